From an optimization exercise on the open Yosys and OpenROAD flow, aimed at small area and a short achievable clock period; shortcuts taken in it are not production practice. Only simulation tests tie the RTL to the original design; equivalence was not proved. Runs are listed by start time; runs that overlapped did not see each other's results, and the first one shown may already differ from the original design. Not every run is shown, and edits may drop behaviour that the tests do not exercise. Power figures rest on the tool's default switching activity, not on a simulated workload.

==> flow/design.v <==
module trysim(input i_clk, input i_rst, input i_cfg_we, input [4:0] i_cfg_idx, input [3:0] i_cfg_vel,
              output o2,o3,o4,o5,o6,o7,o8,o9,o10,o11,o12,o13,o14,o15,o16,o17,o18,o19,o20,o21);
parameter dim = 20;
parameter step = 2;
parameter t = 200;
reg [2:0] b21,b2,b3,b4,b5,b6,b7,b8,b9,b10,b11,b12,b13,b14,b15,b16,b17,b18,b19,b20;
reg [3:0] vel [0:99];
reg [10:0] tim;
reg [10:0] pos [0:99];
reg [1:0] ans [0:99];
integer ctr;
integer i;
reg [1:0] stopp;
integer l;
always @(posedge i_clk) begin
	if (i_rst) begin
		for (i = 0; i < 30; i = i + 1) begin
			if (i_cfg_we && i_cfg_idx == i) begin
				vel[i] <= i_cfg_vel;
			end
			pos[i] <= 0;
		end
		ctr <= 0;
		stopp <= 2'b00;
		b2 <= 0; b3 <= 0; b4 <= 0; b5 <= 0; b6 <= 0; b7 <= 0; b8 <= 0; b9 <= 0; b10 <= 0; b11 <= 0;
		b12 <= 0; b13 <= 0; b14 <= 0; b15 <= 0; b16 <= 0; b17 <= 0; b18 <= 0; b19 <= 0; b20 <= 0; b21 <= 0;
	end else if (stopp==2'b00) begin
			for (i = 0; i < 30; i = i + 1) begin
					tim = 2*i;  
					if (ctr < tim) begin
						pos[i] = 0;
					end 
					if (ctr == tim) begin
							pos[i] = 11'b00000000001;
					end
					if (ctr > tim) begin
							pos[i] = pos[i] + vel[i];
					end
			end
		  for (i = 1; i < 30; i = i + 1) begin
				if ((pos[i] != 0) && (pos[i-1] != 0) && (pos[i] >= pos[i-1])) begin
					 pos[i] = pos[i-1] - 1;
					 vel[i] = vel[i-1];
				 end
		  end
		  for (l = 0; l < dim +1; l = l + 1) begin
				ans[l]=0;
			end
		  for (l = 1; l < dim+1 ; l = l + 1) begin
				for (i = 0; i < 30; i = i + 1) begin
					 if (l == pos[i] ) begin
						  ans[l] = 3'b001;
					 end
				end
		  end
		  for (i = 3; i < 30; i = i + 1) begin
				if ((pos[i] != 0) && (pos[i-3] < dim) && (pos[i] == pos[i-1] - 1) && (pos[i-1] == pos[i-2] - 1) && (pos[i-2] == pos[i-3] - 1)) begin
					 stopp = 2'b01;
				 end
		  end
			ctr <= ctr + 1;
	b2 <= ans[1];
	b3 <= ans[2];
	b4 <= ans[3];
	b5 <= ans[4];
	b6 <= ans[5];
	b7 <= ans[6];
	b8 <= ans[7];
	b9 <= ans[8];
	b10 <= ans[9];
	b11 <= ans[10];
	b12 <= ans[11];
	b13 <= ans[12];
	b14 <= ans[13];
	b15 <= ans[14];
	b16 <= ans[15];
	b17 <= ans[16];
	b18 <= ans[17];
	b19 <= ans[18];
	b20 <= ans[19];
	b21 <= ans[20];
end
end
	assign o2 = b2;
	assign o3 = b3;
	assign o4 = b4;
	assign o5 = b5;
	assign o6 = b6;
	assign o7 = b7;
	assign o8 = b8;
	assign o9 = b9;
	assign o10 = b10;
	assign o11 = b11;
	assign o12 = b12;
	assign o13 = b13;
	assign o14 = b14;
	assign o15 = b15;
	assign o16 = b16;
	assign o17 = b17;
	assign o18 = b18;
	assign o19 = b19;
	assign o20 = b20;
	assign o21 = b21;
endmodule
==> flow/run.sh <==
#!/bin/bash
# synth_recipe.tcl (not shown) runs the flow's synth.tcl, then flattens the netlist and writes it again
# the make line also repeats each setting of config.mk as NAME=value (left out here)
make -C /OpenROAD-flow-scripts/flow DESIGN_CONFIG=/design/flow/config.mk WORK_HOME=/design/flow/orfs CLKGATE_MAP_FILE= SYNTH_SCRIPT=/design/flow/synth_recipe.tcl finish
==> flow/config.mk <==
export PLATFORM = sky130hd
export DESIGN_NAME = trysim
export DESIGN_NICKNAME = trysim
export VERILOG_FILES = /design/flow/design.v
export SDC_FILE = /design/flow/constraint.sdc
export NUM_CORES = 4
export LEC_CHECK = 0
export CAP_MARGIN = 20
export CORE_MARGIN = 2
export CORE_UTILIZATION = 40
export PLACE_DENSITY = 0.6
export SLEW_MARGIN = 20
==> flow/constraint.sdc <==
create_clock -name core_clock -period 65.0 [get_ports {i_clk}]
set_input_delay 13.0000 -clock core_clock [delete_from_list [all_inputs] [get_ports {i_clk}]]
set_output_delay 13.0000 -clock core_clock [all_outputs]
set_load 0.01 [all_outputs]
==> results.toml, run 1 <==
[sta]
postLayoutSetupSlackWorst_ps = 2570
drv_slew = 0
final_period_minus_worst_setup_slack_ps = 62430
final-hold-violation-count = 0
relSlewSlack = 0.173
setup_viol = 0
max_slew.worst_pin.slew_ps = 1230
fin_skew_ps = 50.9
fmax_ghz = 0.0160
min_period_over_period = 0.960

[power_and_ir_drop]
cellInternalPower_mw = 0.685
totalPowerFinal_mw = 1.08
p_leak_nw = 33.5
power_switching_mw = 0.400
sw_frac_of_total = 0.369
cellPowerDensity_mw_per_mm2 = 13.0
vdd_drop_max_mv = 0.0199
seqPwrFrac = 0.313
clock_power_share = 0.399
pwr-share-comb = 0.288

[clock_network]
numCtsBuffers = 73
clock_path_buffers = 3
cts_hold_buf = 0
clock_root_buffer = "clkbuf_16"
htree_num_levels = 3
clock-sinks = 503
tritoncts = "built"
clkSlewWorstSetupHoldPaths_ps = 60
worstSkewPairLatency_ps = 740

[yosys]
synth_sequential_area_ratio = 0.154
asyncSetResetFlopFracSynth = 0
synth_top_cells_by_area = "dfxtp_1 10%, ha_1 8.6%, nor2_1 7.1%, xnor2_1 6.6%, a21oi_1 5.9%"
syn-cell-area_mm2 = 0.0732
synth.avg_cell_area_um2 = 7.41
post_synth_inst_count = 9872
post-synth-top-area-fraction = 0.105
synth_seq_cells = 503
number_of_enable_type_register_cells_in_the_synthesized_netlist = 120
dominantRegCellSynth = "dfxtp_1"
synthesis.yosys.warnings = 4
synthDominantAreaCellType = "dfxtp_1"
synth_cell_types = 215

[detailed_routing]
postRouteAntennaNets = 0
viasPerCell = 6.30
detail_route.drc_violations = 0
wl_per_cell_um = 25.6
initialDrtViolationCount = 8897
postRouteWirelength_mm = 322
num_vias = 79400
detail_route.first_pass.iterations = 9

[critical_path]
critical_path_arrival_ps = 63040
timing.critical_path.from_type = "flip-flop"
worstSetupStartpoint = "ctr[12]"
worst_setup_path_end_kind = "flip-flop"
setup.worst_path.class = "reg2reg"
timing.critical_path.slowest_cell_delay_ps = 570
ff2ff_path_depth = 349
worst_path_most_repeated_cell = "a21o_1"
crit_path_end = "b4[0]"
worst_ep_required_time_ps = 65610
register_to_register_path_setup_slack_ps = 2570
worst_r2r_start = "ctr[12]"
critical_path.slowest_cell = "or4_4"
max_fanout_on_critical_path = 25
regToRegEndpoint = "b4[0]"

[floorplan]
placeableCoreArea_mm2 = 0.181
placement_rows = 156
die_w_um = 432
effective_utilization_at_floorplan = 0.404
chip_height_um = 432
floorplan.io_pins = 32
die_area_mm2 = 0.186

[placement]
gp_routability_congestion = 1.01
hpwl_dp_mm = 254
io_buffers = 31
pre_cts_ws_ps = -1230

[grt]
number_of_antenna_violations_at_the_first_check_in_global_routing = 11
groute.usage.overall = 0.327
via_count_of_the_first_global_routing_pass = 73500
grt_overflow_total = 0
global_route_wire_length_before_repair_mm = 475
maximum_number_of_pins_on_one_net_before_global_route_repair = 130

[layout]
share_of_cells_above_drive_strength_1 = 0.180
nets = 10700
register_area_mm2 = 0.0113
fillers = 18400
multi_input_comb_area_mm2 = 0.0602
area_growth_syn_to_layout_pct = 14.1

[min_path]
hold_path.class = "reg2reg"

[flow_run]
timing.max_cap.violations = 0

[status]
status = "no timing/DRC/antenna violations"
## layer usage
layer,share of wire,track usage,vias to the layer above
met2,0.43,0.500,3608
met1,0.46,0.473,38600
met5,0.000084,0,-
met4,0.030,0.0905,4
li1,-,-,36600
met3,0.080,0.0481,516
## cell usage in the layout (no fill, tap or decap), types with 93 or more instances in the layout
master    count
nor3_1      220
nand4_1     140
nor2b_1     120
xor2_1      227
o21ai_0     459
nor2_1     1342
nand3_1     235
dfxtp_1     380
a21oi_2     103
a221oi_1     93
inv_1       292
a21oi_1     778
buf_4       580
a31oi_1     110
xnor2_1     552
ha_1        474
nand2b_1     96
a21o_1      192
nand2_1     934
edfxtp_1    120
and2_1      132
mux2i_1     171
## critical path, delay by kind of cell, from the launching register on
kind	cells	cell delay [ps]
multiplexers	7	2110
buffers and inverters	44	5690
adder cells (fa/ha/maj)	33	8710
flip-flops	1	330
AND/OR/NAND/NOR	100	15740
XOR/XNOR	2	350
AO/OA/AOI/OAI	163	29160
## sequential cells by signal, indices dropped and copies added, names as in the netlist
signal  cells
b8          1
b19         1
b2          1
b20         1
b11         1
b17         1
b15         1
b14         1
b3          1
stopp       1
b21         1
vel       120
b13         1
b6          1
b9          1
b7          1
ctr        32
pos       330
b18         1
b5          1
b4          1
b12         1
b10         1
b16         1
## what timing repair did
action	CTS	global route
setup endpoints to repair	36	70
cloned	1	12
pin swaps	13	147
resized for setup	43	256
buffers inserted	23	192
## stage by stage
stage | cells | TNS (ps) | hold WS (ps) | utilization | cell area (µm²)
6_report | 12600 | 0 | 459 | 0.461 | 83500
5_1_grt | 12600 | -5890 | 476 | 0.461 | 83500
4_1_cts | 12400 | 0 | 459 | 0.445 | 80700
3_5_place_dp | 12200 | -32640 | 451 | 0.429 | 77800
3_3_place_gp | 12200 | -1440 | 446 | 0.429 | 77800
2_1_floorplan | 9872 | 0 | 436 | - | 74700
## power by group through the flow
stage               Clock, mW  Sequential, mW  Combinational (mW)
floorplan                   0           0.342               0.192
global placement            0           0.346               0.291
detailed placement          0           0.346               0.291
CTS                     0.443           0.339               0.293
global route            0.451           0.340               0.325
finish                  0.433           0.340               0.312
## layout make-up
cell class / instances / share of cell area
well taps: 2370 / 0.0355
multi-input cells: 8594 / 0.721
clock inverters: 40 / 0.00595
diodes: 5 / 0.000150
repair buffers: 649 / 0.0624
inverters: 348 / 0.0163
flip-flops and latches: 503 / 0.135
clock buffers: 95 / 0.0242
## worst min path at each step
stage / start / endpoint / slack, ps / depth (start not counted)
final: pos[27][3] / pos[27][3] / 460 / 2
after global routing: pos[29][0] / pos[29][0] / 480 / 2
after CTS: pos[27][1] / pos[27][1] / 460 / 2
after detailed placement: pos[27][1] / pos[27][1] / 450 / 2
after global placement: pos[22][2] / pos[22][2] / 450 / 2
after floorplan: pos[12][2] / pos[12][2] / 440 / 2
## cell usage after synthesis (all sizes together), types with 32 or more instances
library cell  instances
xor2                233
edfxtp              120
a21boi               32
a221o                84
nand3               251
or3                  95
buf                 175
o221ai               74
nand2b              102
o21a                 99
nor2b               128
o21ai               583
nand4               143
a21o                219
nor4                100
o31ai                67
o22ai                50
o2111ai              37
o211ai               70
a31oi               127
dfxtp               383
mux2                 69
or2                  94
and3                123
inv                 341
a221oi              105
ha                  501
clkbuf              255
nor3b                43
xnor2               567
nor3                255
o31a                 33
and2                169
nor2               1420
mux2i               218
a21oi               908
nand2               982
a211oi               55
## logic make-up (layout without fill, tap and decap cells)
group	after synthesis	after routing	share of synthesized area
simple gates	4058	4066	0.275
compound gates	2895	2896	0.277
xor+xnor	805	805	0.0987
buf+inv	784	1132	0.0565
fa+ha+maj	539	539	0.0950
flops	503	503	0.154
mux	288	288	0.0435
other cells	0	5	0
==> inputs of run 2 (changes only) <==
==> flow/design.v (replaced) <==
module trysim(input i_clk, input i_rst, input i_cfg_we, input [4:0] i_cfg_idx, input [3:0] i_cfg_vel,
              output o2,o3,o4,o5,o6,o7,o8,o9,o10,o11,o12,o13,o14,o15,o16,o17,o18,o19,o20,o21);
localparam N = 30;
localparam W = 12;
reg [W-1:0] pos [0:N-1];     
reg [3:0]   vel [0:N-1];
reg [5:0]   ctr;             
reg         stopp;
reg [20:1]  occ;
wire [W-1:0] c  [0:N-1];
wire [W-1:0] u  [0:N-1];
wire [3:0]   nv [0:N-1];
wire [N-1:0] zero;
wire [N-1:0] eq;             
genvar i, k;
generate
for (i = 0; i < N; i = i + 1) begin : car
	wire notent = !stopp && (ctr < 2*i);
	wire enter  = !stopp && (ctr == 2*i);
	wire [3:0] vm = stopp ? 4'd0 : vel[i];
	wire [W-1:0] s = pos[i] + {8'd0, vm};
	wire wrap = s[W-1] && (s[W-2:0] >= i);
	wire [W-1:0] mv = {s[W-1] & ~wrap, s[W-2:0]};
	assign c[i] = notent ? i : enter ? i + 1 : mv;
	wire [N:i+1] ge;
	wire [N:i+1] g;
	for (k = i + 1; k <= N; k = k + 1) begin : th
		assign ge[k] = (c[i] >= k);
		if (i == 0) begin : g0
			assign g[k] = ge[k];
		end else begin : gn
			assign g[k] = ge[k] & (zero[i-1] | car[i-1].g[k]);
		end
	end
	assign zero[i] = ~g[i+1];
	if (i == 0) begin : r0
		assign u[i]  = c[i];
		assign nv[i] = vel[i];
		assign eq[i] = 1'b0;
	end else begin : rn
		wire [W:0] sa, sb;   
		assign sa[W] = zero[i-1];
		assign sb[W] = 1'b0;
		for (k = W - 1; k >= 0; k = k - 1) begin : bt
			wire a = c[i][k];
			wire b = u[i-1][k];
			assign u[i][k] = (a | sb[k+1]) & (b | sa[k+1]);
			assign sa[k] = sa[k+1] | (~sb[k+1] & ~a & b);
			assign sb[k] = sb[k+1] | (~sa[k+1] & a & ~b);
		end
		assign nv[i] = sb[0] ? nv[i-1] : vel[i];
		assign eq[i] = ~sa[0];
	end
end
endgenerate
wire [20:1] hit [0:N-1];
wire [N-1:0] jam;
generate
for (i = 0; i < N; i = i + 1) begin : res
	for (k = 1; k <= 20; k = k + 1) begin : dec
		assign hit[i][k] = (u[i] == i + k);
	end
	if (i >= 3) begin : jm
		assign jam[i] = eq[i] & eq[i-1] & eq[i-2] & ~zero[i] & (u[i] <= i + 16);
	end else begin : nj
		assign jam[i] = 1'b0;
	end
	always @(posedge i_clk) begin
		pos[i] <= u[i];
		if (i_rst) begin
			if (i_cfg_we && i_cfg_idx == i) vel[i] <= i_cfg_vel;
		end else begin
			vel[i] <= nv[i];
		end
	end
end
endgenerate
reg [20:1] any;
integer j;
always @* begin
	any = 20'd0;
	for (j = 0; j < N; j = j + 1) any = any | hit[j];
end
always @(posedge i_clk) begin
	if (i_rst) begin
		ctr <= 6'd0;
		stopp <= 1'b0;
		occ <= 20'd0;
	end else begin
		if (ctr != 6'd63) ctr <= ctr + 6'd1;
		stopp <= |jam;
		occ <= any;
	end
end
assign {o21,o20,o19,o18,o17,o16,o15,o14,o13,o12,o11,o10,o9,o8,o7,o6,o5,o4,o3,o2} = occ;
endmodule
--- a/flow/config.mk
+++ b/flow/config.mk
@@ -5,6 +5,7 @@
 export SDC_FILE = /design/flow/constraint.sdc
 export NUM_CORES = 4
 export LEC_CHECK = 0
+export ABC_AREA = 1
 export CAP_MARGIN = 20
 export CORE_MARGIN = 2
 export CORE_UTILIZATION = 40
==> results.toml, run 2 <==
[layout]
layout.cells.most_common_list = "2,946 x nand2_1, 1,655 x inv_1, 1,196 x nor2_1, 709 x nand3_1, 595 x o21ai_0"
share_of_cells_above_drive_strength_1 = 0.0860
max_flop_register = "pos"
fillers = 15600
area_growth_syn_to_layout_pct = 8.24
post-route-cell-area_mm2 = 0.0622
largest_registers = "pos: 359 flops, vel: 120 flops, occ: 20 flops"
final_common_cell = "nand2_1"
nets = 10200
largest_register_ff_count = 359

[clock_network]
cts-resized-gates = 0
htree_num_levels = 3
clock-sinks = 506
clkSlewWorstSetupHoldPaths_ps = 60
clock_root_buffer = "clkbuf_16"
clock_path_buffers = 3
tritoncts = "built"
cts_setup_buffers = 0
worstSkewPairLatency_ps = 710
numCtsBuffers = 72
cts_hold_buf = 0

[yosys]
synth_sequential_area_ratio = 0.197
number_of_enable_type_register_cells_in_the_synthesized_netlist = 120
synth_cell_types = 84
ys_top_cells_by_count = "2,948 x nand2_1, 1,655 x inv_1, 1,196 x nor2_1, 709 x nand3_1, 597 x o21ai_0"
syn-cell-area_mm2 = 0.0574
post_synth_inst_count = 10000
post-synth-top-area-fraction = 0.193
synthMostInstantiatedCell = "nand2_1"
dominantRegCellSynth = "dfxtp_1"
synth.avg_cell_area_um2 = 5.72
synthesis.yosys.warnings = 3
synthDominantAreaCellType = "nand2_1"
asyncSetResetFlopFracSynth = 0
synth_seq_cells = 506
synth_top_cells_by_area = "nand2_1 19%, dfxtp_1 13%, inv_1 11%, nor2_1 7.8%, edfxtp_1 6.3%"

[sta]
fin_skew_ps = 44.3
drv_slew = 0
setup_viol = 0
relSlewSlack = 0.239
final_period_minus_worst_setup_slack_ps = 17340
final-hold-violation-count = 0
rsz0062_at_grt = "false"
timing.setup.tns_ps = 0
max_slew.worst_pin.slew_ps = 1140
min_period_over_period = 0.267
fmax_ghz = 0.0577

[floorplan]
die_area_mm2 = 0.147
die_w_um = 383
effective_utilization_at_floorplan = 0.401
floorplan.io_pins = 32
chip_height_um = 383
placeableCoreArea_mm2 = 0.143
placement_rows = 139

[detailed_routing]
initialDrtViolationCount = 6063
detail_route.first_pass.iterations = 7
wl_per_cell_um = 19.2
num_vias = 65100
postRouteAntennaNets = 0
postRouteWirelength_mm = 231
viasPerCell = 5.41
detail_route.drc_violations = 0

[placement]
hpwl_dp_mm = 194
placed_cell_area_mm2 = 0.0597
io_buffers = 31
gp_routability_congestion = 1.04

[power_and_ir_drop]
p_leak_nw = 31.9
vdd_drop_max_mv = 0.0196
cellPowerDensity_mw_per_mm2 = 17.0

[critical_path]
critical_path_arrival_ps = 17680
worst_setup_path_end_kind = "flip-flop"
worst_ep_required_time_ps = 65340
timing.critical_path.slowest_cell_delay_ps = 780
worst_path_most_repeated_cell = "nand2_1"
critical_path.slowest_cell = "a21oi_2"
max_fanout_on_critical_path = 84
setup.worst_path.class = "reg2reg"
register_to_register_path_setup_slack_ps = 47660
timing.critical_path.from_type = "flip-flop"

[status]
status = "no timing/DRC/antenna violations"

[grt]
groute.usage.overall = 0.305
grt_overflow_total = 0
maximum_number_of_pins_on_one_net_before_global_route_repair = 85
number_of_antenna_violations_at_the_first_check_in_global_routing = 4
global_route_wire_length_before_repair_mm = 349
via_count_of_the_first_global_routing_pass = 60500

[min_path]
hold_path.class = "reg2reg"

[flow_run]
timing.max_cap.violations = 0
## run 2: changes by cell type after synthesis, sizes merged, moves of 131 or more
| cell | previous run | this run |
|---|---|---|
| inv | 341 | 1723 |
| xnor2 | 567 | 36 |
| ha | 501 | 123 |
| clkbuf | 255 | 61 |
| nand2 | 982 | 3434 |
| a21o | 219 | 6 |
| mux2i | 218 | 0 |
| nand3 | 251 | 763 |
| and2 | 169 | 7 |
| buf | 175 | 44 |
| a21oi | 908 | 378 |
| nor2 | 1420 | 1230 |
## run 2: cells by family after synthesis
kind of cell,count (synthesis),share of synthesized area
buffers and inverters,1845,0.125
adders and majority gates,153,0.0373
and+or+nand+nor,5907,0.460
AOI/OAI and AO/OA,1419,0.147
xor gates and xnor gates,214,0.0326
DFF,506,0.197
## run 2: per-layer routing
metal	track usage	share of wire
met1	0.411	0.45
met2	0.493	0.44
met3	0.0404	0.066
met4	0.116	0.042
met5	0	0.000099
## run 2: area by class of cell
class | instances | area, µm² | share of cell area
inverter | 1740 | 6560 | 0.105
clock inverter | 38 | 542 | 0.00872
sequential | 506 | 11300 | 0.182
timing repair buffer | 51 | 470 | 0.00757
multi-input combinational | 7693 | 38900 | 0.626
clock buffer | 92 | 1950 | 0.0313
tap | 1903 | 2380 | 0.0383
antenna | 2 | 5.00 | 0.0000805
## run 2: worst max-delay path, delay by kind of cell, from the launching register on
| family | cells | cell delay, ps |
|---|---|---|
| AO/OA/AOI/OAI | 23 | 8660 |
| adder cells (fa/ha/maj) | 2 | 460 |
| buffers and inverters | 5 | 1070 |
| XOR/XNOR | 1 | 360 |
| flip-flops | 1 | 740 |
| AND/OR/NAND/NOR | 45 | 5390 |
## run 2: final timing paths
check / start / end / cells after the start
max: stopp / vel[29][1] / 76
min: pos[4][11] / pos[4][11] / 2
max reg2reg: stopp / vel[29][1] / 76
min reg2reg: pos[4][11] / pos[4][11] / 2
## run 2: stage by stage
stage | hold WS, ps | util | setup slack [ps] | instances | power, mW
floorplan | 495 | - | 50590 | 10000 | 0.531
global placement | 510 | 0.417 | 48500 | 11900 | 0.632
detailed placement | 518 | 0.417 | 47920 | 11900 | 0.632
CTS | 532 | 0.434 | 47880 | 12000 | 1.06
global route | 546 | 0.434 | 45910 | 12000 | 1.10
finish | 527 | 0.434 | 47660 | 12000 | 1.06
## run 2: power breakdown
group	total, mW	internal, mW	switching [mW]	leakage [nW]
clock	0.424	0.250	0.173	1.20
sequential	0.342	0.335	0.00647	4.30
combinational	0.292	0.0809	0.211	26.4
total	1.06	0.667	0.391	31.9
==> inputs of run 3 (changes only) <==
--- a/flow/design.v
+++ b/flow/design.v
@@ -17,15 +17,27 @@
 for (i = 0; i < N; i = i + 1) begin : car
 	wire notent = !stopp && (ctr < 2*i);
 	wire enter  = !stopp && (ctr == 2*i);
+	wire move   = !notent && !enter;
 	wire [3:0] vm = stopp ? 4'd0 : vel[i];
-	wire [W-1:0] s = pos[i] + {8'd0, vm};
-	wire wrap = s[W-1] && (s[W-2:0] >= i);
+	wire [5:0] lo = {1'b0, pos[i][4:0]} + {2'b00, vm};
+	wire [6:0] hi = pos[i][W-1:5];
+	wire       k5 = lo[5];
+	wire [W-1:0] s = {hi + {6'd0, k5}, lo[4:0]};
+	wire hz = (hi == 7'd0) && !k5;                               
+	wire hw = ((hi == 7'd64) && !k5) || ((hi == 7'd63) && k5);    
+	wire loi = (lo[4:0] >= i);
+	wire wrap = s[W-1] && !(hw && !loi);
 	wire [W-1:0] mv = {s[W-1] & ~wrap, s[W-2:0]};
 	assign c[i] = notent ? i : enter ? i + 1 : mv;
+	wire sml = hz || (hw && loi);
 	wire [N:i+1] ge;
 	wire [N:i+1] g;
 	for (k = i + 1; k <= N; k = k + 1) begin : th
-		assign ge[k] = (c[i] >= k);
+		if (k == i + 1) begin : ent
+			assign ge[k] = enter || (move && (!sml || lo[4:0] >= k));
+		end else begin : mov
+			assign ge[k] = move && (!sml || lo[4:0] >= k);
+		end
 		if (i == 0) begin : g0
 			assign g[k] = ge[k];
 		end else begin : gn
--- a/flow/config.mk
+++ b/flow/config.mk
@@ -8,6 +8,6 @@
 export ABC_AREA = 1
 export CAP_MARGIN = 20
 export CORE_MARGIN = 2
-export CORE_UTILIZATION = 40
-export PLACE_DENSITY = 0.6
+export CORE_UTILIZATION = 60
+export PLACE_DENSITY = 0.72
 export SLEW_MARGIN = 20
==> results.toml, run 3 <==
[power_and_ir_drop]
p_leak_nw = 32.2
cellPowerDensity_mw_per_mm2 = 17.2
vdd_drop_max_mv = 0.0195
totalPowerFinal_mw = 1.07

[grt]
grt_overflow_total = 0
global_route_wire_length_before_repair_mm = 342
maximum_number_of_pins_on_one_net_before_global_route_repair = 99
number_of_antenna_violations_at_the_first_check_in_global_routing = 4
via_count_of_the_first_global_routing_pass = 64100
groute.usage.overall = 0.434

[clock_network]
worstSkewPairLatency_ps = 680
cts_setup_buffers = 0
cts_hold_buf = 0
clock_path_buffers = 3
cts-resized-gates = 0
tritoncts = "built"
htree_num_levels = 3
clock_root_buffer = "clkbuf_16"
numCtsBuffers = 69
clock-sinks = 506
clkSlewWorstSetupHoldPaths_ps = 60

[yosys]
number_of_enable_type_register_cells_in_the_synthesized_netlist = 120
synthDominantAreaCellType = "nand2_1"
synth_top_cells_by_area = "nand2_1 18%, dfxtp_1 13%, inv_1 11%, nor2_1 7.4%, edfxtp_1 6.2%"
ys_top_cells_by_count = "2,784 x nand2_1, 1,661 x inv_1, 1,148 x nor2_1, 615 x nand3_1, 544 x o21ai_0"
syn-cell-area_mm2 = 0.0582
dominantRegCellSynth = "dfxtp_1"
synth.avg_cell_area_um2 = 5.82
synthesis.yosys.warnings = 3
synthMostInstantiatedCell = "nand2_1"
synth_sequential_area_ratio = 0.195
synth_cell_types = 85
post-synth-top-area-fraction = 0.180
post_synth_inst_count = 9999
asyncSetResetFlopFracSynth = 0
synth_seq_cells = 506

[critical_path]
max_fanout_on_critical_path = 75
critical_path.n_buffers_inverters = 4
setup.worst_path.class = "reg2reg"
worst_path_most_repeated_cell = "a21oi_4"
worst_ep_required_time_ps = 65360
ff2ff_path_depth = 74
cpLargestDelayFamily = "compound AO/OA/AOI/OAI gates"
crit_path_end = "vel[28][3]"
critical_path_arrival_ps = 17030
timing.critical_path.from_type = "flip-flop"
worst_setup_path_end_kind = "flip-flop"
worstSetupStartpoint = "stopp"
crit_cells = 74
critical_path.slowest_cell = "dfxtp_4"
worst_r2r_start = "stopp"
regToRegEndpoint = "vel[28][3]"
timing.critical_path.slowest_cell_delay_ps = 920
register_to_register_path_setup_slack_ps = 48320

[flow_run]
timing.max_cap.violations = 0

[layout]
final_cells = 11300
largest_register_ff_count = 359
area_growth_syn_to_layout_pct = 6.54
largest_registers = "pos: 359 flops, vel: 120 flops, occ: 20 flops"
max_flop_register = "pos"
multi_input_comb_area_mm2 = 0.0394
utilization = 0.643
share_of_cells_above_drive_strength_1 = 0.104
register_area_mm2 = 0.0113
nets = 10200
layout.cells.most_common_list = "2,784 x nand2_1, 1,661 x inv_1, 1,148 x nor2_1, 615 x nand3_1, 544 x o21ai_0"
fillers = 8989
final_common_cell = "nand2_1"
post-route-cell-area_mm2 = 0.0620

[sta]
setup_viol = 0
fin_skew_ps = 40.9
drv_slew = 0
rsz0062_at_grt = "false"
final_period_minus_worst_setup_slack_ps = 16680
timing.setup.tns_ps = 0
min_period_over_period = 0.257
final-hold-violation-count = 0
fmax_ghz = 0.0600
max_slew.worst_pin.slew_ps = 1170
holdWs_ps = 639
postLayoutSetupSlackWorst_ps = 48320
relSlewSlack = 0.219

[floorplan]
chip_height_um = 315
effective_utilization_at_floorplan = 0.603
die_w_um = 315
placement_rows = 114
placeableCoreArea_mm2 = 0.0964
floorplan.io_pins = 32
die_area_mm2 = 0.0994

[min_path]
min_delay_path_depth = 2
hold_path.class = "reg2reg"

[detailed_routing]
wl_per_cell_um = 19.8
num_vias = 68400
detail_route.drc_violations = 0
postRouteAntennaNets = 0
viasPerCell = 6.03
initialDrtViolationCount = 8642
postRouteWirelength_mm = 224
detail_route.first_pass.iterations = 9

[placement]
gp_routability_congestion = 1.11
placed_cells_incl_taps = 11200
pre_cts_ws_ps = 49080
hpwl_dp_mm = 183
placed_cell_area_mm2 = 0.0594
io_buffers = 31

[status]
status = "no timing/DRC/antenna violations"
-- run 3: layout make-up --
cell class / count / area share
antenna: 4 / 0.000162
clock buffer: 82 / 0.0307
clock inverter: 43 / 0.00913
inverter: 1769 / 0.108
multi-input combinational: 7622 / 0.637
sequential: 506 / 0.183
tap: 1276 / 0.0258
timing repair buffer: 44 / 0.00699
-- run 3: power by group --
part | total [mW] | switching, mW | internal, mW | leakage [nW]
logic | 0.301 | 0.223 | 0.0783 | 26.7
clock network | 0.427 | 0.175 | 0.252 | 1.20
registers | 0.340 | 0.00546 | 0.335 | 4.30
total | 1.07 | 0.404 | 0.665 | 32.2
-- run 3: worst min-delay path by stage --
stage,to,from
3_5_place_dp,pos[0][10],pos[0][10]
3_3_place_gp,pos[20][11],pos[20][11]
4_1_cts,pos[0][10],pos[0][10]
5_1_grt,pos[20][11],pos[20][11]
2_1_floorplan,pos[0][10],pos[0][10]
6_report,pos[0][10],pos[0][10]
-- run 3: cell families (layout without fill, tap and decap cells) --
group / count (synthesis) / after routing / share of synthesized area
AND/OR/NAND/NOR: 5814 / 5814 / 0.457
flip-flops: 506 / 506 / 0.195
XOR/XNOR: 109 / 109 / 0.0168
other: 0 / 4 / 0
adder cells (fa/ha/maj): 213 / 213 / 0.0497
AO/OA/AOI/OAI: 1486 / 1486 / 0.154
buffers and inverters: 1871 / 1938 / 0.127
-- run 3: worst min-delay path, delay by kind of cell, from the launching register on --
kind	cells	cell delay (ps)
AND/OR/NAND/NOR	1	120
AO/OA/AOI/OAI	1	110
flip-flops	1	330
-- run 3: metal layers --
metal	GRT usage	wire, µm	vias up
met3	0.0783	20300	1024
met2	0.740	104000	3905
met1	0.492	82100	31100
met5	0	38	-
li1	-	-	32300
met4	0.302	18200	6
==> inputs of run 4 (changes only) <==
--- a/flow/design.v
+++ b/flow/design.v
@@ -57,8 +57,8 @@
 			wire a = c[i][k];
 			wire b = u[i-1][k];
 			assign u[i][k] = (a | sb[k+1]) & (b | sa[k+1]);
-			assign sa[k] = sa[k+1] | (~sb[k+1] & ~a & b);
-			assign sb[k] = sb[k+1] | (~sa[k+1] & a & ~b);
+			assign sa[k] = sa[k+1] | (b & ~u[i][k]);
+			assign sb[k] = sb[k+1] | (a & ~u[i][k]);
 		end
 		assign nv[i] = sb[0] ? nv[i-1] : vel[i];
 		assign eq[i] = ~sa[0];
@@ -69,11 +69,17 @@
 wire [N-1:0] jam;
 generate
 for (i = 0; i < N; i = i + 1) begin : res
+	wire hz6 = (u[i][W-1:6] == 0);
+	wire [7:0] ah, bl;
+	for (k = 0; k < 8; k = k + 1) begin : pd
+		assign ah[k] = hz6 && (u[i][5:3] == k);
+		assign bl[k] = (u[i][2:0] == k);
+	end
 	for (k = 1; k <= 20; k = k + 1) begin : dec
-		assign hit[i][k] = (u[i] == i + k);
+		assign hit[i][k] = ah[(i + k) >> 3] & bl[(i + k) & 7];
 	end
 	if (i >= 3) begin : jm
-		assign jam[i] = eq[i] & eq[i-1] & eq[i-2] & ~zero[i] & (u[i] <= i + 16);
+		assign jam[i] = eq[i] & eq[i-1] & eq[i-2] & (|hit[i][16:1]);
 	end else begin : nj
 		assign jam[i] = 1'b0;
 	end
==> results.toml, run 4 <==
[status]
status = "no timing/DRC/antenna violations"

[layout]
area_growth_syn_to_layout_pct = 6.49
utilization = 0.646
fillers = 8462
final_cells = 10900
final_common_cell = "nand2_1"
largest_register_ff_count = 359
layout.cells.most_common_list = "2,790 x nand2_1, 1,580 x inv_1, 970 x nor2_1, 573 x nand3_1, 573 x o21ai_0"
largest_registers = "pos: 359 flops, vel: 120 flops, occ: 20 flops"
share_of_cells_above_drive_strength_1 = 0.0810
nets = 9795
max_flop_register = "pos"

[sta]
fmax_ghz = 0.0632
timing.setup.tns_ps = 0
final_period_minus_worst_setup_slack_ps = 15820
drv_slew = 0
fin_skew_ps = 52.4
rsz0062_at_grt = "false"
relSlewSlack = 0.165
min_period_over_period = 0.243
final-hold-violation-count = 0
setup_viol = 0
max_slew.worst_pin.slew_ps = 1220

[grt]
maximum_number_of_pins_on_one_net_before_global_route_repair = 98
groute.usage.overall = 0.412
number_of_antenna_violations_at_the_first_check_in_global_routing = 7
via_count_of_the_first_global_routing_pass = 60000
grt_overflow_total = 0
global_route_wire_length_before_repair_mm = 315

[critical_path]
worst_ep_required_time_ps = 65370
timing.critical_path.from_type = "flip-flop"
worst_setup_path_end_kind = "flip-flop"
max_fanout_on_critical_path = 68
critical_path_arrival_ps = 16190
setup.worst_path.class = "reg2reg"
critical_path.slowest_cell = "a21oi_2"
timing.critical_path.slowest_cell_delay_ps = 730
worst_path_most_repeated_cell = "nand2_1"

[yosys]
synth_sequential_area_ratio = 0.203
post_synth_inst_count = 9560
synthMuxAreaShare = 0.000763
number_of_enable_type_register_cells_in_the_synthesized_netlist = 120
syn-cell-area_mm2 = 0.0557
synth_compound_area_frac = 0.163
synth_xor_xnor_area_share = 0.0194
synthDominantAreaCellType = "nand2_1"
ys_top_cells_by_count = "2,790 x nand2_1, 1,580 x inv_1, 970 x nor2_1, 573 x nand3_1, 573 x o21ai_0"
synthMostInstantiatedCell = "nand2_1"
synth_simple_gate_area_share = 0.436
synth.avg_cell_area_um2 = 5.83
synthesis.yosys.warnings = 3
synth_cell_types = 88
synth_top_cells_by_area = "nand2_1 19%, dfxtp_1 14%, inv_1 11%, nor2_1 6.5%, edfxtp_1 6.5%"
synth_seq_cells = 506
asyncSetResetFlopFracSynth = 0
largest_family_of_logic_cells_by_synthesized_area = "simple AND/OR/NAND/NOR gates"
synth_adder_area_share = 0.0519
post-synth-top-area-fraction = 0.188
dominantRegCellSynth = "dfxtp_1"

[clock_network]
clock_path_buffers = 3
numCtsBuffers = 68
htree_num_levels = 3
worstSkewPairLatency_ps = 680
clock-sinks = 506
clock_root_buffer = "clkbuf_16"
clkSlewWorstSetupHoldPaths_ps = 60
cts_hold_buf = 0
cts-resized-gates = 0
tritoncts = "built"
cts_setup_buffers = 0

[placement]
hpwl_dp_mm = 166
gp_routability_congestion = 1.07
io_buffers = 31
placed_cells_incl_taps = 10700

[power_and_ir_drop]
cellPowerDensity_mw_per_mm2 = 17.4
vdd_drop_max_mv = 0.0176
totalPowerFinal_mw = 1.03
p_leak_nw = 30.5

[detailed_routing]
viasPerCell = 5.95
detail_route.drc_violations = 0
postRouteAntennaNets = 0
wl_per_cell_um = 18.7
num_vias = 64600
initialDrtViolationCount = 7664
detail_route.first_pass.iterations = 7
postRouteWirelength_mm = 203

[floorplan]
placeableCoreArea_mm2 = 0.0918
chip_height_um = 309
placement_rows = 111
die_area_mm2 = 0.0953
die_w_um = 309
floorplan.io_pins = 32
effective_utilization_at_floorplan = 0.607

[flow_run]
timing.max_cap.violations = 0

[min_path]
hold_path.class = "reg2reg"
[run 4: changes by cell type in the layout (fill, tap and decap cells not counted), sizes merged, moves of 31 or more]
cell / previous run / this run
nor3: 196 / 263
nand4: 154 / 122
nand3: 684 / 601
inv: 1758 / 1645
nor2: 1196 / 1004
o21ai: 608 / 639
nand2: 3395 / 3228
[run 4: path summary, 6_finish.rpt]
kind | start | end | slack (ps) | depth (start not counted)
hold / removal | ctr[0] | ctr[0] | 590 | 1
setup reg to reg | stopp | vel[29][2] | 49180 | 74
hold reg to reg | ctr[0] | ctr[0] | 590 | 1
setup / recovery | stopp | vel[29][2] | 49180 | 74
[run 4: worst max-delay path: cells and delay by family, from the launching register on]
kind                       cells  cell delay, ps
buffers and inverters          3            1110
DFF                            1             690
xor gates and xnor gates       1             390
adders and majority gates      1             430
and+or+nand+nor               46            5130
AOI/OAI and AO/OA             23            7690
[run 4: report_power, final]
group          internal [mW]  leakage [nW]  switching (mW)
Clock                  0.231          1.14           0.170
Combinational         0.0797          25.1           0.211
Sequential             0.335          4.30         0.00643
Total                  0.646          30.5           0.387
[run 4: cell type report]
type | instances | area [µm²] | area share
multi-input combinational | 7284 | 37400 | 0.630
sequential | 506 | 11300 | 0.191
inverter | 1665 | 6270 | 0.106
clock buffer | 88 | 1870 | 0.0315
tap | 1243 | 1560 | 0.0262
clock inverter | 38 | 485 | 0.00818
timing repair buffer | 45 | 413 | 0.00696
antenna | 3 | 7.51 | 0.000127
[run 4: kinds of logic after synthesis]
kind of cell,count (synthesis)
multiplexers,4
adder cells (fa/ha/maj),213
AND/OR/NAND/NOR,5433
flip-flops,506
buffers and inverters,1770
AO/OA/AOI/OAI,1514
XOR/XNOR,120
[run 4: metrics by stage]
| step | worst slack [ps] | hold WS (ps) | area [µm²] |
|---|---|---|---|
| floorplan | 50570 | 483 | 55700 |
| global placement | 49690 | 553 | 57000 |
| detailed placement | 49490 | 559 | 57000 |
| CTS | 49580 | 574 | 59300 |
| global route | 47650 | 599 | 59300 |
| finish | 49180 | 592 | 59300 |
[run 4: metal layers]
metal	global-route usage	up-vias	routed length, µm
met5	0	-	54
met4	0.209	8	11400
met3	0.0783	695	18600
met2	0.676	3364	90500
met1	0.516	29500	82300
li1	-	31100	-
==> inputs of run 5 (changes only) <==
--- a/flow/design.v
+++ b/flow/design.v
@@ -6,6 +6,7 @@
 reg [3:0]   vel [0:N-1];
 reg [5:0]   ctr;             
 reg         stopp;
+reg [5:0]   stp;             
 reg [20:1]  occ;
 wire [W-1:0] c  [0:N-1];
 wire [W-1:0] u  [0:N-1];
@@ -15,10 +16,11 @@
 genvar i, k;
 generate
 for (i = 0; i < N; i = i + 1) begin : car
-	wire notent = !stopp && (ctr < 2*i);
-	wire enter  = !stopp && (ctr == 2*i);
+	wire st = stp[i / 5];
+	wire notent = !st && (ctr < 2*i);
+	wire enter  = !st && (ctr == 2*i);
 	wire move   = !notent && !enter;
-	wire [3:0] vm = stopp ? 4'd0 : vel[i];
+	wire [3:0] vm = st ? 4'd0 : vel[i];
 	wire [5:0] lo = {1'b0, pos[i][4:0]} + {2'b00, vm};
 	wire [6:0] hi = pos[i][W-1:5];
 	wire       k5 = lo[5];
@@ -103,10 +105,12 @@
 	if (i_rst) begin
 		ctr <= 6'd0;
 		stopp <= 1'b0;
+		stp <= 6'd0;
 		occ <= 20'd0;
 	end else begin
 		if (ctr != 6'd63) ctr <= ctr + 6'd1;
 		stopp <= |jam;
+		for (j = 0; j < 6; j = j + 1) stp[j] <= (|(jam >> (5 * j + 3))) | (|(jam << (30 - 5 * j - 3)));
 		occ <= any;
 	end
 end
==> results.toml, run 5 <==
[yosys]
synthDominantAreaCellType = "nand2_1"
synth_sequential_area_ratio = 0.207
syn-cell-area_mm2 = 0.0553
synth_top_cells_by_area = "nand2_1 21%, dfxtp_1 14%, inv_1 11%, nor2_1 6.6%, edfxtp_1 6.5%"
dominantRegCellSynth = "dfxtp_1"
synth_seq_cells = 511
ys_top_cells_by_count = "3,033 x nand2_1, 1,640 x inv_1, 975 x nor2_1, 650 x nand3_1, 529 x o21ai_0"
asyncSetResetFlopFracSynth = 0
post-synth-top-area-fraction = 0.206
number_of_enable_type_register_cells_in_the_synthesized_netlist = 120
post_synth_inst_count = 9719
synth.avg_cell_area_um2 = 5.69
synth_cell_types = 79
synthesis.yosys.warnings = 3
synthMostInstantiatedCell = "nand2_1"

[grt]
groute.layer.met2.usage = 0.654
groute.usage.overall = 0.429
grt_overflow_total = 0
via_count_of_the_first_global_routing_pass = 60100
global_route_wire_length_before_repair_mm = 323
gr-usage-met3 = 0.109
gr-usage-met1 = 0.582
maximum_number_of_pins_on_one_net_before_global_route_repair = 114
number_of_antenna_violations_at_the_first_check_in_global_routing = 5
grt_busiest_layer = "met2"

[critical_path]
worst_path_most_repeated_cell = "nand2_1"
worstSetupStartpoint = "ctr[1]"
critical_path.slowest_cell = "dfxtp_1"
worst_setup_path_end_kind = "flip-flop"
worst_ep_required_time_ps = 65540
timing.critical_path.slowest_cell_delay_ps = 980
setup.worst_path.class = "reg2reg"
max_fanout_on_critical_path = 28
timing.critical_path.from_type = "flip-flop"
worst_r2r_start = "ctr[1]"
critical_path_arrival_ps = 17060

[layout]
layout.cells.most_common_list = "3,033 x nand2_1, 1,640 x inv_1, 975 x nor2_1, 650 x nand3_1, 529 x o21ai_0"
max_flop_register = "pos"
final_cells = 11000
final_common_cell = "nand2_1"
register_area_mm2 = 0.0114
area_growth_syn_to_layout_pct = 6.85
nets = 9961
largest_register_ff_count = 359
fillers = 8671
multi_input_comb_area_mm2 = 0.0370
largest_registers = "pos: 359 flops, vel: 120 flops, occ: 20 flops"
share_of_cells_above_drive_strength_1 = 0.0558

[power_and_ir_drop]
totalPowerFinal_mw = 1.05
cellPowerDensity_mw_per_mm2 = 17.7
vdd_drop_max_mv = 0.0231
p_leak_nw = 31.1

[sta]
drv_slew = 0
min_period_over_period = 0.254
setup_viol = 0
final-hold-violation-count = 0
timing.setup.tns_ps = 0
fmax_ghz = 0.0606
fin_skew_ps = 28.2
final_period_minus_worst_setup_slack_ps = 16510
relSlewSlack = 0.119
rsz0062_at_grt = "false"
postLayoutSetupSlackWorst_ps = 48490
max_slew.worst_pin.slew_ps = 1320

[floorplan]
floorplan.io_pins = 32
placement_rows = 111
effective_utilization_at_floorplan = 0.605
die_w_um = 308
placeableCoreArea_mm2 = 0.0915
chip_height_um = 308
die_area_mm2 = 0.0947

[detailed_routing]
num_vias = 66700
postRouteWirelength_mm = 213
detail_route.drc_violations = 0
wl_per_cell_um = 19.4
postRouteAntennaNets = 0
detail_route.first_pass.iterations = 9
viasPerCell = 6.07
initialDrtViolationCount = 9186

[min_path]
timing.hold.worst.start = "ctr[0]"
hold_path.class = "reg2reg"

[clock_network]
htree_num_levels = 3
clkSlewWorstSetupHoldPaths_ps = 50
cts-resized-gates = 0
worstSkewPairLatency_ps = 670
clock-sinks = 511
clock_path_buffers = 3
cts_hold_buf = 0
numCtsBuffers = 69
cts_setup_buffers = 0
clock_root_buffer = "clkbuf_16"
tritoncts = "built"

[placement]
gp_routability_congestion = 1.12
io_buffers = 31
hpwl_dp_mm = 173
placed_cells_incl_taps = 10900
pre_cts_ws_ps = 49260

[status]
status = "no timing/DRC/antenna violations"

[flow_run]
timing.max_cap.violations = 0
-- run 5: cell count changes in the layout (fill, tap and decap cells not counted), sizes merged, moves of 11 or more --
cell | previous run | this run
inv | 1645 | 1687
nor3 | 263 | 297
o2111ai | 52 | 27
o21ai | 639 | 583
nor2 | 1004 | 993
nand3 | 601 | 661
nand4 | 122 | 168
a31o | 12 | 25
nand2 | 3228 | 3298
a21oi | 448 | 430
a211oi | 13 | 24
xnor2 | 29 | 8
-- run 5: final timing paths --
| path | end | slack [ps] | cells after the start |
|---|---|---|---|
| min reg2reg | ctr[0] | 570 | 1 |
| min | ctr[0] | 570 | 1 |
| max reg2reg | stp[0] | 48490 | 77 |
| max | stp[0] | 48490 | 77 |
-- run 5: final cells by class --
cell class,instances,area share
multi-input combinational,7398,0.626
sequential,511,0.193
inverter,1702,0.108
clock buffer,83,0.0316
tap,1186,0.0251
timing repair buffer,54,0.00813
clock inverter,41,0.00766
antenna,5,0.000212
-- run 5: report_power, final --
part           switching, mW  leakage (nW)  internal [mW]
clock network          0.167          1.14          0.235
logic                  0.221          25.6         0.0790
registers            0.00596          4.34          0.338
-- run 5: critical path: cells and delay by family, from the launching register on --
kind	cells	cell delay, ps
AOI/OAI and AO/OA	18	6590
adders and majority gates	1	330
buffers and inverters	3	490
DFF	1	980
and+or+nand+nor	55	7900
-- run 5: metrics by stage --
stage | util | area [µm²] | hold WS (ps)
after floorplan | - | 55300 | 494
after global placement | 0.620 | 56800 | 536
after detailed placement | 0.620 | 56800 | 544
after CTS | 0.646 | 59100 | 560
after global routing | 0.646 | 59100 | 597
final | 0.646 | 59100 | 573
-- run 5: cells by family after synthesis --
family,count (synthesis),share of synthesized area
AO/OA/AOI/OAI,1460,0.158
adder cells (fa/ha/maj),213,0.0522
flip-flops,511,0.207
XOR/XNOR,99,0.0161
buffers and inverters,1810,0.125
AND/OR/NAND/NOR,5626,0.441
-- run 5: metal layers --
layer  vias to the layer above  wire, µm  part of all wire
li1                      31600         -                 -
met1                     30500     87700              0.41
met2                      4009     89000              0.42
met3                       587     27100              0.13
met4                         6      8690             0.041
met5                         -        32           0.00015
==> inputs of run 6 (changes only) <==
--- a/flow/design.v
+++ b/flow/design.v
@@ -2,6 +2,7 @@
               output o2,o3,o4,o5,o6,o7,o8,o9,o10,o11,o12,o13,o14,o15,o16,o17,o18,o19,o20,o21);
 localparam N = 30;
 localparam W = 12;
+localparam NEAR = 3;         
 reg [W-1:0] pos [0:N-1];     
 reg [3:0]   vel [0:N-1];
 reg [5:0]   ctr;             
@@ -11,8 +12,10 @@
 wire [W-1:0] c  [0:N-1];
 wire [W-1:0] u  [0:N-1];
 wire [3:0]   nv [0:N-1];
-wire [N-1:0] zero;
-wire [N-1:0] eq;             
+wire [N-1:0] zero;          
+wire [N-1:0] zerof;         
+wire [N-1:0] eq;
+wire [N-1:0] cp;             
 genvar i, k;
 generate
 for (i = 0; i < N; i = i + 1) begin : car
@@ -42,18 +45,29 @@
 		end
 		if (i == 0) begin : g0
 			assign g[k] = ge[k];
-		end else begin : gn
+		end else if (k == i + 1) begin : gz
+			assign g[k] = ~zero[i];
+		end else if (k <= i + 1 + NEAR) begin : gc
 			assign g[k] = ge[k] & (zero[i-1] | car[i-1].g[k]);
+		end else begin : gf
+			assign g[k] = ge[k] & (zerof[i-1] | car[i-1].g[k]);
 		end
 	end
-	assign zero[i] = ~g[i+1];
+	if (i == 0) begin : z0
+		zgate zc (.c(ge[1]), .z(1'b0), .g(1'b1), .zo(zero[i]));
+		zgate zf (.c(ge[1]), .z(1'b0), .g(1'b1), .zo(zerof[i]));
+	end else begin : zn
+		zgate zc (.c(ge[i+1]), .z(zero[i-1]), .g(car[i-1].g[i+1]), .zo(zero[i]));
+		zgate zf (.c(ge[i+1]), .z(zero[i-1]), .g(car[i-1].g[i+1]), .zo(zerof[i]));
+	end
 	if (i == 0) begin : r0
 		assign u[i]  = c[i];
 		assign nv[i] = vel[i];
+		assign cp[i] = 1'b0;
 		assign eq[i] = 1'b0;
 	end else begin : rn
 		wire [W:0] sa, sb;   
-		assign sa[W] = zero[i-1];
+		assign sa[W] = zerof[i-1];
 		assign sb[W] = 1'b0;
 		for (k = W - 1; k >= 0; k = k - 1) begin : bt
 			wire a = c[i][k];
@@ -62,6 +76,7 @@
 			assign sa[k] = sa[k+1] | (b & ~u[i][k]);
 			assign sb[k] = sb[k+1] | (a & ~u[i][k]);
 		end
+		assign cp[i] = sb[0];
 		assign nv[i] = sb[0] ? nv[i-1] : vel[i];
 		assign eq[i] = ~sa[0];
 	end
@@ -85,12 +100,13 @@
 	end else begin : nj
 		assign jam[i] = 1'b0;
 	end
+	wire wr = i_rst && i_cfg_we && (i_cfg_idx == i);
 	always @(posedge i_clk) begin
 		pos[i] <= u[i];
-		if (i_rst) begin
-			if (i_cfg_we && i_cfg_idx == i) vel[i] <= i_cfg_vel;
-		end else begin
-			vel[i] <= nv[i];
+		if (wr) begin
+			vel[i] <= i_cfg_vel;
+		end else if (!i_rst && cp[i]) begin
+			vel[i] <= nv[(i == 0) ? 0 : i - 1];
 		end
 	end
 end
@@ -116,3 +132,6 @@
 end
 assign {o21,o20,o19,o18,o17,o16,o15,o14,o13,o12,o11,o10,o9,o8,o7,o6,o5,o4,o3,o2} = occ;
 endmodule
+module zgate(input c, input z, input g, output zo);
+	assign zo = ~(c & (z | g));
+endmodule
--- a/flow/config.mk
+++ b/flow/config.mk
@@ -11,3 +11,4 @@
 export CORE_UTILIZATION = 60
 export PLACE_DENSITY = 0.72
 export SLEW_MARGIN = 20
+export SYNTH_HIERARCHICAL = 1
==> results.toml, run 6 <==
[floorplan]
placement_rows = 113
die_w_um = 313
placeableCoreArea_mm2 = 0.0947
chip_height_um = 313
effective_utilization_at_floorplan = 0.604
floorplan.io_pins = 32
die_area_mm2 = 0.0978

[layout]
largest_register_ff_count = 359
final_cells = 11100
largest_registers = "pos: 359 flops, vel: 120 flops, occ: 20 flops"
final_common_cell = "nand2_1"
layout.cells.most_common_list = "2,442 x nand2_1, 1,733 x inv_1, 1,043 x nor2_1, 629 x nand3_1, 541 x o21ai_0"
antenna-diode-count = 0
utilization = 0.648
area_growth_syn_to_layout_pct = 7.27
nets = 10000
share_of_cells_above_drive_strength_1 = 0.0871
max_flop_register = "pos"

[detailed_routing]
postRouteAntennaNets = 0
num_vias = 66800
initialDrtViolationCount = 8279
postRouteWirelength_mm = 213
viasPerCell = 6.01
detail_route.first_pass.iterations = 9
detail_route.drc_violations = 0
wl_per_cell_um = 19.2

[sta]
final_period_minus_worst_setup_slack_ps = 16550
timing.setup.tns_ps = 0
final-hold-violation-count = 0
setup_viol = 0
relSlewSlack = 0.175
drv_slew = 0
fin_skew_ps = 51.3
min_period_over_period = 0.255
rsz0062_at_grt = "false"
max_slew.worst_pin.slew_ps = 1210
fmax_ghz = 0.0604

[clock_network]
htree_num_levels = 3
cts_hold_buf = 0
clock-sinks = 511
numCtsBuffers = 69
clock_path_buffers = 3
cts_setup_buffers = 0
cts-resized-gates = 0
worstSkewPairLatency_ps = 680
clkSlewWorstSetupHoldPaths_ps = 60
tritoncts = "built"
clock_root_buffer = "clkbuf_16"

[critical_path]
max_fanout_on_critical_path = 20
setup.worst_path.class = "reg2reg"
critical_path.slowest_cell = "dfxtp_1"
worst_ep_required_time_ps = 65310
worstSetupStartpoint = "stp[0]"
worst_setup_path_end_kind = "flip-flop"
worst_r2r_start = "stp[0]"
timing.critical_path.from_type = "flip-flop"
regToRegEndpoint = "vel[26][0]"
register_to_register_path_setup_slack_ps = 48450
timing.critical_path.slowest_cell_delay_ps = 800
ff2ff_path_depth = 76
crit_path_end = "vel[26][0]"
critical_path_arrival_ps = 16860
worst_path_most_repeated_cell = "nand2_1"

[yosys]
synth_simple_gate_area_share = 0.442
synth_seq_cells = 511
synth_top_cells_by_area = "nand2_1 16%, dfxtp_1 14%, inv_1 11%, nor2_1 6.8%, edfxtp_1 6.3%"
synth_sequential_area_ratio = 0.200
synthMuxAreaShare = 0.000350
synth_compound_area_frac = 0.164
synth.avg_cell_area_um2 = 5.88
synth_xor_xnor_area_share = 0.0182
synth_adder_area_share = 0.0505
post_synth_inst_count = 9731
ys_top_cells_by_count = "2,442 x nand2_1, 1,733 x inv_1, 1,043 x nor2_1, 629 x nand3_1, 541 x o21ai_0"
largest_family_of_logic_cells_by_synthesized_area = "simple AND/OR/NAND/NOR gates"
synth_cell_types = 86
synthesis.yosys.warnings = 9
dominantRegCellSynth = "dfxtp_1"
synthDominantAreaCellType = "nand2_1"
asyncSetResetFlopFracSynth = 0
synthMostInstantiatedCell = "nand2_1"
number_of_enable_type_register_cells_in_the_synthesized_netlist = 120
post-synth-top-area-fraction = 0.160
syn-cell-area_mm2 = 0.0572

[grt]
via_count_of_the_first_global_routing_pass = 61800
groute.usage.overall = 0.417
grt_overflow_total = 0
grt_busiest_layer = "met2"
maximum_number_of_pins_on_one_net_before_global_route_repair = 50
groute.layer.met2.usage = 0.677
global_route_wire_length_before_repair_mm = 329
gr-usage-met1 = 0.535
gr-usage-met3 = 0.0797
number_of_antenna_violations_at_the_first_check_in_global_routing = 7

[power_and_ir_drop]
cellPowerDensity_mw_per_mm2 = 16.2
vdd_drop_max_mv = 0.0198
p_leak_nw = 32.5

[placement]
gp_routability_congestion = 1.09
hpwl_dp_mm = 173
io_buffers = 31
placed_cells_incl_taps = 11000

[min_path]
hold_path.class = "reg2reg"

[status]
status = "no timing/DRC/antenna violations"

[flow_run]
timing.max_cap.violations = 0
[run 6: changes by cell type in the layout (fill, tap and decap cells not counted), sizes merged, moves of 14 or more]
| cell | previous run | this run |
|---|---|---|
| a21oi | 430 | 515 |
| a31o | 25 | 6 |
| a31oi | 105 | 90 |
| inv | 1687 | 1768 |
| nand2 | 3298 | 3025 |
| nand3b | 76 | 107 |
| nand4 | 168 | 125 |
| nor2 | 993 | 1062 |
| nor3 | 297 | 313 |
| o2111ai | 27 | 41 |
| o21ai | 583 | 626 |
[run 6: where the power goes]
part	switching (mW)	internal, mW	leakage [nW]	total [mW]
logic	0.166	0.0624	27.0	0.228
clock network	0.176	0.249	1.19	0.426
registers	0.00531	0.333	4.24	0.338
total	0.347	0.644	32.5	0.992
[run 6: worst max-delay path, delay by kind of cell (launching register included)]
family | cells | cell delay (ps)
AOI/OAI and AO/OA | 28 | 8380
and+or+nand+nor | 40 | 5080
buffers and inverters | 7 | 1570
DFF | 1 | 800
adders and majority gates | 1 | 320
[run 6: layout make-up]
type,instances,area [µm²]
Fill cell,8980,33400
Inverter,1784,6700
Sequential cell,511,11400
Clock buffer,84,1930
Timing Repair Buffer,57,500
Multi-Input combinational cell,7362,38700
Tap cell,1265,1580
Clock inverter,44,551
[run 6: layer usage]
metal | vias to the layer above | share of wire
met4 | 12 | 0.050
met3 | 658 | 0.10
met2 | 3594 | 0.44
met1 | 30600 | 0.40
li1 | 31900 | -
met5 | - | 0.00032
[run 6: worst min path at each step]
stage / from / to / slack [ps] / cells after the start
2_1_floorplan: pos[0][7] / pos[0][7] / 510 / 2
4_1_cts: pos[0][7] / pos[0][7] / 560 / 2
3_5_place_dp: pos[0][7] / pos[0][7] / 550 / 2
3_3_place_gp: pos[0][7] / pos[0][7] / 540 / 2
5_1_grt: pos[0][7] / pos[0][7] / 580 / 2
6_report: pos[0][7] / pos[0][7] / 560 / 2
[run 6: metrics by stage]
step           instance area [µm²]  setup WS, ps  hold WS [ps]  total power, mW
4_1_cts                      61400         49370           558            0.979
3_3_place_gp                 58900         49640           535            0.561
3_5_place_dp                 58900         49450           553            0.561
6_report                     61400         48450           565            0.992
5_1_grt                      61400         47180           584             1.02
2_1_floorplan                57200         50580           513            0.486
[run 6: cell families (layout without fill, tap and decap cells)]
family,after synthesis,in the layout
flip-flops,511,511
AND/OR/NAND/NOR,5417,5417
XOR/XNOR,118,118
AO/OA/AOI/OAI,1608,1608
multiplexers,2,2
buffers and inverters,1860,1969
other,2,4
adder cells (fa/ha/maj),213,213
[run 6: Yosys stat by module (local to each module, per instance)]
module	flops+latches	cells	cell area, µm²
trysim	511	9674	56900
zgate	0	1	5.00
==> inputs of run 7 (changes only) <==
==> flow/design.v (replaced) <==
module trysim(input i_clk, input i_rst, input i_cfg_we, input [4:0] i_cfg_idx, input [3:0] i_cfg_vel,
              output o2,o3,o4,o5,o6,o7,o8,o9,o10,o11,o12,o13,o14,o15,o16,o17,o18,o19,o20,o21);
localparam N = 30;
localparam W = 12;
reg [W-1:0] pos [0:N-1];     
reg [3:0]   vel [0:N-1];
reg [5:0]   ctr;             
reg         stopp;
reg [20:1]  occ;
wire [W-1:0] c  [0:N-1];
wire [W-1:0] u  [0:N-1];
wire [3:0]   nv [0:N-1];    
wire [3:0]   lc [0:N-1];    
wire [N-1:0] anc;           
wire [N-1:0] zero;
wire [N-1:0] eq;             
genvar i, k;
generate
for (i = 0; i < N; i = i + 1) begin : car
	wire notent = !stopp && (ctr < 2*i);
	wire enter  = !stopp && (ctr == 2*i);
	wire move   = !notent && !enter;
	wire [3:0] vm = stopp ? 4'd0 : vel[i];
	wire [5:0] lo = {1'b0, pos[i][4:0]} + {2'b00, vm};
	wire [6:0] hi = pos[i][W-1:5];
	wire       k5 = lo[5];
	wire [W-1:0] s = {hi + {6'd0, k5}, lo[4:0]};
	wire hz = (hi == 7'd0) && !k5;                               
	wire hw = ((hi == 7'd64) && !k5) || ((hi == 7'd63) && k5);    
	wire loi = (lo[4:0] >= i);
	wire wrap = s[W-1] && !(hw && !loi);
	wire [W-1:0] mv = {s[W-1] & ~wrap, s[W-2:0]};
	assign c[i] = notent ? i : enter ? i + 1 : mv;
	wire sml = hz || (hw && loi);
	wire [N:i+1] ge;
	wire [N:i+1] g;
	for (k = i + 1; k <= N; k = k + 1) begin : th
		if (k == i + 1) begin : ent
			assign ge[k] = enter || (move && (!sml || lo[4:0] >= k));
		end else begin : mov
			assign ge[k] = move && (!sml || lo[4:0] >= k);
		end
		if (i == 0) begin : g0
			assign g[k] = ge[k];
		end else begin : gn
			assign g[k] = ge[k] & (zero[i-1] | car[i-1].g[k]);
		end
	end
	assign zero[i] = ~g[i+1];
	if (i == 0) begin : r0
		assign u[i]  = c[i];
		assign nv[i] = vel[i];
		assign lc[i] = vel[i];
		assign anc[i] = 1'b1;
		assign eq[i] = 1'b0;
	end else begin : rn
		wire [W:0] sa, sb;   
		assign sa[W] = zero[i-1];
		assign sb[W] = 1'b0;
		for (k = W - 1; k >= 0; k = k - 1) begin : bt
			wire a = c[i][k];
			wire b = u[i-1][k];
			assign u[i][k] = (a | sb[k+1]) & (b | sa[k+1]);
			assign sa[k] = sa[k+1] | (~sb[k+1] & ~a & b);
			assign sb[k] = sb[k+1] | (~sa[k+1] & a & ~b);
		end
		if (i % 5 == 0) begin : vb
			assign lc[i]  = vel[i];
			assign anc[i] = ~sb[0];
		end else begin : vr
			assign lc[i]  = sb[0] ? lc[i-1] : vel[i];
			assign anc[i] = anc[i-1] | ~sb[0];
		end
		if (i < 5) begin : vn0
			assign nv[i] = lc[i];
		end else begin : vnx
			assign nv[i] = anc[i] ? lc[i] : nv[(i / 5) * 5 - 1];
		end
		assign eq[i] = ~sa[0];
	end
end
endgenerate
wire [20:1] hit [0:N-1];
wire [N-1:0] jam;
generate
for (i = 0; i < N; i = i + 1) begin : res
	wire hz6 = (u[i][W-1:6] == 0);
	wire [7:0] ah, bl;
	for (k = 0; k < 8; k = k + 1) begin : pd
		assign ah[k] = hz6 && (u[i][5:3] == k);
		assign bl[k] = (u[i][2:0] == k);
	end
	for (k = 1; k <= 20; k = k + 1) begin : dec
		assign hit[i][k] = ah[(i + k) >> 3] & bl[(i + k) & 7];
	end
	if (i >= 3) begin : jm
		assign jam[i] = eq[i] & eq[i-1] & eq[i-2] & (|hit[i][16:1]);
	end else begin : nj
		assign jam[i] = 1'b0;
	end
	always @(posedge i_clk) begin
		pos[i] <= u[i];
		if (i_rst) begin
			if (i_cfg_we && i_cfg_idx == i) vel[i] <= i_cfg_vel;
		end else begin
			vel[i] <= nv[i];
		end
	end
end
endgenerate
reg [20:1] any;
integer j;
always @* begin
	any = 20'd0;
	for (j = 0; j < N; j = j + 1) any = any | hit[j];
end
always @(posedge i_clk) begin
	if (i_rst) begin
		ctr <= 6'd0;
		stopp <= 1'b0;
		occ <= 20'd0;
	end else begin
		if (ctr != 6'd63) ctr <= ctr + 6'd1;
		stopp <= |jam;
		occ <= any;
	end
end
assign {o21,o20,o19,o18,o17,o16,o15,o14,o13,o12,o11,o10,o9,o8,o7,o6,o5,o4,o3,o2} = occ;
endmodule
--- a/flow/config.mk
+++ b/flow/config.mk
@@ -11,4 +11,3 @@
 export CORE_UTILIZATION = 60
 export PLACE_DENSITY = 0.72
 export SLEW_MARGIN = 20
-export SYNTH_HIERARCHICAL = 1
==> results.toml, run 7 <==
[layout]
share_of_cells_above_drive_strength_1 = 0.105
nets = 10100
layout.cells.most_common_list = "2,620 x nand2_1, 1,647 x inv_1, 1,063 x nor2_1, 650 x nand3_1, 541 x o21ai_0"
post-route-cell-area_mm2 = 0.0618
largest_register_ff_count = 359
largest_registers = "pos: 359 flops, vel: 120 flops, occ: 20 flops"
fillers = 8808
max_flop_register = "pos"
area_growth_syn_to_layout_pct = 6.34
final_cells = 11200
utilization = 0.642
final_common_cell = "nand2_1"

[critical_path]
critical_path_arrival_ps = 16490
register_to_register_path_setup_slack_ps = 48810
worst_ep_required_time_ps = 65300
ff2ff_path_depth = 77
regToRegEndpoint = "vel[29][2]"
setup.worst_path.class = "reg2reg"
worst_path_most_repeated_cell = "nand2_1"
max_fanout_on_critical_path = 72
critical_path.slowest_cell = "dfxtp_4"
worst_r2r_start = "stopp"
timing.critical_path.from_type = "flip-flop"
worst_setup_path_end_kind = "flip-flop"
timing.critical_path.slowest_cell_delay_ps = 870

[placement]
gp_routability_congestion = 1.10
placed_cell_area_mm2 = 0.0596
hpwl_dp_mm = 186
io_buffers = 31
placed_cells_incl_taps = 11100

[min_path]
hold_path_end = "pos[20][11]"
hold_path.class = "reg2reg"
timing.hold.worst.start = "pos[20][11]"
min_delay_path_depth = 3

[detailed_routing]
postRouteAntennaNets = 0
viasPerCell = 6.12
postRouteWirelength_mm = 228
initialDrtViolationCount = 9261
detail_route.first_pass.iterations = 8
detail_route.drc_violations = 0
wl_per_cell_um = 20.3
num_vias = 68600

[sta]
relSlewSlack = 0.0962
fin_skew_ps = 40.5
final-hold-violation-count = 0
fmax_ghz = 0.0618
timing.setup.tns_ps = 0
setup_viol = 0
final_period_minus_worst_setup_slack_ps = 16190
rsz0062_at_grt = "false"
drv_slew = 0
max_slew.worst_pin.slew_ps = 1320
min_period_over_period = 0.249

[floorplan]
placeableCoreArea_mm2 = 0.0963
die_area_mm2 = 0.0994
effective_utilization_at_floorplan = 0.604
chip_height_um = 315
placement_rows = 114
die_w_um = 315
floorplan.io_pins = 32

[clock_network]
clock_path_buffers = 3
htree_num_levels = 3
tritoncts = "built"
worstSkewPairLatency_ps = 660
clkSlewWorstSetupHoldPaths_ps = 60
clock_root_buffer = "clkbuf_16"
cts-resized-gates = 0
numCtsBuffers = 68
cts_hold_buf = 0
cts_setup_buffers = 0
clock-sinks = 506

[grt]
groute.usage.overall = 0.440
grt_overflow_total = 0
global_route_wire_length_before_repair_mm = 345
maximum_number_of_pins_on_one_net_before_global_route_repair = 100
via_count_of_the_first_global_routing_pass = 63400
number_of_antenna_violations_at_the_first_check_in_global_routing = 7

[yosys]
synth_sequential_area_ratio = 0.195
number_of_enable_type_register_cells_in_the_synthesized_netlist = 120
asyncSetResetFlopFracSynth = 0
dominantRegCellSynth = "dfxtp_1"
synth_top_cells_by_area = "nand2_1 17%, dfxtp_1 13%, inv_1 11%, nor2_1 6.9%, edfxtp_1 6.2%"
syn-cell-area_mm2 = 0.0581
ys_top_cells_by_count = "2,620 x nand2_1, 1,648 x inv_1, 1,063 x nor2_1, 650 x nand3_1, 542 x o21ai_0"
synthDominantAreaCellType = "nand2_1"
synth.avg_cell_area_um2 = 5.90
synth_seq_cells = 506
synth_cell_types = 95
synthesis.yosys.warnings = 3
synthMostInstantiatedCell = "nand2_1"
post-synth-top-area-fraction = 0.169
post_synth_inst_count = 9849

[power_and_ir_drop]
p_leak_nw = 32.0
cellPowerDensity_mw_per_mm2 = 16.2
vdd_drop_max_mv = 0.0279

[flow_run]
timing.max_cap.violations = 0

[status]
status = "no timing/DRC/antenna violations"
[run 7: cell type report]
class	count	area, µm²	area share
tap	1276	1600	0.0258
antenna	5	12.5	0.000202
timing repair buffer	54	480	0.00777
clock buffer	92	1900	0.0308
inverter	1742	6560	0.106
clock inverter	27	303	0.00490
sequential	506	11300	0.183
multi-input combinational	7503	39600	0.641
[run 7: worst max-delay path, delay by kind of cell (launching register included)]
kind / cells / cell delay [ps]
flip-flops: 1 / 870
adder cells (fa/ha/maj): 1 / 290
buffers and inverters: 4 / 780
AO/OA/AOI/OAI: 19 / 6580
AND/OR/NAND/NOR: 53 / 7160
[run 7: logic make-up (layout without fill, tap and decap cells)]
group	Yosys count	after routing	synth area share
buf+inv	1840	1915	0.124
simple gates	5651	5651	0.453
fa+ha+maj	213	213	0.0497
flops	506	506	0.195
other cells	0	5	0
compound gates	1525	1525	0.161
xor+xnor	114	114	0.0174
[run 7: where the power goes]
group / internal [mW] / switching (mW)
Combinational: 0.0732 / 0.202
Clock: 0.223 / 0.165
Sequential: 0.334 / 0.00619
[run 7: through the flow]
step | hold slack, ps | power (mW) | setup WS [ps]
CTS | 639 | 0.987 | 49280
detailed placement | 631 | 0.606 | 48740
global route | 685 | 1.03 | 47750
floorplan | 483 | 0.519 | 50450
global placement | 605 | 0.603 | 48990
finish | 648 | 1.00 | 48810
[run 7: worst max-delay path by stage]
stage           from          to  slack, ps
2_1_floorplan  i_rst  vel[25][0]      50450
3_3_place_gp   i_rst  vel[10][1]      48990
3_5_place_dp   i_rst  vel[10][1]      48740
4_1_cts        stopp  vel[29][3]      49280
5_1_grt        stopp  vel[29][3]      47750
6_report       stopp  vel[29][2]      48810
[run 7: metal layers]
layer | vias to the layer above | routed length [µm] | GRT usage
met5 | - | 20 | 0
met1 | 31500 | 88400 | 0.551
met4 | 4 | 15000 | 0.250
li1 | 32100 | - | -
met3 | 844 | 25100 | 0.0932
met2 | 4116 | 99500 | 0.700
==> inputs of run 8 (changes only) <==
--- a/flow/design.v
+++ b/flow/design.v
@@ -9,9 +9,7 @@
 reg [20:1]  occ;
 wire [W-1:0] c  [0:N-1];
 wire [W-1:0] u  [0:N-1];
-wire [3:0]   nv [0:N-1];    
-wire [3:0]   lc [0:N-1];    
-wire [N-1:0] anc;           
+wire [3:0]   nv [0:N-1];
 wire [N-1:0] zero;
 wire [N-1:0] eq;             
 genvar i, k;
@@ -50,8 +48,6 @@
 	if (i == 0) begin : r0
 		assign u[i]  = c[i];
 		assign nv[i] = vel[i];
-		assign lc[i] = vel[i];
-		assign anc[i] = 1'b1;
 		assign eq[i] = 1'b0;
 	end else begin : rn
 		wire [W:0] sa, sb;   
@@ -61,21 +57,10 @@
 			wire a = c[i][k];
 			wire b = u[i-1][k];
 			assign u[i][k] = (a | sb[k+1]) & (b | sa[k+1]);
-			assign sa[k] = sa[k+1] | (~sb[k+1] & ~a & b);
-			assign sb[k] = sb[k+1] | (~sa[k+1] & a & ~b);
+			assign sa[k] = sa[k+1] | (b & ~u[i][k]);
+			assign sb[k] = sb[k+1] | (a & ~u[i][k]);
 		end
-		if (i % 5 == 0) begin : vb
-			assign lc[i]  = vel[i];
-			assign anc[i] = ~sb[0];
-		end else begin : vr
-			assign lc[i]  = sb[0] ? lc[i-1] : vel[i];
-			assign anc[i] = anc[i-1] | ~sb[0];
-		end
-		if (i < 5) begin : vn0
-			assign nv[i] = lc[i];
-		end else begin : vnx
-			assign nv[i] = anc[i] ? lc[i] : nv[(i / 5) * 5 - 1];
-		end
+		assign nv[i] = sb[0] ? nv[i-1] : vel[i];
 		assign eq[i] = ~sa[0];
 	end
 end
--- a/flow/config.mk
+++ b/flow/config.mk
@@ -8,6 +8,6 @@
 export ABC_AREA = 1
 export CAP_MARGIN = 20
 export CORE_MARGIN = 2
-export CORE_UTILIZATION = 60
-export PLACE_DENSITY = 0.72
+export CORE_UTILIZATION = 70
+export PLACE_DENSITY = 0.8
 export SLEW_MARGIN = 20
==> results.toml, run 8 <==
[clock_network]
clkSlewWorstSetupHoldPaths_ps = 70
clock_path_buffers = 3
numCtsBuffers = 60
clock_root_buffer = "clkbuf_16"
cts-resized-gates = 0
cts_hold_buf = 0
worstSkewPairLatency_ps = 700
tritoncts = "built"
cts_setup_buffers = 0
clock-sinks = 506
htree_num_levels = 2

[layout]
largest_registers = "pos: 359 flops, vel: 120 flops, occ: 20 flops"
fillers = 6492
nets = 9782
share_of_cells_above_drive_strength_1 = 0.0802
area_growth_syn_to_layout_pct = 5.58
final_cells = 10700
largest_register_ff_count = 359
final_common_cell = "nand2_1"
max_flop_register = "pos"
layout.cells.most_common_list = "2,790 x nand2_1, 1,580 x inv_1, 970 x nor2_1, 573 x nand3_1, 573 x o21ai_0"

[power_and_ir_drop]
pwr-share-comb = 0.288
sw_frac_of_total = 0.382
power_switching_mw = 0.382
seqPwrFrac = 0.342
clock_power_share = 0.370
cellPowerDensity_mw_per_mm2 = 17.0
cellInternalPower_mw = 0.618
p_leak_nw = 30.4
vdd_drop_max_mv = 0.0234

[critical_path]
worst_r2r_start = "ctr[1]"
max_fanout_on_critical_path = 29
critical_path.slowest_cell = "dfxtp_1"
crit_cells = 74
worst_ep_required_time_ps = 65590
register_to_register_path_setup_slack_ps = 48890
worst_path_most_repeated_cell = "nand2_1"
cpLargestDelayFamily = "compound AO/OA/AOI/OAI gates"
critical_path.n_buffers_inverters = 5
crit_path_end = "occ[6]"
setup.worst_path.class = "reg2reg"
worst_setup_path_end_kind = "flip-flop"
regToRegEndpoint = "occ[6]"
timing.critical_path.from_type = "flip-flop"
ff2ff_path_depth = 74
timing.critical_path.slowest_cell_delay_ps = 840
critical_path_arrival_ps = 16690
worstSetupStartpoint = "ctr[1]"

[yosys]
dominantRegCellSynth = "dfxtp_1"
synthDominantAreaCellType = "nand2_1"
syn-cell-area_mm2 = 0.0557
asyncSetResetFlopFracSynth = 0
synth_top_cells_by_area = "nand2_1 19%, dfxtp_1 14%, inv_1 11%, nor2_1 6.5%, edfxtp_1 6.5%"
synthMostInstantiatedCell = "nand2_1"
post_synth_inst_count = 9560
number_of_enable_type_register_cells_in_the_synthesized_netlist = 120
synthesis.yosys.warnings = 3
synth.avg_cell_area_um2 = 5.83
synth_cell_types = 88
post-synth-top-area-fraction = 0.188
ys_top_cells_by_count = "2,790 x nand2_1, 1,580 x inv_1, 970 x nor2_1, 573 x nand3_1, 573 x o21ai_0"
synth_sequential_area_ratio = 0.203
synth_seq_cells = 506

[detailed_routing]
routed.top_layer = "met5"
viasPerCell = 6.19
detail_route.drc_violations = 0
num_vias = 66000
postRouteWirelength_mm = 195
initialDrtViolationCount = 9911
wl_met1_mm = 74.0
met2WireLength_mm = 86.6
detail_route.first_pass.iterations = 10
wl_per_cell_um = 18.3
met3RoutedLength_mm = 21.8
postRouteAntennaNets = 0

[placement]
io_buffers = 31
placed_cells_incl_taps = 10500
pre_cts_ws_ps = 49420
gp_routability_congestion = 1.14
hpwl_dp_mm = 154

[sta]
setup_viol = 0
final-hold-violation-count = 0
min_period_over_period = 0.248
postLayoutSetupSlackWorst_ps = 48890
relSlewSlack = 0.171
fmax_ghz = 0.0621
final_period_minus_worst_setup_slack_ps = 16110
fin_skew_ps = 40.2
timing.setup.tns_ps = 0
drv_slew = 0
rsz0062_at_grt = "false"
max_slew.worst_pin.slew_ps = 1230

[grt]
grt_overflow_total = 0
number_of_antenna_violations_at_the_first_check_in_global_routing = 9
groute.usage.overall = 0.453
maximum_number_of_pins_on_one_net_before_global_route_repair = 114
via_count_of_the_first_global_routing_pass = 60500
global_route_wire_length_before_repair_mm = 304

[floorplan]
floorplan.io_pins = 32
placement_rows = 103
effective_utilization_at_floorplan = 0.707
die_w_um = 286
die_area_mm2 = 0.0819
placeableCoreArea_mm2 = 0.0789
chip_height_um = 286

[min_path]
hold_path.class = "reg2reg"

[status]
status = "no timing/DRC/antenna violations"

[flow_run]
timing.max_cap.violations = 0
run 8: changes by cell type after synthesis, moves of 31 or more:
cell	delta
o21ai_0	+31
nand3_1	-77
nand3_2	-57
nand2_4	-31
nand2_1	+170
nor2_1	-93
nand2_2	-149
inv_1	-68
run 8: cells by family (layout without fill, tap and decap cells):
group	count (synthesis)	in the layout	share of synthesized area
flip-flops	506	506	0.203
other	0	9	0
buffers and inverters	1770	1819	0.125
XOR/XNOR	120	120	0.0194
AND/OR/NAND/NOR	5433	5433	0.436
multiplexers	4	4	0.000763
AO/OA/AOI/OAI	1514	1514	0.163
adder cells (fa/ha/maj)	213	213	0.0519
run 8: through the flow:
stage / power, mW / util / cell area (µm²) / hold WS, ps
5_1_grt: 1.03 / 0.746 / 58800 / 608
3_3_place_gp: 0.612 / 0.719 / 56700 / 533
6_report: 1.00 / 0.746 / 58800 / 597
3_5_place_dp: 0.618 / 0.719 / 56700 / 553
2_1_floorplan: 0.539 / - / 55700 / 483
4_1_cts: 0.980 / 0.746 / 58800 / 573
run 8: how the worst min path moves through the flow:
| stage | cells after the start | slack, ps | end | start |
|---|---|---|---|---|
| 6_report | 1 | 600 | ctr[0] | ctr[0] |
| 2_1_floorplan | 1 | 480 | ctr[0] | ctr[0] |
| 5_1_grt | 1 | 610 | ctr[0] | ctr[0] |
| 3_5_place_dp | 1 | 550 | ctr[0] | ctr[0] |
| 4_1_cts | 1 | 570 | ctr[0] | ctr[0] |
| 3_3_place_gp | 1 | 530 | ctr[0] | ctr[0] |
run 8: cell type report:
type | count | area (µm²) | area share
Tap cell | 1050 | 1310 | 0.0223
Antenna cell | 9 | 22.5 | 0.000383
Timing Repair Buffer | 40 | 375 | 0.00638
Sequential cell | 506 | 11300 | 0.193
Inverter | 1665 | 6270 | 0.107
Clock inverter | 46 | 523 | 0.00889
Multi-Input combinational cell | 7284 | 37400 | 0.636
Clock buffer | 68 | 1590 | 0.0271
run 8: metal layers:
metal / vias to the layer above / GRT usage
met5: - / 0
met4: 6 / 0.243
met3: 959 / 0.0913
met2: 4314 / 0.743
met1: 29700 / 0.561
li1: 31000 / -
run 8: power groups by stage:
stage / Clock (mW) / Combinational (mW) / Sequential (mW)
2_1_floorplan: 0 / 0.193 / 0.346
3_3_place_gp: 0 / 0.265 / 0.348
3_5_place_dp: 0 / 0.270 / 0.348
4_1_cts: 0.367 / 0.272 / 0.341
5_1_grt: 0.379 / 0.308 / 0.342
6_report: 0.370 / 0.288 / 0.342
==> inputs of run 9 (changes only) <==
--- a/flow/design.v
+++ b/flow/design.v
@@ -11,14 +11,15 @@
 wire [W-1:0] u  [0:N-1];
 wire [3:0]   nv [0:N-1];
 wire [N-1:0] zero;
-wire [N-1:0] eq;             
+wire [N-1:0] eq;
+wire [N-1:0] cp;             
 genvar i, k;
 generate
 for (i = 0; i < N; i = i + 1) begin : car
-	wire notent = !stopp && (ctr < 2*i);
-	wire enter  = !stopp && (ctr == 2*i);
+	wire notent = (ctr < 2*i);
+	wire enter  = (ctr == 2*i);
 	wire move   = !notent && !enter;
-	wire [3:0] vm = stopp ? 4'd0 : vel[i];
+	wire [3:0] vm = vel[i];
 	wire [5:0] lo = {1'b0, pos[i][4:0]} + {2'b00, vm};
 	wire [6:0] hi = pos[i][W-1:5];
 	wire       k5 = lo[5];
@@ -48,6 +49,7 @@
 	if (i == 0) begin : r0
 		assign u[i]  = c[i];
 		assign nv[i] = vel[i];
+		assign cp[i] = 1'b0;
 		assign eq[i] = 1'b0;
 	end else begin : rn
 		wire [W:0] sa, sb;   
@@ -60,6 +62,7 @@
 			assign sa[k] = sa[k+1] | (b & ~u[i][k]);
 			assign sb[k] = sb[k+1] | (a & ~u[i][k]);
 		end
+		assign cp[i] = sb[0];
 		assign nv[i] = sb[0] ? nv[i-1] : vel[i];
 		assign eq[i] = ~sa[0];
 	end
@@ -83,12 +86,13 @@
 	end else begin : nj
 		assign jam[i] = 1'b0;
 	end
+	wire wr = i_rst && i_cfg_we && (i_cfg_idx == i);
 	always @(posedge i_clk) begin
 		pos[i] <= u[i];
-		if (i_rst) begin
-			if (i_cfg_we && i_cfg_idx == i) vel[i] <= i_cfg_vel;
-		end else begin
-			vel[i] <= nv[i];
+		if (wr) begin
+			vel[i] <= i_cfg_vel;
+		end else if (!i_rst && !stopp && cp[i]) begin
+			vel[i] <= nv[(i == 0) ? 0 : i - 1];
 		end
 	end
 end
@@ -106,8 +110,10 @@
 		occ <= 20'd0;
 	end else begin
 		if (ctr != 6'd63) ctr <= ctr + 6'd1;
-		stopp <= |jam;
-		occ <= any;
+		if (!stopp) begin
+			stopp <= |jam;
+			occ <= any;
+		end
 	end
 end
 assign {o21,o20,o19,o18,o17,o16,o15,o14,o13,o12,o11,o10,o9,o8,o7,o6,o5,o4,o3,o2} = occ;
--- a/flow/config.mk
+++ b/flow/config.mk
@@ -8,6 +8,6 @@
 export ABC_AREA = 1
 export CAP_MARGIN = 20
 export CORE_MARGIN = 2
-export CORE_UTILIZATION = 70
-export PLACE_DENSITY = 0.8
+export CORE_UTILIZATION = 60
+export PLACE_DENSITY = 0.72
 export SLEW_MARGIN = 20
==> results.toml, run 9 <==
[power_and_ir_drop]
p_leak_nw = 30.9
totalPowerFinal_mw = 0.938
sw_frac_of_total = 0.342
cellInternalPower_mw = 0.617
cellPowerDensity_mw_per_mm2 = 15.7
power_switching_mw = 0.321
pwr-share-comb = 0.230
vdd_drop_max_mv = 0.0220
seqPwrFrac = 0.356
clock_power_share = 0.414

[detailed_routing]
postRouteWirelength_mm = 200
detail_route.drc_violations = 0
postRouteAntennaNets = 0
wl_per_cell_um = 18.1
detail_route.first_pass.iterations = 7
viasPerCell = 5.85
initialDrtViolationCount = 6797
num_vias = 64500

[floorplan]
die_w_um = 310
floorplan.io_pins = 32
placeableCoreArea_mm2 = 0.0932
placement_rows = 112
effective_utilization_at_floorplan = 0.604
chip_height_um = 310
die_area_mm2 = 0.0963

[layout]
largest_register_ff_count = 359
post-route-cell-area_mm2 = 0.0599
largest_registers = "pos: 359 flops, vel: 120 flops, occ: 20 flops"
multi_input_comb_area_mm2 = 0.0382
utilization = 0.643
final_cells = 11000
fillers = 9131
share_of_cells_above_drive_strength_1 = 0.0850
max_flop_register = "pos"
final_common_cell = "nand2_1"
register_area_mm2 = 0.0113
layout.cells.most_common_list = "2,995 x nand2_1, 1,541 x inv_1, 923 x nor2_1, 583 x nand3_1, 482 x o21ai_0"
nets = 9939
area_growth_syn_to_layout_pct = 6.33

[critical_path]
critical_path.slowest_cell = "nor2_1"
crit_path_cell_trace = "clkdlybuf4s50_1, nand2_1, nor2_1, inv_1, nor2_1, nand3_1, o21ai_0"
timing.critical_path.slowest_cell_delay_ps = 770
critical_path.n_buffers_inverters = 2
worst_setup_path_end_kind = "flip-flop"
register_to_register_path_setup_slack_ps = 49480
cpLargestDelayFamily = "simple AND/OR/NAND/NOR gates"
worst_r2r_start = "ctr[1]"
setup.worst_path.class = "in2reg"
worst_path_most_repeated_cell = "nor2_1"
ff2ff_path_depth = 73
critical_path_arrival_ps = 15820
max_fanout_on_critical_path = 13
regToRegEndpoint = "vel[29][3]"
timing.critical_path.from_type = "input pin"
worst_ep_required_time_ps = 65270

[yosys]
asyncSetResetFlopFracSynth = 0
ys_top_cells_by_count = "2,995 x nand2_1, 1,541 x inv_1, 924 x nor2_1, 583 x nand3_1, 483 x o21ai_0"
synthesis.yosys.warnings = 3
post_synth_inst_count = 9675
number_of_enable_type_register_cells_in_the_synthesized_netlist = 120
syn-cell-area_mm2 = 0.0563
synth_seq_cells = 506
synthDominantAreaCellType = "nand2_1"
synth_top_cells_by_area = "nand2_1 20%, dfxtp_1 14%, inv_1 10%, edfxtp_1 6.4%, nor2_1 6.2%"
synth_sequential_area_ratio = 0.201
post-synth-top-area-fraction = 0.200
synth_cell_types = 89
synthMostInstantiatedCell = "nand2_1"
dominantRegCellSynth = "dfxtp_1"
synth.avg_cell_area_um2 = 5.82

[placement]
io_buffers = 31
placed_cell_area_mm2 = 0.0576
placed_cells_incl_taps = 10900
gp_routability_congestion = 1.09
hpwl_dp_mm = 163

[sta]
fin_skew_ps = 33.5
max_slew.worst_pin.slew_ps = 1200
timing.setup.tns_ps = 0
fmax_ghz = 0.0643
relSlewSlack = 0.177
rsz0062_at_grt = "false"
final-hold-violation-count = 0
final_period_minus_worst_setup_slack_ps = 15550
drv_slew = 0
setup_viol = 0
min_period_over_period = 0.239

[min_path]
min_delay_path_depth = 2
hold_path.class = "reg2reg"
timing.hold.worst.start = "occ[3]"
hold_path_end = "occ[3]"

[flow_run]
timing.max_cap.violations = 0

[grt]
via_count_of_the_first_global_routing_pass = 58700
grt_overflow_total = 0
number_of_antenna_violations_at_the_first_check_in_global_routing = 10
maximum_number_of_pins_on_one_net_before_global_route_repair = 32
groute.usage.overall = 0.400
global_route_wire_length_before_repair_mm = 307

[clock_network]
clock_root_buffer = "clkbuf_16"
cts_setup_buffers = 0
clkSlewWorstSetupHoldPaths_ps = 60
cts-resized-gates = 0
cts_hold_buf = 0
worstSkewPairLatency_ps = 660
htree_num_levels = 3
clock-sinks = 506
clock_path_buffers = 3
tritoncts = "built"
numCtsBuffers = 67

[status]
status = "no timing/DRC/antenna violations"
==> run 9: changes by cell type in the layout (fill, tap and decap cells not counted), moves of 16 or more <==
| cell | delta |
|---|---|
| nand3_2 | +16 |
| or2_2 | +38 |
| inv_1 | -39 |
| o2111ai_1 | -17 |
| nor3_1 | +34 |
| nand2_1 | +205 |
| nor2_1 | -47 |
| nand4_1 | +24 |
| o21ai_0 | -91 |
| a21oi_1 | +50 |
==> run 9: worst max path at each step <==
stage / cells past startpoint / slack (ps) / endpoint / startpoint
floorplan: 5 / 50700 / vel[10][0] / i_rst
global placement: 7 / 48940 / vel[7][0] / i_rst
detailed placement: 7 / 48900 / vel[7][0] / i_rst
CTS: 7 / 49550 / vel[7][0] / i_rst
global route: 75 / 48410 / vel[28][0] / ctr[1]
finish: 7 / 49450 / vel[7][0] / i_rst
==> run 9: power by group through the flow <==
stage / combinational [mW] / clock, mW / sequential [mW]
after floorplan: 0.144 / 0 / 0.339
after global placement: 0.203 / 0 / 0.340
after detailed placement: 0.205 / 0 / 0.340
after CTS: 0.207 / 0.389 / 0.334
after global routing: 0.230 / 0.401 / 0.334
final: 0.216 / 0.388 / 0.334
==> run 9: cells by family after synthesis <==
kind of cell / share of synthesized area
compound gates: 0.155
fa+ha+maj: 0.0513
buf+inv: 0.120
mux: 0.000555
xor+xnor: 0.0163
flops: 0.201
simple gates: 0.455
==> run 9: per-stage QoR <==
step	hold slack (ps)	worst slack, ps
final	542	49450
after global routing	571	48410
after CTS	550	49550
after detailed placement	531	48900
after global placement	535	48940
after floorplan	506	50700
==> run 9: area by class of cell <==
type | count | share of cell area
Antenna cell | 10 | 0.000418
Clock buffer | 81 | 0.0306
Clock inverter | 34 | 0.00631
Inverter | 1615 | 0.102
Multi-Input combinational cell | 7471 | 0.638
Sequential cell | 506 | 0.189
Tap cell | 1254 | 0.0262
Timing Repair Buffer | 53 | 0.00756
==> run 9: tightest hold or removal path, cell delays in order, from the launching register on <==
cell and delay, ps:
dfxtp_1 320, o21ai_0 80, a21oi_1 110
==> run 9: metal layers <==
layer | vias up | part of all wire | global-route usage
met1 | 29400 | 0.40 | 0.503
met4 | 2 | 0.044 | 0.169
met2 | 3004 | 0.45 | 0.664
met5 | - | 0.000065 | 0
met3 | 553 | 0.10 | 0.0823
li1 | 31600 | - | -
==> inputs of run 10 (changes only) <==
--- a/flow/design.v
+++ b/flow/design.v
@@ -68,6 +68,16 @@
 	end
 end
 endgenerate
+wire [3:0] wa;
+wire [7:0] wb;
+generate
+for (i = 0; i < 8; i = i + 1) begin : wdec
+	if (i < 4) begin : ha
+		assign wa[i] = i_rst & i_cfg_we & (i_cfg_idx[4:3] == i);
+	end
+	assign wb[i] = (i_cfg_idx[2:0] == i);
+end
+endgenerate
 wire [20:1] hit [0:N-1];
 wire [N-1:0] jam;
 generate
@@ -86,7 +96,7 @@
 	end else begin : nj
 		assign jam[i] = 1'b0;
 	end
-	wire wr = i_rst && i_cfg_we && (i_cfg_idx == i);
+	wire wr = wa[i >> 3] & wb[i & 7];
 	always @(posedge i_clk) begin
 		pos[i] <= u[i];
 		if (wr) begin
==> results.toml, run 10 <==
[yosys]
synth_top_cells_by_area = "nand2_1 17%, dfxtp_1 13%, inv_1 9.6%, nand2_2 6.6%, edfxtp_1 6.2%"
synth_cell_types = 92
post_synth_inst_count = 9672
dominantRegCellSynth = "dfxtp_1"
synthMostInstantiatedCell = "nand2_1"
synth_seq_cells = 506
synthDominantAreaCellType = "nand2_1"
ys_top_cells_by_count = "2,612 x nand2_1, 1,479 x inv_1, 904 x nor2_1, 613 x nand2_2, 589 x nand3_1"
synthesis.yosys.warnings = 3
asyncSetResetFlopFracSynth = 0
synth.avg_cell_area_um2 = 5.98
number_of_enable_type_register_cells_in_the_synthesized_netlist = 120
synth_sequential_area_ratio = 0.196
post-synth-top-area-fraction = 0.169
syn-cell-area_mm2 = 0.0579

[power_and_ir_drop]
power_switching_mw = 0.386
cellInternalPower_mw = 0.658
seqPwrFrac = 0.324
sw_frac_of_total = 0.369
pwr-share-comb = 0.271
clock_power_share = 0.404
cellPowerDensity_mw_per_mm2 = 16.9
vdd_drop_max_mv = 0.0202
p_leak_nw = 31.0

[layout]
largest_registers = "pos: 359 flops, vel: 120 flops, occ: 20 flops"
nets = 9949
max_flop_register = "pos"
post-route-cell-area_mm2 = 0.0618
final_cells = 11000
share_of_cells_above_drive_strength_1 = 0.135
area_growth_syn_to_layout_pct = 6.84
layout.cells.most_common_list = "2,612 x nand2_1, 1,479 x inv_1, 903 x nor2_1, 613 x nand2_2, 589 x nand3_1"
final_common_cell = "nand2_1"
largest_register_ff_count = 359

[clock_network]
clock-sinks = 506
tritoncts = "built"
worstSkewPairLatency_ps = 670
cts-resized-gates = 0
htree_num_levels = 3
cts_setup_buffers = 0
clkSlewWorstSetupHoldPaths_ps = 70
clock_root_buffer = "clkbuf_16"
cts_hold_buf = 0
numCtsBuffers = 70
clock_path_buffers = 3

[detailed_routing]
postRouteWirelength_mm = 220
wl_per_cell_um = 20.0
postRouteAntennaNets = 0
detail_route.drc_violations = 0
num_vias = 66400
viasPerCell = 6.01
detail_route.first_pass.iterations = 8
initialDrtViolationCount = 6963

[critical_path]
worst_ep_required_time_ps = 65380
critical_path.slowest_cell = "dfxtp_1"
max_fanout_on_critical_path = 27
critical_path_arrival_ps = 16390
setup.worst_path.class = "reg2reg"
timing.critical_path.slowest_cell_delay_ps = 870
timing.critical_path.from_type = "flip-flop"
critical_path.n_buffers_inverters = 8
worst_path_most_repeated_cell = "nand2_2"
cpLargestDelayFamily = "compound AO/OA/AOI/OAI gates"
worst_setup_path_end_kind = "flip-flop"

[grt]
via_count_of_the_first_global_routing_pass = 61700
global_route_wire_length_before_repair_mm = 336
grt_overflow_total = 0
maximum_number_of_pins_on_one_net_before_global_route_repair = 31
number_of_antenna_violations_at_the_first_check_in_global_routing = 10
groute.usage.overall = 0.430

[floorplan]
floorplan.io_pins = 32
die_w_um = 315
chip_height_um = 315
effective_utilization_at_floorplan = 0.607
placeableCoreArea_mm2 = 0.0953
die_area_mm2 = 0.0989
placement_rows = 113

[sta]
rsz0062_at_grt = "false"
fin_skew_ps = 38.4
drv_slew = 0
min_period_over_period = 0.246
holdWs_ps = 558
timing.setup.tns_ps = 0
setup_viol = 0
max_slew.worst_pin.slew_ps = 1230
final_period_minus_worst_setup_slack_ps = 16000
final-hold-violation-count = 0
relSlewSlack = 0.160
fmax_ghz = 0.0625
postLayoutSetupSlackWorst_ps = 49000

[flow_run]
timing.max_cap.violations = 0

[placement]
pre_cts_ws_ps = 48820
io_buffers = 31
placed_cell_area_mm2 = 0.0594
hpwl_dp_mm = 180
gp_routability_congestion = 1.08
placed_cells_incl_taps = 10900

[min_path]
hold_path.class = "reg2reg"

[status]
status = "no timing/DRC/antenna violations"
run 10: cell types whose count changed after synthesis, moves of 16 or more:
cell / previous run / this run
nand2_1: 2995 / 2612
nand2_2: 357 / 613
nand2_4: 88 / 160
inv_1: 1541 / 1479
a21oi_1: 462 / 426
o21ai_0: 483 / 515
inv_2: 44 / 75
nand3_2: 44 / 70
or2_2: 50 / 74
nor4_1: 100 / 121
nor2_1: 924 / 904
o211ai_1: 40 / 24
run 10: worst paths after layout:
path | startpoint | depth (start not counted) | to | slack, ps
max | ctr[1] | 80 | vel[29][3] | 49000
min | occ[12] | 2 | occ[12] | 560
max reg2reg | ctr[1] | 80 | vel[29][3] | 49000
min reg2reg | occ[12] | 2 | occ[12] | 560
run 10: worst min-delay path: cells and delay by family (launching register included):
kind	cells	cell delay (ps)
flip-flops	1	330
AO/OA/AOI/OAI	1	100
AND/OR/NAND/NOR	1	100
run 10: logic make-up (layout without fill, tap and decap cells):
logic type / Yosys count / after routing / synth area share
fa+ha+maj: 213 / 213 / 0.0500
xor+xnor: 93 / 93 / 0.0143
compound gates: 1407 / 1407 / 0.145
simple gates: 5773 / 5773 / 0.480
other cells: 0 / 4 / 0
flops: 506 / 506 / 0.196
buf+inv: 1678 / 1783 / 0.115
mux: 2 / 2 / 0.000346
run 10: per-stage QoR:
stage	power, mW	util
3_5_place_dp	0.613	0.623
2_1_floorplan	0.527	-
5_1_grt	1.07	0.649
4_1_cts	1.03	0.649
6_report	1.04	0.649
3_3_place_gp	0.611	0.623
run 10: metal layers:
layer | vias up | part of all wire | global-route usage
met2 | 3556 | 0.45 | 0.707
met5 | - | 0.00034 | 0
met3 | 845 | 0.097 | 0.0863
li1 | 31600 | - | -
met1 | 30400 | 0.39 | 0.521
met4 | 14 | 0.068 | 0.253
run 10: power by group through the flow:
stage          Clock, mW  Sequential (mW)  Combinational [mW]
2_1_floorplan          0            0.342               0.185
3_5_place_dp           0            0.345               0.269
5_1_grt            0.433            0.338               0.300
6_report           0.422            0.338               0.283
4_1_cts            0.419            0.338               0.270
3_3_place_gp           0            0.344               0.266
run 10: layout make-up:
type	instances	area (µm²)
multi-input combinational	7488	39900
antenna	4	10.0
inverter	1602	6070
fill	8830	33500
sequential	506	11300
tap	1265	1580
clock buffer	89	1970
clock inverter	36	483
timing repair buffer	56	493
==> inputs of run 11 (changes only) <==
--- a/flow/design.v
+++ b/flow/design.v
@@ -12,6 +12,10 @@
 wire [3:0]   nv [0:N-1];
 wire [N-1:0] zero;
 wire [N-1:0] eq;
+wire [3:0]   ve [0:N-1];    
+reg         wq;              
+reg [4:0]   iq;
+reg [3:0]   vq;
 wire [N-1:0] cp;             
 genvar i, k;
 generate
@@ -19,7 +23,7 @@
 	wire notent = (ctr < 2*i);
 	wire enter  = (ctr == 2*i);
 	wire move   = !notent && !enter;
-	wire [3:0] vm = vel[i];
+	wire [3:0] vm = ve[i];
 	wire [5:0] lo = {1'b0, pos[i][4:0]} + {2'b00, vm};
 	wire [6:0] hi = pos[i][W-1:5];
 	wire       k5 = lo[5];
@@ -48,7 +52,7 @@
 	assign zero[i] = ~g[i+1];
 	if (i == 0) begin : r0
 		assign u[i]  = c[i];
-		assign nv[i] = vel[i];
+		assign nv[i] = ve[i];
 		assign cp[i] = 1'b0;
 		assign eq[i] = 1'b0;
 	end else begin : rn
@@ -63,19 +67,9 @@
 			assign sb[k] = sb[k+1] | (a & ~u[i][k]);
 		end
 		assign cp[i] = sb[0];
-		assign nv[i] = sb[0] ? nv[i-1] : vel[i];
+		assign nv[i] = sb[0] ? nv[i-1] : ve[i];
 		assign eq[i] = ~sa[0];
 	end
-end
-endgenerate
-wire [3:0] wa;
-wire [7:0] wb;
-generate
-for (i = 0; i < 8; i = i + 1) begin : wdec
-	if (i < 4) begin : ha
-		assign wa[i] = i_rst & i_cfg_we & (i_cfg_idx[4:3] == i);
-	end
-	assign wb[i] = (i_cfg_idx[2:0] == i);
 end
 endgenerate
 wire [20:1] hit [0:N-1];
@@ -96,13 +90,13 @@
 	end else begin : nj
 		assign jam[i] = 1'b0;
 	end
-	wire wr = wa[i >> 3] & wb[i & 7];
+	assign ve[i] = (wq && iq == i) ? vq : vel[i];
 	always @(posedge i_clk) begin
 		pos[i] <= u[i];
-		if (wr) begin
-			vel[i] <= i_cfg_vel;
-		end else if (!i_rst && !stopp && cp[i]) begin
+		if (!i_rst && !stopp && cp[i]) begin
 			vel[i] <= nv[(i == 0) ? 0 : i - 1];
+		end else begin
+			vel[i] <= ve[i];
 		end
 	end
 end
@@ -114,6 +108,9 @@
 	for (j = 0; j < N; j = j + 1) any = any | hit[j];
 end
 always @(posedge i_clk) begin
+	wq <= i_rst && i_cfg_we;
+	iq <= i_cfg_idx;
+	vq <= i_cfg_vel;
 	if (i_rst) begin
 		ctr <= 6'd0;
 		stopp <= 1'b0;
==> results.toml, run 11 <==
[sta]
relSlewSlack = 0.197
min_period_over_period = 0.261
drv_slew = 0
final-hold-violation-count = 0
max_slew.worst_pin.slew_ps = 1200
setup_viol = 0
final_period_minus_worst_setup_slack_ps = 16960
fin_skew_ps = 36.6
fmax_ghz = 0.0590
timing.setup.tns_ps = 0
rsz0062_at_grt = "false"

[layout]
share_of_cells_above_drive_strength_1 = 0.0752
final_cells = 11000
max_flop_register = "pos"
largest_registers = "pos: 359 flops, vel: 120 flops, occ: 20 flops"
final_common_cell = "nand2_1"
antenna-diode-count = 0
nets = 10000
fillers = 8847
layout.cells.most_common_list = "3,139 x nand2_1, 1,526 x inv_1, 885 x nor2_1, 632 x nand3_1, 554 x o21ai_0"
largest_register_ff_count = 359
area_growth_syn_to_layout_pct = 6.98

[clock_network]
htree_num_levels = 3
numCtsBuffers = 68
worstSkewPairLatency_ps = 670
cts_hold_buf = 0
cts_setup_buffers = 0
clkSlewWorstSetupHoldPaths_ps = 60
clock-sinks = 516
cts-resized-gates = 0
tritoncts = "built"
clock_root_buffer = "clkbuf_16"
clock_path_buffers = 3

[power_and_ir_drop]
clock_power_share = 0.370
cellInternalPower_mw = 0.664
cellPowerDensity_mw_per_mm2 = 18.1
vdd_drop_max_mv = 0.0271
seqPwrFrac = 0.319
power_switching_mw = 0.408
p_leak_nw = 30.8
sw_frac_of_total = 0.381
pwr-share-comb = 0.311

[detailed_routing]
detail_route.first_pass.iterations = 13
initialDrtViolationCount = 7927
met3RoutedLength_mm = 20.8
postRouteAntennaNets = 0
postRouteWirelength_mm = 209
wl_met1_mm = 83.2
met2WireLength_mm = 91.4
detail_route.drc_violations = 0
viasPerCell = 6.05
routed.top_layer = "met5"
num_vias = 66800
wl_per_cell_um = 18.9

[floorplan]
die_area_mm2 = 0.0946
placeableCoreArea_mm2 = 0.0915
die_w_um = 308
placement_rows = 111
effective_utilization_at_floorplan = 0.604
chip_height_um = 308
floorplan.io_pins = 32

[yosys]
synth_xor_xnor_area_share = 0.0131
synth.avg_cell_area_um2 = 5.67
dominantRegCellSynth = "dfxtp_1"
synth_seq_cells = 516
post_synth_inst_count = 9761
asyncSetResetFlopFracSynth = 0
synth_top_cells_by_area = "nand2_1 21%, dfxtp_1 19%, inv_1 10%, nor2_1 6.0%, nand3_1 5.7%"
synth_simple_gate_area_share = 0.452
largest_family_of_logic_cells_by_synthesized_area = "simple AND/OR/NAND/NOR gates"
synth_adder_area_share = 0.0525
synthDominantAreaCellType = "nand2_1"
synth_compound_area_frac = 0.163
synthesis.yosys.warnings = 3
ys_top_cells_by_count = "3,139 x nand2_1, 1,526 x inv_1, 886 x nor2_1, 632 x nand3_1, 554 x o21ai_0"
post-synth-top-area-fraction = 0.213
synthMuxAreaShare = 0.0170
synth_cell_types = 85
synthMostInstantiatedCell = "nand2_1"
syn-cell-area_mm2 = 0.0553
number_of_enable_type_register_cells_in_the_synthesized_netlist = 0
synth_sequential_area_ratio = 0.187

[grt]
grt_overflow_total = 0
via_count_of_the_first_global_routing_pass = 61700
maximum_number_of_pins_on_one_net_before_global_route_repair = 30
number_of_antenna_violations_at_the_first_check_in_global_routing = 4
global_route_wire_length_before_repair_mm = 324
groute.usage.overall = 0.424

[critical_path]
critical_path.slowest_cell = "a21oi_2"
max_fanout_on_critical_path = 26
worst_setup_path_end_kind = "flip-flop"
timing.critical_path.slowest_cell_delay_ps = 840
setup.worst_path.class = "reg2reg"
timing.critical_path.from_type = "flip-flop"
critical_path_arrival_ps = 17560
worst_ep_required_time_ps = 65600
worst_path_most_repeated_cell = "nand2_1"

[placement]
placed_cells_incl_taps = 10900
gp_routability_congestion = 1.12
hpwl_dp_mm = 170
io_buffers = 31

[status]
status = "no timing/DRC/antenna violations"

[min_path]
hold_path.class = "reg2reg"

[flow_run]
timing.max_cap.violations = 0
-- run 11: cell types whose count changed after synthesis, sizes merged, moves of 18 or more --
cell and change:
a21oi -47, nand2 +80, dfxtp +130, mux2 +80
nand3 -18, a31oi +18, nor4 -28, edfxtp -120
o21ai +35, nor2 -44, or2 -47, clkinv -21
-- run 11: final timing paths --
check | from | endpoint | slack [ps] | depth (start not counted)
max | wq | occ[12] | 48040 | 78
min | occ[11] | occ[11] | 550 | 2
max reg2reg | wq | occ[12] | 48040 | 78
min reg2reg | occ[11] | occ[11] | 550 | 2
-- run 11: worst max-delay path, delay by kind of cell (launching register included) --
| kind | cells | cell delay (ps) |
|---|---|---|
| AOI/OAI and AO/OA | 27 | 9570 |
| adders and majority gates | 2 | 860 |
| buffers and inverters | 4 | 700 |
| DFF | 1 | 320 |
| and+or+nand+nor | 45 | 5330 |
-- run 11: power groups by stage --
stage	clock [mW]	combinational (mW)	sequential (mW)
after detailed placement	0	0.318	0.348
after CTS	0.396	0.321	0.341
after floorplan	0	0.230	0.345
final	0.397	0.333	0.341
after global routing	0.407	0.363	0.342
after global placement	0	0.314	0.347
-- run 11: per-stage QoR --
step | worst slack [ps] | hold WS, ps | area (µm²) | util | power, mW
2_1_floorplan | 50760 | 471 | 55300 | - | 0.575
3_3_place_gp | 48980 | 516 | 56900 | 0.622 | 0.661
3_5_place_dp | 48500 | 527 | 56900 | 0.622 | 0.665
4_1_cts | 48430 | 545 | 59200 | 0.646 | 1.06
5_1_grt | 46140 | 589 | 59200 | 0.646 | 1.11
6_report | 48040 | 547 | 59200 | 0.646 | 1.07
-- run 11: layout make-up --
type	count	area, µm²	share of cell area
Timing Repair Buffer	64	558	0.00943
Tap cell	1186	1480	0.0251
Sequential cell	516	10300	0.175
Inverter	1587	5970	0.101
Clock inverter	29	353	0.00596
Multi-Input combinational cell	7574	38500	0.652
Clock buffer	90	1930	0.0325
-- run 11: routing by layer --
layer / global-route usage / vias to the layer above
met5: 0 / -
met4: 0.233 / 4
met3: 0.0766 / 789
met2: 0.687 / 3716
met1: 0.533 / 30400
li1: - / 31900
-- run 11: cells by family after synthesis --
group,count (synthesis)
AND/OR/NAND/NOR,5704
buffers and inverters,1671
AO/OA/AOI/OAI,1489
flip-flops,516
adder cells (fa/ha/maj),214
multiplexers,84
XOR/XNOR,83

==> static timing again, ports no longer ideal <==
The flow's constraints put no driver on any port. The routed layouts listed below were extracted and timed again, unchanged, in two steps. Step 1, drivers: a clkbuf_16 drives i_clk and a buf_2 each remaining input, both assumed. Step 2 times the ports against the registers' clock, not the clock port: input delays grow and output delays shrink by t, the midpoint of the rising clock arrivals with the driver on. a / b / c = ideal / step 1 / step 2; a / b = the first two.
run	t, ns	setup WS [ns]	worst hold slack (ns)	worst setup path at the end
run 1	0.812	2.568 / 2.568 / 2.568	0.459 / 0.459 / 0.459	register to register
run 2	0.764	47.659 / 47.659 / 47.659	0.527 / 0.527 / 0.527	register to register
run 3	0.740	48.324 / 48.324 / 48.324	0.639 / 0.639 / 0.639	register to register
run 4	0.727	49.182 / 49.182 / 49.182	0.592 / 0.592 / 0.592	register to register
run 5	0.736	48.487 / 48.487 / 48.487	0.573 / 0.573 / 0.573	register to register
run 6	0.740	48.449 / 48.449 / 48.449	0.565 / 0.565 / 0.565	register to register
run 7	0.724	48.813 / 48.813 / 48.813	0.648 / 0.648 / 0.648	register to register
run 8	0.754	48.894 / 48.894 / 48.894	0.597 / 0.597 / 0.597	register to register
run 9	0.721	49.454 / 49.480 / 48.784	0.542 / 0.542 / 0.542	input to register
run 10	0.726	48.996 / 48.996 / 48.654	0.558 / 0.558 / 0.558	input to register
run 11	0.727	48.044 / 48.044 / 48.044	0.547 / 0.547 / 0.547	register to register
After both steps every run listed still meets setup and hold. The setup slack of run 9, which loses most, moves by +0.026 ns with the drivers and by -0.670 ns with both steps.
